Source: an optimization exercise on an open RTL-to-GDS flow (aim: small area). Production flows keep margins and buffers that such runs may drop.
Function was checked by simulation only, so behaviour that the tests miss may differ from the original.
The runs stand in the order in which they began. Some may have run side by side, so a run need not build on the results above it, and the first need not be the original design.
Some runs may be left out. An edit can pass the tests and still lose a function that they never use.

==> design/flow/design.v <==
module pov
	(MemOE, MemWR, RamCS, FlashCS, QuadSpiFlashCS,
	ClkPort,
	BtnL, BtnU, BtnD, BtnR,
	BtnC,
	Sw7, Sw6, Sw5, Sw4, Sw3, Sw2, Sw1, Sw0,
	Ld2, Ld1, Ld0,
	JA1,
	JA2,
	JA3,
	JA4
	);
	input		ClkPort;
	input		BtnL, BtnU, BtnD, BtnR, BtnC;
	input		Sw7, Sw6, Sw5, Sw4, Sw3, Sw2, Sw1, Sw0;
	output 	MemOE, MemWR, RamCS, FlashCS, QuadSpiFlashCS;
	output 	Ld0, Ld1, Ld2;
	output wire JA1, JA2, JA4;
	input wire JA3;
	wire clk = ClkPort;
	wire rst = BtnC;
	assign {MemOE, MemWR, RamCS, FlashCS, QuadSpiFlashCS} = 5'b11111;
	assign JA4 = 1'b1;
	reg [4:0] cnt20;
	reg [5:0] cnt50;
	wire sec_tick = (cnt20 == 5'd19);
	wire pix_evt  = (cnt20 == 5'd18) && (cnt50 == 6'd49);
	always @(posedge clk, posedge rst)
		if (rst) begin
			cnt20 <= 5'd0;
			cnt50 <= 6'd0;
		end else begin
			cnt20 <= sec_tick ? 5'd0 : cnt20 + 5'd1;
			if (sec_tick)
				cnt50 <= (cnt50 == 6'd49) ? 6'd0 : cnt50 + 6'd1;
		end
	reg [3:0] so, mo, ho;
	reg [2:0] st, mt;
	reg [1:0] ht;
	reg       pending;    
	reg       blank;      
	wire s1 = (so == 4'd9);
	wire s2 = s1 && (st == 3'd5);
	wire m1 = s2 && (mo == 4'd9);
	wire m2 = m1 && (mt == 3'd5);
	wire hwrap = (ht == 2'd2) && (ho == 4'd4);
	wire [3:0] n_so = s1 ? 4'd0 : so + 4'd1;
	wire [2:0] n_st = s2 ? 3'd0 : (s1 ? st + 3'd1 : st);
	wire [3:0] n_mo = m1 ? 4'd0 : (s2 ? mo + 4'd1 : mo);
	wire [2:0] n_mt = m2 ? 3'd0 : (m1 ? mt + 3'd1 : mt);
	wire [3:0] n_ho = m2 ? ((hwrap || ho == 4'd9) ? 4'd0 : ho + 4'd1) : ho;
	wire [1:0] n_ht = m2 ? (hwrap ? 2'd0 : (ho == 4'd9 ? ht + 2'd1 : ht)) : ht;
	wire [2:0] c_s = {1'b0, n_st} + {2'b0, n_so != 4'd0};
	wire [2:0] c_m = {1'b0, n_mt} + {2'b0, n_mo != 4'd0};
	wire [2:0] c_h = {1'b0, n_ht} + {2'b0, n_ho != 4'd0};
	wire latch = pending && (cnt20 >= 5'd3) &&
		(cnt20 >= {2'b0, c_s} + 5'd2) &&
		(cnt20 >= {2'b0, c_m} + 5'd2) &&
		(cnt20 >= {2'b0, c_h} + 5'd2);
	always @(posedge clk, posedge rst)
		if (rst) begin
			so <= 4'd0; st <= 3'd4;
			mo <= 4'd4; mt <= 3'd3;
			ho <= 4'd4; ht <= 2'd0;
			pending <= 1'b0;
			blank <= 1'b1;
		end else begin
			if (sec_tick)
				pending <= 1'b1;
			if (latch) begin
				pending <= 1'b0;
				blank <= 1'b0;
				so <= n_so; st <= n_st;
				mo <= n_mo; mt <= n_mt;
				ho <= n_ho; ht <= n_ht;
			end
		end
	localparam WAIT = 2'd0, RIGHT_PAD = 2'd1, DIGIT = 2'd2, DIGIT_PAD = 2'd3;
	reg [1:0] state;
	reg [4:0] pc;
	reg [2:0] dc;
	reg       write_data;
	reg [6:0] col;       
	assign {Ld2, Ld1, Ld0} = {1'b0, state};
	reg [3:0] digit;
	always @* begin
		case (dc)
			3'd0: digit = so;
			3'd1: digit = {1'b0, st};
			3'd2: digit = mo;
			3'd3: digit = {1'b0, mt};
			3'd4: digit = ho;
			default: digit = {2'b0, ht};
		endcase
		if (blank)
			digit = 4'd0;
	end
	reg [6:0] glyph;
	always @* begin
		glyph = 7'd0;
		case (digit)
			4'd1: case (pc)
				5'd0: glyph = 7'b1000000;
				5'd1: glyph = 7'b1111111;
				5'd2: glyph = 7'b1000010;
				default: glyph = 7'd0;
			endcase
			4'd2: case (pc)
				5'd0: glyph = 7'b1000110;
				5'd1: glyph = 7'b1001001;
				5'd2: glyph = 7'b1010001;
				5'd3: glyph = 7'b1100001;
				5'd4: glyph = 7'b1000010;
				default: glyph = 7'd0;
			endcase
			4'd3: case (pc)
				5'd0: glyph = 7'b0110110;
				5'd1: glyph = 7'b1001001;
				5'd2: glyph = 7'b1001001;
				5'd3: glyph = 7'b1001001;
				5'd4: glyph = 7'b0100010;
				default: glyph = 7'd0;
			endcase
			4'd4: case (pc)
				5'd0: glyph = 7'b0010000;
				5'd1: glyph = 7'b1111111;
				5'd2: glyph = 7'b0010010;
				5'd3: glyph = 7'b0010100;
				5'd4: glyph = 7'b0011000;
				default: glyph = 7'd0;
			endcase
			4'd5: case (pc)
				5'd0: glyph = 7'b0110001;
				5'd1: glyph = 7'b1001001;
				5'd2: glyph = 7'b1001001;
				5'd3: glyph = 7'b1001001;
				5'd4: glyph = 7'b0101111;
				default: glyph = 7'd0;
			endcase
			4'd6: case (pc)
				5'd0: glyph = 7'b0110010;
				5'd1: glyph = 7'b1001001;
				5'd2: glyph = 7'b1001001;
				5'd3: glyph = 7'b1001001;
				5'd4: glyph = 7'b0111110;
				default: glyph = 7'd0;
			endcase
			4'd7: case (pc)
				5'd0: glyph = 7'b0000111;
				5'd1: glyph = 7'b0001001;
				5'd2: glyph = 7'b1110001;
				5'd3: glyph = 7'b0000001;
				5'd4: glyph = 7'b0111110;
				default: glyph = 7'd0;
			endcase
			4'd8: case (pc)
				5'd0: glyph = 7'b0110110;
				5'd1: glyph = 7'b1001001;
				5'd2: glyph = 7'b1001001;
				5'd3: glyph = 7'b1001001;
				5'd4: glyph = 7'b0110110;
				default: glyph = 7'd0;
			endcase
			4'd9: case (pc)
				5'd0: glyph = 7'b0111110;
				5'd1: glyph = 7'b1001001;
				5'd2: glyph = 7'b1001001;
				5'd3: glyph = 7'b1001001;
				5'd4: glyph = 7'b0100110;
				default: glyph = 7'd0;
			endcase
			default: case (pc)
				5'd0: glyph = 7'b0111110;
				5'd1: glyph = 7'b1000101;
				5'd2: glyph = 7'b1001001;
				5'd3: glyph = 7'b1010001;
				5'd4: glyph = 7'b0111110;
				default: glyph = 7'd0;
			endcase
		endcase
	end
	always @(posedge clk, posedge rst)
		if (rst) begin
			state <= WAIT;
			write_data <= 1'b1;
			col <= 7'd0;
		end else begin
			case (state)
				WAIT: begin
					write_data <= 1'b0;
					if (!JA3) begin
						state <= RIGHT_PAD;
						write_data <= 1'b1;
					end
				end
				RIGHT_PAD:
					if (pix_evt && pc == 5'd31)
						state <= DIGIT;
				DIGIT: begin
					if (pix_evt && pc == 5'd5) begin
						if (dc == 3'd1 || dc == 3'd3)
							state <= DIGIT_PAD;
						else if (dc == 3'd5)
							state <= WAIT;
					end
					col <= glyph;
				end
				DIGIT_PAD:
					if (pix_evt && pc == 5'd1)
						state <= DIGIT;
			endcase
		end
	always @(posedge clk)
		case (state)
			WAIT:
				if (!JA3) begin
					pc <= 5'd0;
					dc <= 3'd0;
				end
			RIGHT_PAD:
				if (pix_evt)
					pc <= pc + 5'd1;
			DIGIT:
				if (pix_evt) begin
					if (pc == 5'd5) begin
						pc <= 5'd0;
						dc <= dc + 3'd1;
					end else
						pc <= pc + 5'd1;
				end
			DIGIT_PAD:
				if (pix_evt)
					pc <= (pc == 5'd1) ? 5'd0 : pc + 5'd1;
		endcase
	localparam F_IDLE = 3'd0, F_START = 3'd1, F_TRIG = 3'd2, F_LOAD = 3'd3,
	           F_XFER = 3'd4, F_TAIL = 3'd5, F_UNLOAD = 3'd6, F_DONE = 3'd7;
	reg [2:0] phase;
	reg [1:0] div3;
	reg       bus_clk;
	reg [3:0] w;         
	reg [4:0] k;         
	reg       lit;       
	always @(posedge clk, posedge rst)
		if (rst)
			div3 <= 2'd0;
		else
			div3 <= (div3 == 2'd2) ? 2'd0 : div3 + 2'd1;
	always @(posedge clk, posedge rst)
		if (rst) begin
			phase <= F_IDLE;
			bus_clk <= 1'b0;
		end else
			case (phase)
				F_IDLE:   if (write_data) phase <= F_START;
				F_START:  phase <= F_TRIG;
				F_TRIG:   phase <= F_LOAD;
				F_LOAD:   phase <= F_XFER;
				F_XFER:
					if (div3 == 2'd2) begin
						bus_clk <= !bus_clk;
						if (bus_clk && k == 5'd0)
							phase <= F_TAIL;
					end
				F_TAIL:   phase <= F_UNLOAD;
				F_UNLOAD: phase <= F_DONE;
				F_DONE:   phase <= (w == 4'd9) ? F_IDLE : F_TRIG;
			endcase
	wire [7:0] led_lit = {col[0], col[1], col[2], col[3], col[4], col[5], col[6], 1'b0};
	always @(posedge clk)
		case (phase)
			F_START: w <= 4'd0;
			F_DONE: begin
				w <= w + 4'd1;
				lit <= led_lit[w[2:0]];
			end
			F_LOAD: k <= 5'd31;
			F_XFER:
				if (div3 == 2'd2 && bus_clk)
					k <= k - 5'd1;
			default: ;
		endcase
	reg bit_val;
	always @*
		if (w == 4'd0)
			bit_val = 1'b0;
		else if (w == 4'd9)
			bit_val = 1'b1;
		else
			bit_val = (k[4:3] == 2'b11) || ((k == 5'd23 || k == 5'd6) && lit);
	assign JA1 = (phase == F_XFER) && bit_val;
	assign JA2 = bus_clk;
endmodule
==> design/flow/run.sh <==
#!/bin/bash
# synth_recipe.tcl (not shown) runs the flow's synth.tcl, then flattens the netlist and writes it again
# the make line also repeats each setting of config.mk as NAME=value (left out here)
make -C /OpenROAD-flow-scripts/flow DESIGN_CONFIG=/design/flow/config.mk WORK_HOME=/design/flow/orfs CLKGATE_MAP_FILE= SYNTH_SCRIPT=/design/flow/synth_recipe.tcl finish
==> design/flow/config.mk <==
export PLATFORM = sky130hd
export DESIGN_NAME = pov
export DESIGN_NICKNAME = pov
export VERILOG_FILES = /design/flow/design.v
export SDC_FILE = /design/flow/constraint.sdc
export NUM_CORES = 4
export LEC_CHECK = 0
export CAP_MARGIN = 20
export CORE_MARGIN = 2
export CORE_UTILIZATION = 40
export SLEW_MARGIN = 20
==> design/flow/constraint.sdc <==
create_clock -name core_clock -period 10.0 [get_ports {ClkPort}]
set_input_delay 2.0000 -clock core_clock [delete_from_list [all_inputs] [get_ports {ClkPort}]]
set_output_delay 2.0000 -clock core_clock [all_outputs]
set_load 0.01 [all_outputs]
==> flow_summary.toml, run 1 <==
[outcome]
status = "no timing/DRC/antenna violations"

[die]
num_rows = 40
start_util = 0.415
ios = 26
core_mm2 = 0.0121
fp.dieH_um = 116
die_area_mm2 = 0.0135
fp.dieW_um = 116

[timing]
hold_viol = 0
tns_ns = 0
fin_ws_ns = 5.23
relSlewSlack = 0.422
fin_worst_skew_ns = 0.00703
setup_viol = 0
rsz0062_at_grt = "no"
drv_slew = 0
post-route-min-period_ns = 4.77
fin_crit_sh = 0.477
clock.fmax_ghz = 0.209
worst_pin_slew_ns = 0.867

[clocking]
cts-root-buf = "clkbuf_16"
hold_buffers = 0
insertion_delay_ns = 0.33
cts_setup_buffers = 0
clk_path_buf_depth = 2
post_cts_resized = 0
numCtsBuffers = 9
cts_tree = "built"
clk_pin_slew_ns = 0.06
cts_sinks = 67
h-tree-depth = 3

[final_layout]
nNetsFinal = 604
fillers = 1190
antenna_cells = 0
final_core_util = 0.449
seq_area_mm2 = 0.00178
design_area_mm2 = 0.00544
final_common_cell = "nor2_1"
syn2layout_area_growth_pct = 8.22
most-common-layout-cells = "nor2_1 (51), ha_1 (50), dfrtp_1 (42), nand2_1 (40), inv_1 (37)"
multi_input_area_mm2 = 0.00294
drive_above_1_share = 0.0956

[global_routing]
gr-total-overflow = 0
track_usage = 0.164
antenna_found_initial = 0
grt_pass1_vias = 3739
grt_pass1_wl_mm = 17.8
grt_max_degree = 50

[job]
maxCapViolCount = 0

[place]
dp_slack_ns = 5.26
gp_congestion = 0.936
place_area_mm2 = 0.00514
io_buffers = 6
dpl.hpwl_mm = 7.56

[critical_path]
path_buf_inv = 2
r2r_cells = 18
cp_top_family = "simple AND/OR/NAND/NOR gates"
timing.rr.end = "ho[3]"
cpMaxStageDelayCell = "dfrtp_1"
path_depth = 18
cp_data_required_time_ns = 10.22
worstPathArrival_ns = 4.99
max_stage_delay_ns = 0.51
startpoint = "mo[0]"
r2r-start = "mo[0]"
cp-end-kind = "flip-flop"
reg2reg_slack_ns = 5.23
path_max_fanout = 14
cpMostUsedCell = "ha_1"
worstSetupEndpoint = "ho[3]"
crit_chain = "ha_1 -> and3b_1 -> and4_1 -> and3_1 -> o21ai_0 -> a221oi_1 -> nand2_1 -> ha_1 -> inv_1 -> ha_1 -> ha_1 -> a21o_1 -> a21o_1 -> a21oi_1 -> o31ai_2 -> buf_4 -> nand2_1 -> mux2_2"
startpoint_type = "flip-flop"
path_class = "reg -> reg"

[route]
drc_errors = 0
drt_wl_total_mm = 10.3
firstDrtPassIters = 5
via_per_inst = 5.46
ant_nets = 0
wire_per_inst_um = 14.5
drtIter0Drc = 243
vias = 3887

[min_path]
hp-start = "div3[0]"
worstHoldPathType = "reg -> reg"

[synthesis]
async_reset_ff_frac = 0.731
ys_warn_count = 1
synth_area_mm2 = 0.00502
avgSynthCellArea_um2 = 9.25
synth_edf_count = 18
yosys_register_bits = 67
yosysSeqAreaShare = 0.353
synth_flop_cell = "dfrtp_1"
synth_cell_types = 73
synthCells = 543
## registers in the layout (all words and copies together) (netlist names), 2 cells and up
register and count:
state 2, k 5, dc 3, mo 4, cnt50 6, ht 2
mt 3, st 3, col 7, phase 3, so 4, div3 2
w 4, pc 5, ho 4, cnt20 5
## Yosys cell counts (all sizes together) (5+ instances only)
cell    count  share of area
dfrtp      42           0.21
mux2       13          0.029
edfxtp     18           0.11
nand2b      7         0.0087
dfstp       7          0.037
nor2       51          0.038
and2        8          0.010
o21ai      38          0.042
ha         50           0.12
xnor2      15          0.026
nand4       7         0.0087
clkbuf      9         0.0067
a22o        6          0.010
nand2      40          0.030
inv        39          0.029
buf        18          0.029
a21o       11          0.016
a31oi       9          0.011
mux2i       9          0.018
o211ai      5         0.0075
a211oi      6          0.011
nand3      22          0.022
nor2b       9          0.011
nor3       10          0.012
a21oi      20          0.020
o21a        5         0.0075
and3        9          0.011
## cell type report
| type | instances | area share |
|---|---|---|
| Sequential cell | 67 | 0.327 |
| Clock buffer | 10 | 0.0421 |
| Tap cell | 168 | 0.0387 |
| Multi-Input combinational cell | 415 | 0.541 |
| Timing Repair Buffer | 7 | 0.0124 |
| Inverter | 39 | 0.0272 |
| Clock inverter | 6 | 0.0122 |
## through the flow
step | hold slack [ns] | instances
2_1_floorplan | 0.411 | 548
3_3_place_gp | 0.425 | 696
5_1_grt | 0.452 | 712
6_report | 0.434 | 712
4_1_cts | 0.437 | 712
3_5_place_dp | 0.429 | 696
## how the worst min path moves through the flow
stage	to	slack, ns	depth (start not counted)
floorplan	div3[0]	0.41	1
global placement	div3[0]	0.42	1
detailed placement	div3[0]	0.43	1
CTS	div3[0]	0.44	1
global route	div3[0]	0.45	1
finish	div3[0]	0.43	1
## logic make-up after synthesis
family | Yosys count | synth area share
compound gates | 138 | 0.194
fa+ha+maj | 51 | 0.127
flops | 67 | 0.353
other cells | 2 | 0.00149
mux | 23 | 0.0516
xor+xnor | 18 | 0.0314
simple gates | 178 | 0.176
buf+inv | 66 | 0.0650
## metal layers
metal  vias up  share of wire  GRT usage
met1      1864           0.47      0.214
met5         -              0          0
met2        70           0.48      0.274
met4         0          0.011     0.0429
met3        11          0.031     0.0403
li1       1942              -          -
Power of run 1 is not shown: the default activity estimate is doubtful for this run.
==> inputs of run 2 (changes only) <==
--- a/design/flow/config.mk
+++ b/design/flow/config.mk
@@ -9,3 +9,6 @@
 export CORE_MARGIN = 2
-export CORE_UTILIZATION = 40
+export CORE_UTILIZATION = 60
+export CTS_BUF_LIST = sky130_fd_sc_hd__clkbuf_4
+export CTS_CLUSTER_DIAMETER = 100
+export CTS_CLUSTER_SIZE = 20
 export SLEW_MARGIN = 20
==> flow_summary.toml, run 2 <==
[outcome]
status = "no timing/DRC/antenna violations"

[synthesis]
synth_top_cell_by_area = "dfrtp_1"
synthCells = 543
muxShareOfSynthArea = 0.0516
synth_cell_types = 73
synth_area_leaders = "dfrtp_1 (21%), ha_1 (12%), edfxtp_1 (11%)"
avgSynthCellArea_um2 = 9.25
yosys_register_bits = 67
yosysSeqAreaShare = 0.353
async_reset_ff_frac = 0.731
synth-compound-area-share = 0.194
synth_top_family_by_area = "compound AO/OA/AOI/OAI gates"
ys_warn_count = 1
synth_xor_area_frac = 0.0314
synth.most_common_cell = "nor2_1"
synth_top_area_share = 0.209
synth_edf_count = 18
synth_area_mm2 = 0.00502
synth_flop_cell = "dfrtp_1"
synth_adder_area_share = 0.127
synth_common_cells = "nor2_1 (51), ha_1 (50), dfrtp_1 (42)"
synthSimpleGateAreaFrac = 0.176

[clocking]
h-tree-depth = 3
numCtsBuffers = 9
hold_buffers = 0
clk_path_buf_depth = 2
cts_tree = "built"
insertion_delay_ns = 0.42
clk_pin_slew_ns = 0.12
cts_setup_buffers = 0
post_cts_resized = 0
cts_sinks = 67
cts-root-buf = "clkbuf_4"

[timing]
clock.fmax_ghz = 0.188
relSlewSlack = 0.324
rsz0062_at_grt = "no"
post-route-min-period_ns = 5.32
fin_crit_sh = 0.532
tns_ns = 0
setup_viol = 0
hold_viol = 0
fin_worst_skew_ns = 0.0166
drv_slew = 0
fin_ws_ns = 4.68
worst_pin_slew_ns = 1.01

[place]
dpl.hpwl_mm = 7.50
io_buffers = 6
dp_slack_ns = 4.76
gp_congestion = 0.934

[final_layout]
most-common-layout-cells = "nor2_1 (51), ha_1 (50), dfrtp_1 (42), nand2_1 (40), inv_1 (37)"
syn2layout_area_growth_pct = 4.86
nNetsFinal = 603
drive_above_1_share = 0.0958
largest_reg_flops = 7
antenna_cells = 0
largest-register = "col"
largestRegisters = "col: 7 flops, cnt50: 6 flops"
fillers = 698
multi_input_area_mm2 = 0.00294
final_common_cell = "nor2_1"
seq_area_mm2 = 0.00178

[die]
ios = 26
start_util = 0.614
fp.dieH_um = 95.5
core_mm2 = 0.00818
num_rows = 33
fp.dieW_um = 95.5
die_area_mm2 = 0.00912

[global_routing]
gr-total-overflow = 0
grt_max_degree = 50
track_usage = 0.243
antenna_found_initial = 0
grt_pass1_vias = 3598
grt_pass1_wl_mm = 17.1

[critical_path]
path_max_fanout = 14
cp-end-kind = "flip-flop"
startpoint_type = "flip-flop"
worstPathArrival_ns = 5.64
r2r_cells = 17
path_class = "reg -> reg"
cp_data_required_time_ns = 10.32

[min_path]
hold_depth = 1
worstHoldPathType = "reg -> reg"

[route]
firstDrtPassIters = 5
ant_nets = 0
via_per_inst = 5.95
wire_per_inst_um = 15.8
vias = 3855
drtIter0Drc = 196
drt_wl_total_mm = 10.2
drc_errors = 0

[job]
maxCapViolCount = 0
## run 2: cell counts after synthesis
No cell type changed its count.
## run 2: kinds of logic (layout without fill, tap and decap cells)
group / Yosys count / after routing
AOI/OAI and AO/OA: 138 / 138
DFF: 67 / 67
other: 2 / 7
buffers and inverters: 66 / 61
xor gates and xnor gates: 18 / 18
adders and majority gates: 51 / 51
muxes: 23 / 23
and+or+nand+nor: 178 / 178
## run 2: area by class of cell
type                            count  share of cell area
Sequential cell                    67               0.337
Multi-Input combinational cell    415               0.558
Timing Repair Buffer                6              0.0114
Inverter                           39              0.0280
Clock inverter                      6              0.0261
Tap cell                          105              0.0249
Clock buffer                       10              0.0143
## run 2: stage by stage
step | std cells | utilization | area, µm² | hold slack, ns
2_1_floorplan | 548 | - | 5040 | 0.411
3_3_place_gp | 632 | 0.618 | 5050 | 0.423
3_5_place_dp | 632 | 0.618 | 5050 | 0.431
4_1_cts | 648 | 0.644 | 5270 | 0.448
5_1_grt | 648 | 0.644 | 5270 | 0.469
6_report | 648 | 0.644 | 5270 | 0.449
## run 2: final timing paths
kind | from | to | slack, ns
max in group asynchronous | BtnC | col[1] | 7.45
worst max-delay path | mo[0] | ho[3] | 4.68
worst max register to register | mo[0] | ho[3] | 4.68
worst min-delay path | div3[1] | div3[0] | 0.45
worst min register to register | div3[1] | div3[0] | 0.45
min in group asynchronous | BtnC | cnt50[2] | 2.03
## run 2: worst max-delay path, stage by stage (launching register included)
cell and delay (ns):
dfrtp_1 0.51, ha_1 0.19, and3b_1 0.28, and4_1 0.42, and3_1 0.40, o21ai_0 0.16
a221oi_1 0.28, nand2_1 0.10, ha_1 0.19, inv_1 0.05, ha_1 0.22, ha_1 0.27
a21o_1 0.10, a21o_1 0.10, a21oi_1 0.06, o31ai_2 0.82, nand2_1 0.61, mux2_2 0.45
## run 2: routing by layer
| metal | GRT usage | up-vias | routed length [µm] |
|---|---|---|---|
| met1 | 0.319 | 1820 | 4750 |
| met5 | 0 | - | 0 |
| met3 | 0.0348 | 25 | 383 |
| met4 | 0.120 | 0 | 284 |
| li1 | - | 1936 | - |
| met2 | 0.393 | 74 | 4830 |
Power of run 2 is not shown: the default activity estimate is doubtful for this run.
==> inputs of run 3 (changes only) <==
--- a/design/flow/config.mk
+++ b/design/flow/config.mk
@@ -9,6 +9,6 @@
 export CORE_MARGIN = 2
-export CORE_UTILIZATION = 60
-export CTS_BUF_LIST = sky130_fd_sc_hd__clkbuf_4
+export CORE_UTILIZATION = 40
+export CTS_BUF_LIST = sky130_fd_sc_hd__clkbuf_8
 export CTS_CLUSTER_DIAMETER = 100
-export CTS_CLUSTER_SIZE = 20
+export CTS_CLUSTER_SIZE = 40
 export SLEW_MARGIN = 20
==> flow_summary.toml, run 3 <==
[timing]
fin_crit_sh = 0.477
fin_ws_ns = 5.23
relSlewSlack = 0.419
rsz0062_at_grt = "no"
hold_viol = 0
fin_worst_skew_ns = 0.0126
drv_slew = 0
tns_ns = 0
clock.fmax_ghz = 0.210
worst_pin_slew_ns = 0.871
setup_viol = 0
post-route-min-period_ns = 4.77

[final_layout]
antenna_cells = 0
largest-register = "col"
most-common-layout-cells = "nor2_1 (51), ha_1 (50), dfrtp_1 (42), nand2_1 (40), inv_1 (38)"
final_core_util = 0.440
largest_reg_flops = 7
seq_area_mm2 = 0.00178
final_common_cell = "nor2_1"
fillers = 1200
multi_input_area_mm2 = 0.00294
largestRegisters = "col: 7 flops, cnt50: 6 flops"
drive_above_1_share = 0.0956
syn2layout_area_growth_pct = 6.20
nNetsFinal = 604

[clocking]
numCtsBuffers = 9
clk_path_buf_depth = 2
post_cts_resized = 0
insertion_delay_ns = 0.36
cts_sinks = 67
cts_setup_buffers = 0
h-tree-depth = 3
cts_tree = "built"
hold_buffers = 0
clk_pin_slew_ns = 0.08
cts-root-buf = "clkbuf_8"

[global_routing]
grt_pass1_vias = 3761
grt_pass1_wl_mm = 17.8
antenna_found_initial = 0
grt_max_degree = 50
gr-total-overflow = 0
track_usage = 0.165

[die]
core_mm2 = 0.0121
start_util = 0.415
num_rows = 40
fp.dieH_um = 116
fp.dieW_um = 116
ios = 26
die_area_mm2 = 0.0135

[critical_path]
max_stage_delay_ns = 0.51
path_max_fanout = 14
startpoint_type = "flip-flop"
cpMostUsedCell = "ha_1"
cp-end-kind = "flip-flop"
crit_chain = "ha_1 -> and3b_1 -> and4_1 -> and3_1 -> o21ai_0 -> a221oi_1 -> nand2_1 -> ha_1 -> inv_1 -> ha_1 -> ha_1 -> a21o_1 -> a21o_1 -> a21oi_1 -> o31ai_2 -> buf_4 -> nand2_1 -> mux2_2"
cpMaxStageDelayCell = "dfrtp_1"
cp_data_required_time_ns = 10.25
path_depth = 18
path_buf_inv = 2
cp_top_family = "simple AND/OR/NAND/NOR gates"
worstPathArrival_ns = 5.01
path_class = "reg -> reg"
r2r_cells = 18

[synthesis]
synthCells = 543
synth_top_cell_by_area = "dfrtp_1"
yosysSeqAreaShare = 0.353
synth_cell_types = 73
ys_warn_count = 1
synth_area_leaders = "dfrtp_1 (21%), ha_1 (12%), edfxtp_1 (11%)"
async_reset_ff_frac = 0.731
synth.most_common_cell = "nor2_1"
yosys_register_bits = 67
synth_area_mm2 = 0.00502
synth_edf_count = 18
synth_flop_cell = "dfrtp_1"
synth_common_cells = "nor2_1 (51), ha_1 (50), dfrtp_1 (42)"
avgSynthCellArea_um2 = 9.25
synth_top_area_share = 0.209

[place]
io_buffers = 6
gp_congestion = 0.936
dp_slack_ns = 5.26
dpl.hpwl_mm = 7.56

[route]
vias = 3869
ant_nets = 0
wire_per_inst_um = 14.5
drtIter0Drc = 238
drt_wl_total_mm = 10.3
via_per_inst = 5.43
firstDrtPassIters = 4
drc_errors = 0

[job]
maxCapViolCount = 0

[min_path]
worstHoldPathType = "reg -> reg"
hold_depth = 1

[outcome]
status = "no timing/DRC/antenna violations"
-- run 3: final timing paths --
kind	from	endpoint	slack (ns)
setup / recovery	mo[0]	ho[3]	5.23
setup reg to reg	mo[0]	ho[3]	5.23
min in group asynchronous	BtnC	cnt50[0]	2.10
hold / removal	div3[0]	div3[0]	0.44
max in group asynchronous	BtnC	col[5]	7.36
hold reg to reg	div3[0]	div3[0]	0.44
-- run 3: worst register-to-register path: stages (launching register included) --
cell      delay, ns
dfrtp_1        0.51
ha_1           0.19
and3b_1        0.27
and4_1         0.40
and3_1         0.40
o21ai_0        0.15
a221oi_1       0.26
nand2_1        0.11
ha_1           0.19
inv_1          0.08
ha_1           0.23
ha_1           0.27
a21o_1         0.15
a21o_1         0.17
a21oi_1        0.15
o31ai_2        0.07
buf_4          0.20
nand2_1        0.46
mux2_2         0.41
-- run 3: logic make-up after synthesis --
family | count (synthesis) | synth area share
xor+xnor | 18 | 0.0314
mux | 23 | 0.0516
fa+ha+maj | 51 | 0.127
flops | 67 | 0.353
simple gates | 178 | 0.176
other cells | 2 | 0.00149
buf+inv | 66 | 0.0650
compound gates | 138 | 0.194
-- run 3: layer usage --
metal | global-route usage | share of wire | wire length (µm)
met3 | 0.0356 | 0.028 | 286
met5 | 0 | 0 | 0
met2 | 0.273 | 0.48 | 4950
met4 | 0.0540 | 0.012 | 127
met1 | 0.216 | 0.48 | 4930
-- run 3: final cells by class --
| class | count | share of cell area |
|---|---|---|
| clock buffer | 9 | 0.0232 |
| inverter | 39 | 0.0277 |
| clock inverter | 7 | 0.0131 |
| timing repair buffer | 7 | 0.0127 |
| sequential | 67 | 0.333 |
| multi-input combinational | 415 | 0.551 |
| tap | 168 | 0.0394 |
-- run 3: per-stage QoR --
stage | hold slack, ns | instances | area, µm²
final | 0.437 | 712 | 5340
after global routing | 0.456 | 712 | 5340
after CTS | 0.440 | 712 | 5330
after detailed placement | 0.429 | 696 | 5140
after global placement | 0.425 | 696 | 5140
after floorplan | 0.411 | 548 | 5040
Power of run 3 is not shown: the default activity estimate is doubtful for this run.
==> inputs of run 4 (changes only) <==
--- a/design/flow/design.v
+++ b/design/flow/design.v
@@ -23,12 +23,12 @@
 	assign JA4 = 1'b1;
-	reg [4:0] cnt20;
+	reg [4:0] r;
 	reg [5:0] cnt50;
-	wire sec_tick = (cnt20 == 5'd19);
-	wire pix_evt  = (cnt20 == 5'd18) && (cnt50 == 6'd49);
-	always @(posedge clk, posedge rst)
-		if (rst) begin
-			cnt20 <= 5'd0;
+	wire sec_tick = (r == 5'd17);                       
+	wire pix_evt  = (r == 5'd16) && (cnt50 == 6'd49);   
+	always @(posedge clk, posedge rst)
+		if (rst) begin
+			r <= 5'd18;
 			cnt50 <= 6'd0;
 		end else begin
-			cnt20 <= sec_tick ? 5'd0 : cnt20 + 5'd1;
+			r <= (r == 5'd19) ? 5'd0 : r + 5'd1;
 			if (sec_tick)
@@ -52,9 +52,7 @@
 	wire [1:0] n_ht = m2 ? (hwrap ? 2'd0 : (ho == 4'd9 ? ht + 2'd1 : ht)) : ht;
-	wire [2:0] c_s = {1'b0, n_st} + {2'b0, n_so != 4'd0};
-	wire [2:0] c_m = {1'b0, n_mt} + {2'b0, n_mo != 4'd0};
-	wire [2:0] c_h = {1'b0, n_ht} + {2'b0, n_ho != 4'd0};
-	wire latch = pending && (cnt20 >= 5'd3) &&
-		(cnt20 >= {2'b0, c_s} + 5'd2) &&
-		(cnt20 >= {2'b0, c_m} + 5'd2) &&
-		(cnt20 >= {2'b0, c_h} + 5'd2);
+	wire [2:0] q = r[2:0];    
+	wire done_s = s2 || (q > st);
+	wire done_m = m2 || (q > mt) || (!s2 && mo == 4'd0 && q == mt);
+	wire done_h = (m2 && hwrap) || (q > {1'b0, ht}) || (!m2 && ho == 4'd0 && q == {1'b0, ht});
+	wire latch = pending && !r[4] && (q != 3'd0) && done_s && done_m && done_h;
 	always @(posedge clk, posedge rst)
@@ -82,3 +80,2 @@
 	reg       write_data;
-	reg [6:0] col;       
 	assign {Ld2, Ld1, Ld0} = {1'b0, state};
@@ -101,78 +98,78 @@
 		case (digit)
-			4'd1: case (pc)
-				5'd0: glyph = 7'b1000000;
-				5'd1: glyph = 7'b1111111;
-				5'd2: glyph = 7'b1000010;
-				default: glyph = 7'd0;
-			endcase
-			4'd2: case (pc)
-				5'd0: glyph = 7'b1000110;
-				5'd1: glyph = 7'b1001001;
-				5'd2: glyph = 7'b1010001;
-				5'd3: glyph = 7'b1100001;
-				5'd4: glyph = 7'b1000010;
-				default: glyph = 7'd0;
-			endcase
-			4'd3: case (pc)
-				5'd0: glyph = 7'b0110110;
-				5'd1: glyph = 7'b1001001;
-				5'd2: glyph = 7'b1001001;
-				5'd3: glyph = 7'b1001001;
-				5'd4: glyph = 7'b0100010;
-				default: glyph = 7'd0;
-			endcase
-			4'd4: case (pc)
-				5'd0: glyph = 7'b0010000;
-				5'd1: glyph = 7'b1111111;
-				5'd2: glyph = 7'b0010010;
-				5'd3: glyph = 7'b0010100;
-				5'd4: glyph = 7'b0011000;
-				default: glyph = 7'd0;
-			endcase
-			4'd5: case (pc)
-				5'd0: glyph = 7'b0110001;
-				5'd1: glyph = 7'b1001001;
-				5'd2: glyph = 7'b1001001;
-				5'd3: glyph = 7'b1001001;
-				5'd4: glyph = 7'b0101111;
-				default: glyph = 7'd0;
-			endcase
-			4'd6: case (pc)
-				5'd0: glyph = 7'b0110010;
-				5'd1: glyph = 7'b1001001;
-				5'd2: glyph = 7'b1001001;
-				5'd3: glyph = 7'b1001001;
-				5'd4: glyph = 7'b0111110;
-				default: glyph = 7'd0;
-			endcase
-			4'd7: case (pc)
-				5'd0: glyph = 7'b0000111;
-				5'd1: glyph = 7'b0001001;
-				5'd2: glyph = 7'b1110001;
-				5'd3: glyph = 7'b0000001;
-				5'd4: glyph = 7'b0111110;
-				default: glyph = 7'd0;
-			endcase
-			4'd8: case (pc)
-				5'd0: glyph = 7'b0110110;
-				5'd1: glyph = 7'b1001001;
-				5'd2: glyph = 7'b1001001;
-				5'd3: glyph = 7'b1001001;
-				5'd4: glyph = 7'b0110110;
-				default: glyph = 7'd0;
-			endcase
-			4'd9: case (pc)
-				5'd0: glyph = 7'b0111110;
-				5'd1: glyph = 7'b1001001;
-				5'd2: glyph = 7'b1001001;
-				5'd3: glyph = 7'b1001001;
-				5'd4: glyph = 7'b0100110;
-				default: glyph = 7'd0;
-			endcase
-			default: case (pc)
-				5'd0: glyph = 7'b0111110;
-				5'd1: glyph = 7'b1000101;
-				5'd2: glyph = 7'b1001001;
-				5'd3: glyph = 7'b1010001;
-				5'd4: glyph = 7'b0111110;
+			4'd1: case (pc[2:0])
+				3'd0: glyph = 7'b1000000;
+				3'd1: glyph = 7'b1111111;
+				3'd2: glyph = 7'b1000010;
+				default: glyph = 7'd0;
+			endcase
+			4'd2: case (pc[2:0])
+				3'd0: glyph = 7'b1000110;
+				3'd1: glyph = 7'b1001001;
+				3'd2: glyph = 7'b1010001;
+				3'd3: glyph = 7'b1100001;
+				3'd4: glyph = 7'b1000010;
+				default: glyph = 7'd0;
+			endcase
+			4'd3: case (pc[2:0])
+				3'd0: glyph = 7'b0110110;
+				3'd1: glyph = 7'b1001001;
+				3'd2: glyph = 7'b1001001;
+				3'd3: glyph = 7'b1001001;
+				3'd4: glyph = 7'b0100010;
+				default: glyph = 7'd0;
+			endcase
+			4'd4: case (pc[2:0])
+				3'd0: glyph = 7'b0010000;
+				3'd1: glyph = 7'b1111111;
+				3'd2: glyph = 7'b0010010;
+				3'd3: glyph = 7'b0010100;
+				3'd4: glyph = 7'b0011000;
+				default: glyph = 7'd0;
+			endcase
+			4'd5: case (pc[2:0])
+				3'd0: glyph = 7'b0110001;
+				3'd1: glyph = 7'b1001001;
+				3'd2: glyph = 7'b1001001;
+				3'd3: glyph = 7'b1001001;
+				3'd4: glyph = 7'b0101111;
+				default: glyph = 7'd0;
+			endcase
+			4'd6: case (pc[2:0])
+				3'd0: glyph = 7'b0110010;
+				3'd1: glyph = 7'b1001001;
+				3'd2: glyph = 7'b1001001;
+				3'd3: glyph = 7'b1001001;
+				3'd4: glyph = 7'b0111110;
+				default: glyph = 7'd0;
+			endcase
+			4'd7: case (pc[2:0])
+				3'd0: glyph = 7'b0000111;
+				3'd1: glyph = 7'b0001001;
+				3'd2: glyph = 7'b1110001;
+				3'd3: glyph = 7'b0000001;
+				3'd4: glyph = 7'b0111110;
+				default: glyph = 7'd0;
+			endcase
+			4'd8: case (pc[2:0])
+				3'd0: glyph = 7'b0110110;
+				3'd1: glyph = 7'b1001001;
+				3'd2: glyph = 7'b1001001;
+				3'd3: glyph = 7'b1001001;
+				3'd4: glyph = 7'b0110110;
+				default: glyph = 7'd0;
+			endcase
+			4'd9: case (pc[2:0])
+				3'd0: glyph = 7'b0111110;
+				3'd1: glyph = 7'b1001001;
+				3'd2: glyph = 7'b1001001;
+				3'd3: glyph = 7'b1001001;
+				3'd4: glyph = 7'b0100110;
+				default: glyph = 7'd0;
+			endcase
+			default: case (pc[2:0])
+				3'd0: glyph = 7'b0111110;
+				3'd1: glyph = 7'b1000101;
+				3'd2: glyph = 7'b1001001;
+				3'd3: glyph = 7'b1010001;
+				3'd4: glyph = 7'b0111110;
 				default: glyph = 7'd0;
@@ -185,3 +182,2 @@
 			write_data <= 1'b1;
-			col <= 7'd0;
 		end else begin
@@ -205,3 +201,2 @@
 					end
-					col <= glyph;
 				end
@@ -267,3 +262,4 @@
 			endcase
-	wire [7:0] led_lit = {col[0], col[1], col[2], col[3], col[4], col[5], col[6], 1'b0};
+	wire [7:0] led_lit = (state == DIGIT) ?
+		{glyph[0], glyph[1], glyph[2], glyph[3], glyph[4], glyph[5], glyph[6], 1'b0} : 8'd0;
 	always @(posedge clk)
@@ -271,6 +267,4 @@
 			F_START: w <= 4'd0;
-			F_DONE: begin
-				w <= w + 4'd1;
-				lit <= led_lit[w[2:0]];
-			end
+			F_UNLOAD: lit <= led_lit[w[2:0]];
+			F_DONE: w <= w + 4'd1;
 			F_LOAD: k <= 5'd31;
==> flow_summary.toml, run 4 <==
[timing]
post-route-min-period_ns = 4.24
drv_slew = 0
hold_viol = 0
tns_ns = 0
fin_worst_skew_ns = 0.0111
relSlewSlack = 0.434
worst_pin_slew_ns = 0.837
fin_crit_sh = 0.424
setup_viol = 0
clock.fmax_ghz = 0.236
rsz0062_at_grt = "no"

[synthesis]
synth_area_leaders = "dfrtp_1 (18%), edfxtp_1 (12%), ha_1 (12%)"
synth_edf_count = 18
synth_top_cell_by_area = "dfrtp_1"
yosysSeqAreaShare = 0.355
synth_top_family_by_area = "compound AO/OA/AOI/OAI gates"
synthCells = 499
synth_xor_area_frac = 0.0291
synth_area_mm2 = 0.00452
synth_cell_types = 76
synth_common_cells = "nand2_1 (49), nor2_1 (48), ha_1 (42)"
async_reset_ff_frac = 0.700
yosys_register_bits = 60
ys_warn_count = 1
synthSimpleGateAreaFrac = 0.199
synth-compound-area-share = 0.201
synth_adder_area_share = 0.116
synth_top_area_share = 0.183
synth_flop_cell = "dfrtp_1"
muxShareOfSynthArea = 0.0416
synth.most_common_cell = "nand2_1"
avgSynthCellArea_um2 = 9.05

[min_path]
worstHoldPathType = "reg -> reg"

[outcome]
status = "no timing/DRC/antenna violations"

[global_routing]
grt_pass1_wl_mm = 16.0
grt_pass1_vias = 3307
gr-total-overflow = 0
antenna_found_initial = 0
grt_max_degree = 43
track_usage = 0.168

[clocking]
clk_pin_slew_ns = 0.08
h-tree-depth = 3
numCtsBuffers = 9
insertion_delay_ns = 0.35
hold_buffers = 0
clk_path_buf_depth = 2
cts_sinks = 60
cts-root-buf = "clkbuf_8"
post_cts_resized = 0
cts_setup_buffers = 0
cts_tree = "built"

[die]
fp.dieW_um = 110
fp.dieH_um = 110
core_mm2 = 0.0109
die_area_mm2 = 0.0122
start_util = 0.413
ios = 26
num_rows = 38

[route]
via_per_inst = 5.62
drt_wl_total_mm = 9.42
drc_errors = 0
ant_nets = 0
wire_per_inst_um = 14.6
firstDrtPassIters = 5
vias = 3639
drtIter0Drc = 288

[critical_path]
path_class = "reg -> out"
path_max_fanout = 4
cpMaxStageDelayCell = "clkdlybuf4s50_1"
max_stage_delay_ns = 0.48
worstPathArrival_ns = 2.24
path_buf_inv = 2
cp_data_required_time_ns = 8.00
startpoint_type = "flip-flop"
crit_chain = "inv_1 -> ha_1 -> a22o_1 -> a32o_1 -> o21ai_0 -> a21oi_1 -> clkdlybuf4s50_1"
cp-end-kind = "output pin"
cp_top_family = "compound AO/OA/AOI/OAI gates"

[final_layout]
nNetsFinal = 559
most-common-layout-cells = "nand2_1 (49), nor2_1 (48), ha_1 (42), inv_1 (35)"
drive_above_1_share = 0.124
largest_reg_flops = 6
syn2layout_area_growth_pct = 7.54
final_common_cell = "nand2_1"
largest-register = "cnt50"
antenna_cells = 0

[place]
gp_congestion = 0.877
io_buffers = 6
dpl.hpwl_mm = 6.97

[job]
maxCapViolCount = 0
run 4: cell count changes in the layout (fill, tap and decap cells not counted), sizes merged, moves of 5 or more:
| cell | delta |
|---|---|
| a21o | -7 |
| nand2 | +9 |
| mux2i | -6 |
| dfrtp | -9 |
| a31o | +5 |
| o211ai | -5 |
| a21oi | -5 |
| ha | -8 |
run 4: worst register-to-register path, cell delays in order, from the launching register on:
cell	delay, ns
edfxtp_1	0.57
inv_1	0.08
ha_1	0.31
a222oi_1	0.51
a311o_1	0.69
mux2_2	0.41
a32o_1	0.27
or4_1	0.48
nand4_1	0.12
a211oi_2	0.08
run 4: final timing paths:
path | from | to | slack (ns) | depth (start not counted)
max | k[0] | JA1 | 5.76 | 7
min | div3[1] | div3[1] | 0.45 | 1
max reg2reg | dc[2] | lit | 6.23 | 9
min reg2reg | div3[1] | div3[1] | 0.45 | 1
max in group asynchronous | BtnC | mt[1] | 7.52 | 3
min in group asynchronous | BtnC | state[0] | 2.08 | 3
run 4: cells by family (layout without fill, tap and decap cells):
family,count (synthesis),count (layout)
muxes,16,16
buffers and inverters,58,61
adders and majority gates,42,42
AOI/OAI and AO/OA,126,126
other,2,7
and+or+nand+nor,180,180
xor gates and xnor gates,15,15
DFF,60,60
run 4: area by class of cell:
type                       count  area, µm²
inverter                      36        135
clock buffer                  10        138
clock inverter                 6       45.0
sequential                    60       1600
fill                        1042       6080
timing repair buffer           9       82.6
multi-input combinational    386       2680
tap                          140        175
run 4: per-stage QoR:
stage	utilization	setup slack [ns]	cells	hold WS (ns)	instance area [µm²]
final	0.444	5.76	647	0.452	4860
after global routing	0.444	5.54	647	0.491	4860
after global placement	0.427	6.14	631	0.427	4670
after detailed placement	0.427	6.13	631	0.436	4670
after CTS	0.444	5.73	647	0.452	4860
after floorplan	-	6.68	504	0.411	4530
run 4: per-layer routing:
layer,vias up,part of all wire,track usage
li1,1797,-,-
met2,90,0.46,0.267
met3,16,0.036,0.0329
met1,1736,0.49,0.230
met4,0,0.015,0.0554
met5,-,0,0
Power of run 4 is not shown: the default activity estimate is doubtful for this run.
==> inputs of run 5 (changes only) <==
--- a/design/flow/design.v
+++ b/design/flow/design.v
@@ -24,14 +24,10 @@
 	reg [4:0] r;
-	reg [5:0] cnt50;
 	wire sec_tick = (r == 5'd17);                       
-	wire pix_evt  = (r == 5'd16) && (cnt50 == 6'd49);   
-	always @(posedge clk, posedge rst)
-		if (rst) begin
+	always @(posedge clk, posedge rst)
+		if (rst)
 			r <= 5'd18;
-			cnt50 <= 6'd0;
-		end else begin
+		else
 			r <= (r == 5'd19) ? 5'd0 : r + 5'd1;
-			if (sec_tick)
-				cnt50 <= (cnt50 == 6'd49) ? 6'd0 : cnt50 + 6'd1;
-		end
+	reg [2:0] sec5;
+	wire pix_evt;                                      
 	reg [3:0] so, mo, ho;
@@ -52,2 +48,3 @@
 	wire [1:0] n_ht = m2 ? (hwrap ? 2'd0 : (ho == 4'd9 ? ht + 2'd1 : ht)) : ht;
+	assign pix_evt = (r == 5'd16) && (sec5 == 3'd4) && (so == 4'd9);
 	wire [2:0] q = r[2:0];    
@@ -64,2 +61,3 @@
 			blank <= 1'b1;
+			sec5 <= 3'd0;
 		end else begin
@@ -73,2 +71,4 @@
 				ho <= n_ho; ht <= n_ht;
+				if (s1)
+					sec5 <= (sec5 == 3'd4) ? 3'd0 : sec5 + 3'd1;
 			end
==> design/flow/flow/run.sh (new file) <==
#!/bin/bash
set -euo pipefail
export ADDER_MAP_FILE=
export CTS_ARGS="-sink_clustering_enable -repair_clock_nets -dont_use_dummy_load -buf_list sky130_fd_sc_hd__clkbuf_8 -sink_clustering_size 30 -sink_clustering_max_diameter 100"
export BUFFER_PORTS_ARGS="-buffer_cell sky130_fd_sc_hd__buf_1"
bash standard.sh > standard.log 2>&1
==> design/flow/standard.sh (new file) <==
#!/bin/bash
# synth_recipe.tcl (not shown) runs the flow's synth.tcl, then flattens the netlist and writes it again
# the make line also repeats each setting of config.mk as NAME=value (left out here)
make -C /OpenROAD-flow-scripts/flow DESIGN_CONFIG=/design/flow/config.mk WORK_HOME=/design/flow/orfs CLKGATE_MAP_FILE= SYNTH_SCRIPT=/design/flow/synth_recipe.tcl "${@:-finish}"
--- a/design/flow/config.mk
+++ b/design/flow/config.mk
@@ -10,5 +10,2 @@
 export CORE_UTILIZATION = 40
-export CTS_BUF_LIST = sky130_fd_sc_hd__clkbuf_8
-export CTS_CLUSTER_DIAMETER = 100
-export CTS_CLUSTER_SIZE = 40
 export SLEW_MARGIN = 20
removed: design/flow/run.sh
==> flow_summary.toml, run 5 <==
[outcome]
status = "no timing/DRC/antenna violations"

[critical_path]
path_class = "reg -> out"
max_stage_delay_ns = 0.46
cpMaxStageDelayCell = "edfxtp_1"
worstPathArrival_ns = 1.74
reg2reg_slack_ns = 6.69
cp-end-kind = "output pin"
cp_top_family = "compound AO/OA/AOI/OAI gates"
path_buf_inv = 1
r2r-start = "dc[1]"
path_max_fanout = 6
crit_chain = "nor3_1 -> a21oi_1 -> o21ai_0 -> o21ai_0 -> a21oi_1 -> buf_1"
r2r_cells = 9
timing.rr.end = "lit"
startpoint_type = "flip-flop"
cp_data_required_time_ns = 8.00

[global_routing]
antenna_found_initial = 0
grt_pass1_vias = 3140
grt_pass1_wl_mm = 15.4
gr-total-overflow = 0
grt_max_degree = 40
track_usage = 0.171

[clocking]
cts-root-buf = "clkbuf_8"
numCtsBuffers = 9
clk_path_buf_depth = 2
post_cts_resized = 0
h-tree-depth = 3
hold_buffers = 0
insertion_delay_ns = 0.34
cts_sinks = 57
clk_pin_slew_ns = 0.06
cts_tree = "built"
cts_setup_buffers = 0

[synthesis]
synth_common_cells = "nor2_1 (47), nand2_1 (43), dfrtp_1 (30)"
synth.most_common_cell = "nor2_1"
synth_area_leaders = "dfrtp_1 (19%), edfxtp_1 (13%), dfstp_2 (5.8%)"
synth_adder_area_share = 0.00494
yosys_register_bits = 57
ys_warn_count = 1
synthSimpleGateAreaFrac = 0.245
synth_top_cell_by_area = "dfrtp_1"
synth_top_area_share = 0.185
synthCells = 463
synth_area_mm2 = 0.00405
synth_xor_area_frac = 0.0540
synth-compound-area-share = 0.219
synth_cell_types = 82
async_reset_ff_frac = 0.684
muxShareOfSynthArea = 0.0343
synth_flop_cell = "dfrtp_1"
yosysSeqAreaShare = 0.377
synth_top_family_by_area = "simple AND/OR/NAND/NOR gates"
synth_edf_count = 18
avgSynthCellArea_um2 = 8.75

[die]
start_util = 0.413
num_rows = 36
fp.dieW_um = 105
ios = 26
core_mm2 = 0.00982
fp.dieH_um = 105
die_area_mm2 = 0.0109

[final_layout]
antenna_cells = 0
largestRegisters = "k: 5 flops, pc: 5 flops, r: 5 flops"
most-common-layout-cells = "nor2_1 (47), nand2_1 (43), dfrtp_1 (30), a21oi_1 (22), o21ai_0 (22)"
multi_input_area_mm2 = 0.00228
seq_area_mm2 = 0.00153
syn2layout_area_growth_pct = 3.61
fillers = 1002
final_cells = 581
nNetsFinal = 465
final_common_cell = "nor2_1"
drive_above_1_share = 0.0960

[job]
maxCapViolCount = 0

[route]
ant_nets = 0
drt_wl_total_mm = 8.90
wire_per_inst_um = 15.3
firstDrtPassIters = 5
vias = 3344
drc_errors = 0
via_per_inst = 5.76
drtIter0Drc = 298

[timing]
hold_ws_ns = 0.438
worst_pin_slew_ns = 0.853
fin_worst_skew_ns = 0.0215
drv_slew = 0
fin_crit_sh = 0.374
clock.fmax_ghz = 0.267
post-route-min-period_ns = 3.74
tns_ns = 0
setup_viol = 0
rsz0062_at_grt = "no"
hold_viol = 0
fin_ws_ns = 6.26
relSlewSlack = 0.429

[min_path]
worstHoldPathType = "reg -> reg"
hold_depth = 1
hp-start = "div3[0]"
whs_endpoint = "div3[0]"

[place]
io_buffers = 6
dpl.hpwl_mm = 6.37
dp.cells = 572
dp_slack_ns = 6.61
gp_congestion = 0.977
run 5: routing by layer:
metal  track usage  up-vias  part of all wire
li1              -     1635                 -
met1         0.245     1607              0.49
met2         0.255       89              0.45
met3        0.0399       13             0.047
met4        0.0524        0             0.014
met5             0        -                 0
run 5: cell type report:
class	instances	share of cell area
multi-input cells	357	0.544
flip-flops and latches	57	0.364
well taps	133	0.0396
clock buffers	9	0.0295
inverters	18	0.0161
repair buffers	7	0.00715
run 5: worst max-delay path by stage:
stage / start / to / slack [ns] / cells past startpoint
2_1_floorplan: k[0] / JA1 / 6.81 / 5
3_3_place_gp: k[0] / JA1 / 6.60 / 6
3_5_place_dp: k[0] / JA1 / 6.61 / 6
4_1_cts: k[0] / JA1 / 6.23 / 6
5_1_grt: k[0] / JA1 / 6.05 / 6
6_report: k[0] / JA1 / 6.26 / 6
run 5: cell families (layout without fill, tap and decap cells):
kind of cell / Yosys count / count (layout)
flops: 57 / 57
buf+inv: 54 / 34
fa+ha+maj: 2 / 2
compound gates: 119 / 119
simple gates: 192 / 192
mux: 12 / 12
other cells: 2 / 7
xor+xnor: 25 / 25
run 5: stage by stage:
stage,cell area (µm²),util
finish,4200,0.427
global route,4200,0.427
CTS,4200,0.427
detailed placement,4070,0.415
global placement,4070,0.415
floorplan,4070,-
Power of run 5 is not shown: the default activity estimate is doubtful for this run.
==> inputs of run 6 (changes only) <==
==> design/flow/flow/run.sh (replaced) <==
#!/bin/bash
set -euo pipefail
export ADDER_MAP_FILE=
export CTS_ARGS="-sink_clustering_enable -repair_clock_nets -dont_use_dummy_load -buf_list sky130_fd_sc_hd__clkbuf_4 -sink_clustering_size 20 -sink_clustering_max_diameter 100"
export BUFFER_PORTS_ARGS="-buffer_cell sky130_fd_sc_hd__buf_1"
bash standard.sh > standard.log 2>&1
==> flow_summary.toml, run 6 <==
[outcome]
status = "no timing/DRC/antenna violations"

[synthesis]
synthCells = 463
yosysSeqAreaShare = 0.377
synth_flop_cell = "dfrtp_1"
avgSynthCellArea_um2 = 8.75
synth_edf_count = 18
synth_top_cell_by_area = "dfrtp_1"
ys_warn_count = 1
yosys_register_bits = 57
synth_common_cells = "nor2_1 (47), nand2_1 (43), dfrtp_1 (30)"
synth_area_leaders = "dfrtp_1 (19%), edfxtp_1 (13%), dfstp_2 (5.8%)"
synth_top_area_share = 0.185
synth.most_common_cell = "nor2_1"
synth_cell_types = 82
async_reset_ff_frac = 0.684
synth_area_mm2 = 0.00405

[route]
via_per_inst = 5.72
drc_errors = 0
vias = 3325
drt_wl_total_mm = 8.83
drtIter0Drc = 328
wire_per_inst_um = 15.2
firstDrtPassIters = 5
ant_nets = 0

[min_path]
hold_depth = 1
whs_endpoint = "div3[0]"
hp-start = "div3[0]"
worstHoldPathType = "reg -> reg"

[clocking]
post_cts_resized = 0
clk_path_buf_depth = 2
insertion_delay_ns = 0.40
h-tree-depth = 3
cts_setup_buffers = 0
cts-root-buf = "clkbuf_4"
numCtsBuffers = 9
hold_buffers = 0
cts_sinks = 57
clk_pin_slew_ns = 0.09
cts_tree = "built"

[critical_path]
cp_data_required_time_ns = 8.00
reg2reg_slack_ns = 6.69
worstPathArrival_ns = 1.81
cp_top_family = "compound AO/OA/AOI/OAI gates"
crit_chain = "nor3_1 -> a21oi_1 -> o21ai_0 -> o21ai_0 -> a21oi_1 -> buf_1"
path_buf_inv = 1
r2r-start = "dc[1]"
path_max_fanout = 6
cp-end-kind = "output pin"
startpoint_type = "flip-flop"
max_stage_delay_ns = 0.47
cpMaxStageDelayCell = "edfxtp_1"
timing.rr.end = "lit"
r2r_cells = 9
path_class = "reg -> out"

[global_routing]
grt_max_degree = 40
antenna_found_initial = 0
track_usage = 0.170
gr-total-overflow = 0
grt_pass1_vias = 3123
grt_pass1_wl_mm = 15.3

[final_layout]
multi_input_area_mm2 = 0.00228
most-common-layout-cells = "nor2_1 (47), nand2_1 (43), dfrtp_1 (30), a21oi_1 (22), o21ai_0 (22)"
drive_above_1_share = 0.0960
seq_area_mm2 = 0.00153
largestRegisters = "k: 5 flops, pc: 5 flops, r: 5 flops"
final_common_cell = "nor2_1"
syn2layout_area_growth_pct = 2.22
design_area_mm2 = 0.00414
fillers = 1004
antenna_cells = 0
nNetsFinal = 465

[timing]
tns_ns = 0
fin_worst_skew_ns = 0.0363
hold_viol = 0
relSlewSlack = 0.424
rsz0062_at_grt = "no"
post-route-min-period_ns = 3.81
drv_slew = 0
worst_pin_slew_ns = 0.861
clock.fmax_ghz = 0.263
fin_ws_ns = 6.19
fin_crit_sh = 0.381
setup_viol = 0

[die]
fp.dieW_um = 105
start_util = 0.413
fp.dieH_um = 105
core_mm2 = 0.00982
die_area_mm2 = 0.0109
ios = 26
num_rows = 36

[job]
maxCapViolCount = 0

[place]
io_buffers = 6
gp_congestion = 0.977
dp_slack_ns = 6.61
dpl.hpwl_mm = 6.37
place_area_mm2 = 0.00407
-- run 6: cell counts after synthesis --
No cell type changed its count.
-- run 6: area by class of cell --
| class | instances | area share |
|---|---|---|
| flip-flops and latches | 57 | 0.369 |
| inverters | 18 | 0.0163 |
| multi-input cells | 357 | 0.551 |
| clock buffers | 9 | 0.0163 |
| repair buffers | 7 | 0.00725 |
| well taps | 133 | 0.0402 |
-- run 6: logic make-up (layout without fill, tap and decap cells) --
family | count (synthesis) | in the layout | synth area share
muxes | 12 | 12 | 0.0343
DFF | 57 | 57 | 0.377
and+or+nand+nor | 192 | 192 | 0.245
adders and majority gates | 2 | 2 | 0.00494
other | 2 | 7 | 0.00185
xor gates and xnor gates | 25 | 25 | 0.0540
buffers and inverters | 54 | 34 | 0.0642
AOI/OAI and AO/OA | 119 | 119 | 0.219
-- run 6: metal layers --
layer,wire length [µm],GRT usage,vias up
met2,4000,0.253,99
met4,95,0.0505,0
met3,458,0.0418,9
met1,4280,0.244,1578
met5,0,0,-
li1,-,-,1639
-- run 6: through the flow --
| step | util | hold slack [ns] | std cells |
|---|---|---|---|
| floorplan | - | 0.411 | 468 |
| global placement | 0.415 | 0.425 | 572 |
| detailed placement | 0.415 | 0.434 | 572 |
| CTS | 0.422 | 0.448 | 581 |
| global route | 0.422 | 0.476 | 581 |
| finish | 0.422 | 0.441 | 581 |
-- run 6: how the worst max path moves through the flow --
stage	startpoint	end	cells after the start	slack (ns)
2_1_floorplan	k[0]	JA1	5	6.81
3_3_place_gp	k[0]	JA1	6	6.60
3_5_place_dp	k[0]	JA1	6	6.61
4_1_cts	k[0]	JA1	6	6.15
5_1_grt	k[0]	JA1	6	5.95
6_report	k[0]	JA1	6	6.19
Power of run 6 is not shown: the default activity estimate is doubtful for this run.
==> inputs of run 7 (changes only) <==
--- a/design/flow/flow/run.sh
+++ b/design/flow/flow/run.sh
@@ -1,3 +1,25 @@
 #!/bin/bash
+# The standard layout (standard.sh) with these changes:
+#  - synthesis: synth_recipe.tcl unchanged, except that ABC maps the logic with
+#    an area-oriented script (flow/abc_area.script) and adders are left to ABC
+#    instead of being mapped to half/full-adder cells;
+#  - CTS: small clock buffers (clkbuf_4) and no dummy loads;
+#  - ports are buffered with buf_1.
+# make's output goes to standard.log; each ORFS step writes its own log
+# under orfs/logs.
 set -euo pipefail
+work=$(pwd)
+script="$work/flow/abc_area.script"
+{
+  cat <<EOT
+proc abc {args} {
+  set i [lsearch -exact \$args -script]
+  if {\$i >= 0} { lset args [expr {\$i + 1}] {$script} }
+  yosys abc {*}\$args
+}
+EOT
+  cat "$work/synth_recipe.tcl"
+} > "$work/area_synth.tcl"
+sed "s|SYNTH_SCRIPT=[^ ]*|SYNTH_SCRIPT=$work/area_synth.tcl|" "$work/standard.sh" > "$work/area_standard.sh"
+grep -q "SYNTH_SCRIPT=$work/area_synth.tcl" "$work/area_standard.sh"
 export ADDER_MAP_FILE=
@@ -5,2 +27,2 @@
 export BUFFER_PORTS_ARGS="-buffer_cell sky130_fd_sc_hd__buf_1"
-bash standard.sh > standard.log 2>&1
+bash "$work/area_standard.sh" > "$work/standard.log" 2>&1
==> design/flow/flow/abc_area.script (new file) <==
strash
balance
rewrite
refactor
balance
rewrite
rewrite -z
balance
refactor -z
rewrite -z
balance
dch -f
amap
topo
==> flow_summary.toml, run 7 <==
[synthesis]
synth_cell_types = 40
ys_warn_count = 1
synthCells = 429
synth_top_cell_by_area = "dfrtp_1"
synth_common_cells = "nor2_1 (95), clkinv_1 (68), nand2_1 (42)"
yosys_register_bits = 57
yosysSeqAreaShare = 0.454
synth_edf_count = 18
avgSynthCellArea_um2 = 7.84
synth_area_mm2 = 0.00336
synth.most_common_cell = "nor2_1"
synth_top_area_share = 0.223
synth_flop_cell = "dfrtp_1"
synth_area_leaders = "dfrtp_1 (22%), edfxtp_1 (16%), nor2_1 (11%)"
async_reset_ff_frac = 0.684

[critical_path]
path_class = "reg -> reg"
cp-end-kind = "flip-flop"
path_buf_inv = 3
crit_chain = "clkinv_1 -> nor4_1 -> nand3_1 -> nor4_1 -> nand2_1 -> o21ai_0 -> a311oi_1 -> nor3_1 -> clkinv_1 -> nor2_1 -> clkinv_1 -> nor2b_1 -> nand2_1 -> o21a_1 -> nor2_1 -> o22ai_1"
worstPathArrival_ns = 4.17
cpMaxStageDelayCell = "nor4_1"
cp_top_family = "simple AND/OR/NAND/NOR gates"
cp_data_required_time_ns = 10.30
startpoint_type = "flip-flop"
max_stage_delay_ns = 0.62
path_max_fanout = 4
cpMostUsedCell = "clkinv_1"

[global_routing]
grt_pass1_wl_mm = 13.3
grt_max_degree = 40
gr-total-overflow = 0
antenna_found_initial = 0
grt_pass1_vias = 2869
track_usage = 0.188

[timing]
tns_ns = 0
hold_viol = 0
rsz0062_at_grt = "no"
drv_slew = 0
post-route-min-period_ns = 3.88
clock.fmax_ghz = 0.258
relSlewSlack = 0.506
worst_pin_slew_ns = 0.730
fin_ws_ns = 6.12
fin_crit_sh = 0.388
setup_viol = 0
fin_worst_skew_ns = 0.0260

[die]
ios = 26
num_rows = 33
fp.dieH_um = 95.7
core_mm2 = 0.00818
start_util = 0.412
die_area_mm2 = 0.00916
fp.dieW_um = 95.7

[clocking]
cts-root-buf = "clkbuf_4"
clk_path_buf_depth = 2
numCtsBuffers = 9
cts_tree = "built"
insertion_delay_ns = 0.41
post_cts_resized = 0
h-tree-depth = 3
cts_sinks = 57
cts_setup_buffers = 0
clk_pin_slew_ns = 0.10
hold_buffers = 0

[final_layout]
drive_above_1_share = 0.0450
final_common_cell = "nor2_1"
syn2layout_area_growth_pct = 6.02
seq_area_mm2 = 0.00153
multi_input_area_mm2 = 0.00155
nNetsFinal = 461
most-common-layout-cells = "nor2_1 (95), clkinv_1 (68), nand2_1 (42), dfrtp_1 (30), a21oi_1 (20)"
largestRegisters = "k: 5 flops, pc: 5 flops, r: 5 flops"
final_cells = 549
antenna_cells = 0
fillers = 833

[min_path]
worstHoldPathType = "reg -> reg"

[route]
vias = 3068
drtIter0Drc = 173
drc_errors = 0
drt_wl_total_mm = 7.70
via_per_inst = 5.59
wire_per_inst_um = 14.0
ant_nets = 0
firstDrtPassIters = 4

[job]
maxCapViolCount = 0

[outcome]
status = "no timing/DRC/antenna violations"

[place]
gp_congestion = 0.931
dp.cells = 540
io_buffers = 6
dp_slack_ns = 6.17
dpl.hpwl_mm = 5.77
run 7: cell count changes in the layout (fill, tap and decap cells not counted), sizes merged, moves of 6 or more:
cell and delta:
nand2b -7, inv -18, o22ai +6, nor3b -7, mux2i -7, xor2 -9
nor2 +48, o21ai -6, nor2b -7, and2 -8, clkinv +68, xnor2 -15
run 7: area by class of cell:
| type | instances | share of cell area |
|---|---|---|
| clock buffers | 9 | 0.0189 |
| multi-input cells | 302 | 0.434 |
| well taps | 105 | 0.0368 |
| flip-flops and latches | 57 | 0.428 |
| repair buffers | 8 | 0.0105 |
| inverters | 68 | 0.0716 |
run 7: cell families after synthesis:
group                     Yosys count  synth area share
other                               2           0.00223
and+or+nand+nor                   186             0.234
AOI/OAI and AO/OA                 108             0.216
xor gates and xnor gates            1           0.00260
DFF                                57             0.454
buffers and inverters              75            0.0915
run 7: metrics by stage:
step | cell area [µm²] | util | hold WS [ns]
2_1_floorplan | 3380 | - | 0.404
3_3_place_gp | 3500 | 0.428 | 0.414
3_5_place_dp | 3500 | 0.428 | 0.419
4_1_cts | 3570 | 0.436 | 0.431
5_1_grt | 3570 | 0.436 | 0.465
6_report | 3570 | 0.436 | 0.425
run 7: worst register-to-register path, stage by stage (launching register included):
cell,delay (ns)
dfstp_2,0.54
clkinv_1,0.15
nor4_1,0.62
nand3_1,0.22
nor4_1,0.50
nand2_1,0.09
o21ai_0,0.10
a311oi_1,0.07
nor3_1,0.28
clkinv_1,0.18
nor2_1,0.23
clkinv_1,0.18
nor2b_1,0.23
nand2_1,0.10
o21a_1,0.12
nor2_1,0.09
o22ai_1,0.08
run 7: routing by layer:
layer,GRT usage,vias to the layer above,part of all wire
met5,0,-,0
met4,0.100,0,0.035
met3,0.0439,29,0.045
met2,0.280,88,0.45
met1,0.254,1410,0.47
li1,-,1541,-
run 7: worst paths after layout:
kind | slack (ns) | startpoint | cells after the start | to
setup reg to reg | 6.12 | st[2] | 16 | sec5[2]
setup / recovery | 6.12 | st[2] | 16 | sec5[2]
hold reg to reg | 0.42 | div3[0] | 1 | div3[0]
hold / removal | 0.42 | div3[0] | 1 | div3[0]
max in group asynchronous | 7.95 | BtnC | 3 | mt[0]
min in group asynchronous | 1.66 | BtnC | 3 | div3[1]
Power of run 7 is not shown: the default activity estimate is doubtful for this run.
==> inputs of run 8 (changes only) <==
--- a/design/flow/design.v
+++ b/design/flow/design.v
@@ -36,3 +36,3 @@
 	reg       pending;    
-	reg       blank;      
+	wire      blank = sec5[2] & sec5[0];   
 	wire s1 = (so == 4'd9);
@@ -48,3 +48,3 @@
 	wire [1:0] n_ht = m2 ? (hwrap ? 2'd0 : (ho == 4'd9 ? ht + 2'd1 : ht)) : ht;
-	assign pix_evt = (r == 5'd16) && (sec5 == 3'd4) && (so == 4'd9);
+	assign pix_evt = (r == 5'd16) && sec5[2] && (so == 4'd9);   
 	wire [2:0] q = r[2:0];    
@@ -60,4 +60,3 @@
 			pending <= 1'b0;
-			blank <= 1'b1;
-			sec5 <= 3'd0;
+			sec5 <= 3'd5;
 		end else begin
@@ -67,3 +66,2 @@
 				pending <= 1'b0;
-				blank <= 1'b0;
 				so <= n_so; st <= n_st;
@@ -71,4 +69,4 @@
 				ho <= n_ho; ht <= n_ht;
-				if (s1)
-					sec5 <= (sec5 == 3'd4) ? 3'd0 : sec5 + 3'd1;
+				if (s1 || blank)
+					sec5 <= sec5[2] ? 3'd0 : sec5 + 3'd1;
 			end
@@ -77,3 +75,3 @@
 	reg [1:0] state;
-	reg [4:0] pc;
+	reg [2:0] pc;
 	reg [2:0] dc;
@@ -192,6 +190,6 @@
 				RIGHT_PAD:
-					if (pix_evt && pc == 5'd31)
+					if (pix_evt && {dc[1:0], pc} == 5'd31)
 						state <= DIGIT;
 				DIGIT: begin
-					if (pix_evt && pc == 5'd5) begin
+					if (pix_evt && pc == 3'd5) begin
 						if (dc == 3'd1 || dc == 3'd3)
@@ -203,3 +201,3 @@
 				DIGIT_PAD:
-					if (pix_evt && pc == 5'd1)
+					if (pix_evt && pc == 3'd1)
 						state <= DIGIT;
@@ -211,3 +209,3 @@
 				if (!JA3) begin
-					pc <= 5'd0;
+					pc <= 3'd0;
 					dc <= 3'd0;
@@ -216,10 +214,10 @@
 				if (pix_evt)
-					pc <= pc + 5'd1;
+					{dc[1:0], pc} <= {dc[1:0], pc} + 5'd1;
 			DIGIT:
 				if (pix_evt) begin
-					if (pc == 5'd5) begin
-						pc <= 5'd0;
+					if (pc == 3'd5) begin
+						pc <= 3'd0;
 						dc <= dc + 3'd1;
 					end else
-						pc <= pc + 5'd1;
+						pc <= pc + 3'd1;
 				end
@@ -227,3 +225,3 @@
 				if (pix_evt)
-					pc <= (pc == 5'd1) ? 5'd0 : pc + 5'd1;
+					pc <= (pc == 3'd1) ? 3'd0 : pc + 3'd1;
 		endcase
--- a/design/flow/flow/run.sh
+++ b/design/flow/flow/run.sh
@@ -5,3 +5,3 @@
 #    instead of being mapped to half/full-adder cells;
-#  - CTS: small clock buffers (clkbuf_4) and no dummy loads;
+#  - CTS: clkbuf_8 clock buffers and no dummy loads;
 #  - ports are buffered with buf_1.
@@ -25,3 +25,3 @@
 export ADDER_MAP_FILE=
-export CTS_ARGS="-sink_clustering_enable -repair_clock_nets -dont_use_dummy_load -buf_list sky130_fd_sc_hd__clkbuf_4 -sink_clustering_size 20 -sink_clustering_max_diameter 100"
+export CTS_ARGS="-sink_clustering_enable -repair_clock_nets -dont_use_dummy_load -buf_list sky130_fd_sc_hd__clkbuf_8 -sink_clustering_size 20 -sink_clustering_max_diameter 100"
 export BUFFER_PORTS_ARGS="-buffer_cell sky130_fd_sc_hd__buf_1"
==> design/flow/flow/abc_area.script (replaced) <==
strash
balance
rewrite
refactor
balance
rewrite
rewrite -z
balance
refactor -z
rewrite -z
balance
dch -f
amap
strash
balance
rewrite
refactor
balance
rewrite
rewrite -z
balance
refactor -z
rewrite -z
balance
dch -f
amap
strash
balance
rewrite
refactor
balance
rewrite
rewrite -z
balance
refactor -z
rewrite -z
balance
dch -f
amap
topo
--- a/design/flow/config.mk
+++ b/design/flow/config.mk
@@ -9,3 +9,4 @@
 export CORE_MARGIN = 2
-export CORE_UTILIZATION = 40
+export CORE_UTILIZATION = 70
+export PLACE_DENSITY = 0.8
 export SLEW_MARGIN = 20
==> flow_summary.toml, run 8 <==
[outcome]
status = "no timing/DRC/antenna violations"

[clocking]
hold_buffers = 0
post_cts_resized = 0
h-tree-depth = 2
cts_setup_buffers = 0
insertion_delay_ns = 0.30
clk_pin_slew_ns = 0.10
cts_sinks = 54
cts_tree = "built"
numCtsBuffers = 5
cts-root-buf = "clkbuf_8"
clk_path_buf_depth = 2

[synthesis]
yosysSeqAreaShare = 0.439
synthCells = 426
avgSynthCellArea_um2 = 7.72
async_reset_ff_frac = 0.704
synth.most_common_cell = "nor2_1"
synth_area_leaders = "dfrtp_1 (21%), edfxtp_1 (15%), nor2_1 (11%)"
synth_edf_count = 16
synth_common_cells = "nor2_1 (92), clkinv_1 (73), nand2_1 (43)"
synth_top_area_share = 0.213
yosys_register_bits = 54
synth_flop_cell = "dfrtp_1"
ys_warn_count = 1
synth_cell_types = 43
synth_top_cell_by_area = "dfrtp_1"
synth_area_mm2 = 0.00329

[final_layout]
most-common-layout-cells = "nor2_1 (92), clkinv_1 (73), nand2_1 (43), dfrtp_1 (28), o21ai_0 (22)"
syn2layout_area_growth_pct = 4.19
largestRegisters = "k: 5 flops, r: 5 flops"
antenna_cells = 0
fillers = 334
nNetsFinal = 454
seq_area_mm2 = 0.00144
final_common_cell = "nor2_1"
drive_above_1_share = 0.0389
multi_input_area_mm2 = 0.00154

[timing]
relSlewSlack = 0.502
fin_worst_skew_ns = 0.0249
drv_slew = 0
clock.fmax_ghz = 0.254
hold_ws_ns = 0.449
hold_viol = 0
worst_pin_slew_ns = 0.744
fin_crit_sh = 0.394
setup_viol = 0
tns_ns = 0
post-route-min-period_ns = 3.94
rsz0062_at_grt = "no"

[critical_path]
cpMostUsedCell = "nor2_1"
worstPathArrival_ns = 3.98
max_stage_delay_ns = 0.68
cpMaxStageDelayCell = "o32ai_1"
reg2reg_slack_ns = 6.06
cp_data_required_time_ns = 10.04
path_class = "reg -> reg"
startpoint_type = "flip-flop"
crit_chain = "nor2_1 -> nor2_1 -> a221o_1 -> o21ai_0 -> clkinv_1 -> o32ai_1 -> clkinv_1 -> nor2_1 -> clkinv_1 -> o221a_1 -> o21ai_0 -> and3_1 -> nor2_1"
path_max_fanout = 9
cp-end-kind = "flip-flop"

[route]
firstDrtPassIters = 5
drc_errors = 0
ant_nets = 0
drtIter0Drc = 391
wire_per_inst_um = 15.4
via_per_inst = 6.51
vias = 3184
drt_wl_total_mm = 7.52

[die]
ios = 26
start_util = 0.740
core_mm2 = 0.00444
die_area_mm2 = 0.00526
fp.dieW_um = 72.5
fp.dieH_um = 72.5
num_rows = 24

[global_routing]
grt_pass1_vias = 2932
antenna_found_initial = 0
gr-total-overflow = 0
grt_pass1_wl_mm = 13.1
grt_max_degree = 39
track_usage = 0.315

[place]
gp_congestion = 0.962
io_buffers = 6
dpl.hpwl_mm = 5.62

[job]
maxCapViolCount = 0

[min_path]
worstHoldPathType = "reg -> reg"
## run 8: final cells by class
class,count,share of cell area
Clock buffer,5,0.0201
Sequential cell,54,0.421
Timing Repair Buffer,8,0.0110
Tap cell,52,0.0190
Multi-Input combinational cell,297,0.449
Inverter,73,0.0800
## run 8: worst max-delay path: cells and delay by family, from the launching register on
family                 cells  cell delay, ns
AO/OA/AOI/OAI              5            1.76
flip-flops                 1            0.52
buffers and inverters      3            0.62
AND/OR/NAND/NOR            5            0.77
## run 8: path summary, 6_finish.rpt
| kind | from | end | depth (start not counted) |
|---|---|---|---|
| min reg2reg | div3[0] | div3[0] | 1 |
| max in group asynchronous | BtnC | write_data | 3 |
| max reg2reg | dc[0] | lit | 13 |
| min in group asynchronous | BtnC | mt[2] | 3 |
| min | div3[0] | div3[0] | 1 |
| max | dc[0] | lit | 13 |
## run 8: layer usage
metal | up-vias | share of wire | track usage
li1 | 1516 | - | -
met1 | 1481 | 0.43 | 0.443
met2 | 165 | 0.47 | 0.504
met3 | 22 | 0.079 | 0.0444
met4 | 0 | 0.021 | 0.109
met5 | - | 0 | 0
## run 8: kinds of logic (layout without fill, tap and decap cells)
logic type	after synthesis	in the layout	synth area share
buffers and inverters	80	86	0.0993
other	2	7	0.00228
flip-flops	54	54	0.439
AO/OA/AOI/OAI	110	110	0.232
AND/OR/NAND/NOR	180	180	0.228
## run 8: stage by stage
step           std cells  worst slack (ns)  cell area (µm²)   util
4_1_cts              489              6.15             3430  0.771
2_1_floorplan        431              6.57             3310      -
3_3_place_gp         484              6.19             3360  0.755
5_1_grt              489              5.68             3430  0.771
6_report             489              6.06             3430  0.771
3_5_place_dp         484              6.22             3360  0.755
Power of run 8 is not shown: the default activity estimate is doubtful for this run.
==> inputs of run 9 (changes only) <==
--- a/design/flow/flow/run.sh
+++ b/design/flow/flow/run.sh
@@ -3,3 +3,4 @@
 #  - synthesis: synth_recipe.tcl unchanged, except that ABC maps the logic with
-#    an area-oriented script (flow/abc_area.script) and adders are left to ABC
+#    an area-oriented script (flow/abc_area.script, with &deepsyn) and adders
+#    are left to ABC
 #    instead of being mapped to half/full-adder cells;
==> design/flow/flow/abc_area.script (replaced) <==
strash
balance
rewrite
refactor
balance
rewrite
rewrite -z
balance
refactor -z
rewrite -z
balance
&get -n
&deepsyn -T 90 -S 7
&put
dch -f
amap
strash
balance
rewrite
refactor
balance
rewrite
rewrite -z
balance
refactor -z
rewrite -z
balance
dch -f
amap
topo
==> flow_summary.toml, run 9 <==
[outcome]
status = "no timing/DRC/antenna violations"

[route]
drtIter0Drc = 286
drt_wl_total_mm = 6.56
ant_nets = 0
firstDrtPassIters = 5
vias = 2696
wire_per_inst_um = 14.3
drc_errors = 0
via_per_inst = 5.90

[synthesis]
synth_area_mm2 = 0.00308
synth_edf_count = 16
synth.most_common_cell = "nor2_1"
synth_cell_types = 34
async_reset_ff_frac = 0.704
ys_warn_count = 1
synth_top_area_share = 0.228
synth_top_cell_by_area = "dfrtp_1"
avgSynthCellArea_um2 = 7.81
synth_flop_cell = "dfrtp_1"
synth_area_leaders = "dfrtp_1 (23%), edfxtp_1 (16%), nor2_1 (12%)"
yosys_register_bits = 54
synth_common_cells = "nor2_1 (101), clkinv_1 (70), nand2_1 (32)"
synthCells = 394
yosysSeqAreaShare = 0.469

[die]
fp.dieH_um = 70.3
core_mm2 = 0.00429
num_rows = 24
start_util = 0.716
die_area_mm2 = 0.00494
fp.dieW_um = 70.3
ios = 26

[clocking]
clk_path_buf_depth = 2
clk_pin_slew_ns = 0.09
hold_buffers = 0
h-tree-depth = 2
insertion_delay_ns = 0.31
cts-root-buf = "clkbuf_8"
cts_tree = "built"
cts_setup_buffers = 0
cts_sinks = 54
numCtsBuffers = 5
post_cts_resized = 0

[final_layout]
design_area_mm2 = 0.00321
antenna_cells = 0
final_common_cell = "nor2_1"
largestRegisters = "k: 5 flops, r: 5 flops"
nNetsFinal = 422
fillers = 323
most-common-layout-cells = "nor2_1 (101), clkinv_1 (70), nand2_1 (32), dfrtp_1 (28), o21ai_0 (24)"
syn2layout_area_growth_pct = 4.47
drive_above_1_share = 0.0420

[timing]
fin_crit_sh = 0.407
worst_pin_slew_ns = 0.922
fin_ws_ns = 5.93
clock.fmax_ghz = 0.246
setup_viol = 0
post-route-min-period_ns = 4.07
rsz0062_at_grt = "no"
relSlewSlack = 0.370
hold_viol = 0
drv_slew = 0
hold_ws_ns = 0.440
fin_worst_skew_ns = 0.0126
tns_ns = 0

[critical_path]
cp-end-kind = "flip-flop"
cp_data_required_time_ns = 10.06
crit_chain = "nor2_1 -> clkinv_1 -> o21ai_0 -> o21ai_0 -> a2111oi_0 -> a21oi_1 -> nand2_1 -> o221ai_1 -> clkinv_1 -> o21ai_0 -> nor2_1 -> clkinv_1 -> a21oi_1 -> a211oi_1 -> o21ai_0 -> o21ai_0 -> a31oi_1 -> a31oi_1 -> nor2b_1 -> nor2_1"
r2r_cells = 20
cp_top_family = "compound AO/OA/AOI/OAI gates"
startpoint = "dc[0]"
path_max_fanout = 6
path_buf_inv = 3
r2r-start = "dc[0]"
cpMaxStageDelayCell = "a2111oi_0"
path_class = "reg -> reg"
timing.rr.end = "lit"
worstPathArrival_ns = 4.13
path_depth = 20
startpoint_type = "flip-flop"
worstSetupEndpoint = "lit"
cpMostUsedCell = "o21ai_0"
reg2reg_slack_ns = 5.93
max_stage_delay_ns = 0.74

[job]
maxCapViolCount = 0

[global_routing]
gr-total-overflow = 0
grt_max_degree = 39
antenna_found_initial = 0
grt_pass1_wl_mm = 11.2
grt_pass1_vias = 2512
track_usage = 0.283

[place]
gp_congestion = 0.906
dpl.hpwl_mm = 5.03
io_buffers = 6
dp_slack_ns = 6.02
place_area_mm2 = 0.00315

[min_path]
worstHoldPathType = "reg -> reg"
run 9: cell types whose count changed after synthesis, moves of 3 or more:
cell	delta
nand3_1	-10
a211oi_1	+4
nand2_1	-11
nor2_1	+9
clkinv_1	-3
a21oi_1	+4
o221ai_1	-3
nor3_1	-5
o22ai_1	-3
a31oi_1	-6
run 9: kinds of logic after synthesis:
kind of cell    count (synthesis)  share of synthesized area
simple gates                  163                      0.216
compound gates                 98                      0.210
buf+inv                        77                      0.102
flops                          54                      0.469
other cells                     2                    0.00244
run 9: cell type report:
cell class                 instances  area, µm²  share of cell area
sequential                        54       1440               0.449
multi-input combinational        268       1340               0.416
inverter                          70        263              0.0817
clock buffer                       5       68.8              0.0214
tap                               52       65.1              0.0202
timing repair buffer               8       37.5              0.0117
run 9: how the worst min path moves through the flow:
stage / start / end / depth (start not counted) / slack [ns]
floorplan: div3[0] / div3[0] / 1 / 0.40
global placement: div3[0] / div3[0] / 1 / 0.42
detailed placement: div3[0] / div3[0] / 1 / 0.42
CTS: div3[0] / div3[0] / 1 / 0.44
global route: div3[0] / div3[0] / 1 / 0.46
finish: div3[0] / div3[0] / 1 / 0.44
run 9: metrics by stage:
step                 util  instances
CTS                 0.749        457
floorplan               -        399
detailed placement  0.733        452
global placement    0.733        452
global route        0.749        457
finish              0.749        457
run 9: routing by layer:
| layer | vias up | part of all wire | global-route usage |
|---|---|---|---|
| met2 | 77 | 0.47 | 0.442 |
| li1 | 1382 | - | - |
| met1 | 1229 | 0.47 | 0.397 |
| met5 | - | 0 | 0 |
| met3 | 8 | 0.047 | 0.0592 |
| met4 | 0 | 0.012 | 0.0940 |
Power of run 9 is not shown: the default activity estimate is doubtful for this run.
==> inputs of run 10 (changes only) <==
--- a/design/flow/design.v
+++ b/design/flow/design.v
@@ -205,4 +205,7 @@
 		end
-	always @(posedge clk)
-		case (state)
+	always @(posedge clk, posedge rst)
+		if (rst) begin
+			pc <= 3'd0;
+			dc <= 3'd0;
+		end else case (state)
 			WAIT:
@@ -262,4 +265,8 @@
 		{glyph[0], glyph[1], glyph[2], glyph[3], glyph[4], glyph[5], glyph[6], 1'b0} : 8'd0;
-	always @(posedge clk)
-		case (phase)
+	always @(posedge clk, posedge rst)
+		if (rst) begin
+			w <= 4'd0;
+			k <= 5'd0;
+			lit <= 1'b0;
+		end else case (phase)
 			F_START: w <= 4'd0;
==> flow_summary.toml, run 10 <==
[clocking]
hold_buffers = 0
post_cts_resized = 0
insertion_delay_ns = 0.31
cts_sinks = 54
clk_pin_slew_ns = 0.09
h-tree-depth = 2
cts_tree = "built"
numCtsBuffers = 5
cts_setup_buffers = 0
clk_path_buf_depth = 2
cts-root-buf = "clkbuf_8"

[route]
drc_errors = 0
ant_nets = 0
drt_wl_total_mm = 6.71
firstDrtPassIters = 5
via_per_inst = 6.12
drtIter0Drc = 340
wire_per_inst_um = 14.5
vias = 2827

[synthesis]
muxShareOfSynthArea = 0
synth_top_family_by_area = "compound AO/OA/AOI/OAI gates"
synth_top_cell_by_area = "dfrtp_1"
synth_top_area_share = 0.357
async_reset_ff_frac = 1.00
yosysSeqAreaShare = 0.442
synthCells = 401
synth_area_mm2 = 0.00309
synth_adder_area_share = 0
synth_common_cells = "nor2_1 (90), clkinv_1 (68), dfrtp_1 (44)"
synthSimpleGateAreaFrac = 0.221
synth-compound-area-share = 0.235
avgSynthCellArea_um2 = 7.70
yosys_register_bits = 54
synth_edf_count = 0
ys_warn_count = 1
synth_area_leaders = "dfrtp_1 (36%), nor2_1 (11%), dfstp_2 (8.5%)"
synth_xor_area_frac = 0
synth.most_common_cell = "nor2_1"
synth_cell_types = 41
synth_flop_cell = "dfrtp_1"

[place]
dp_slack_ns = 6.37
io_buffers = 6
gp_congestion = 0.945
dpl.hpwl_mm = 5.00

[final_layout]
drive_above_1_share = 0.0390
final_common_cell = "nor2_1"
largestRegisters = "k: 5 flops, r: 5 flops"
most-common-layout-cells = "nor2_1 (90), clkinv_1 (67), dfrtp_1 (44), nand2_1 (40), o21ai_0 (25)"
antenna_cells = 0
nNetsFinal = 427
fillers = 328
syn2layout_area_growth_pct = 4.01

[outcome]
status = "no timing/DRC/antenna violations"

[critical_path]
cp_data_required_time_ns = 10.22
timing.rr.end = "lit"
cp-end-kind = "flip-flop"
worstPathArrival_ns = 4.04
path_class = "reg -> reg"
reg2reg_slack_ns = 6.18
max_stage_delay_ns = 0.42
cpMostUsedCell = "nor2_1"
path_buf_inv = 2
crit_chain = "clkinv_1 -> nand3_1 -> o22ai_1 -> nor3_1 -> clkinv_1 -> nor2_1 -> nor2_1 -> nor2_1 -> o21ai_0 -> o21a_1 -> o221a_1 -> o21ai_0 -> o221ai_1 -> a311oi_1 -> o21bai_1"
cp_top_family = "compound AO/OA/AOI/OAI gates"
cpMaxStageDelayCell = "dfrtp_1"
r2r-start = "dc[2]"
path_max_fanout = 6
r2r_cells = 15
startpoint_type = "flip-flop"

[timing]
setup_viol = 0
clock.fmax_ghz = 0.262
relSlewSlack = 0.406
fin_crit_sh = 0.382
drv_slew = 0
hold_viol = 0
fin_worst_skew_ns = 0.0136
fin_ws_ns = 6.18
worst_pin_slew_ns = 0.890
post-route-min-period_ns = 3.82
tns_ns = 0
rsz0062_at_grt = "no"

[global_routing]
grt_pass1_wl_mm = 12.1
grt_pass1_vias = 2634
grt_max_degree = 55
gr-total-overflow = 0
antenna_found_initial = 0
track_usage = 0.307

[die]
die_area_mm2 = 0.00496
fp.dieH_um = 70.4
start_util = 0.719
fp.dieW_um = 70.4
num_rows = 24
ios = 26
core_mm2 = 0.00429

[min_path]
worstHoldPathType = "reg -> reg"
hold_depth = 1
whs_endpoint = "div3[0]"
hp-start = "div3[0]"

[job]
maxCapViolCount = 0
==> run 10: changes by cell type after synthesis, moves of 4 or more <==
cell and delta:
a211oi_1 -8, a21oi_1 -4, dfrtp_1 +16, edfxtp_1 -16
nand2_1 +8, nor2_1 -11, o21a_1 +7, o221ai_1 +6
==> run 10: metrics by stage <==
| step | util | std cells | cell area [µm²] | hold slack [ns] |
|---|---|---|---|---|
| final | 0.748 | 462 | 3210 | 0.447 |
| after global routing | 0.748 | 462 | 3210 | 0.464 |
| after CTS | 0.747 | 462 | 3210 | 0.440 |
| after detailed placement | 0.731 | 457 | 3140 | 0.427 |
| after global placement | 0.731 | 457 | 3140 | 0.418 |
| after floorplan | - | 406 | 3110 | 0.404 |
==> run 10: logic make-up (layout without fill, tap and decap cells) <==
group,count (synthesis),count (layout)
and+or+nand+nor,164,164
buffers and inverters,75,79
DFF,54,54
AOI/OAI and AO/OA,106,106
other,2,7
==> run 10: cell type report <==
| type | instances | area [µm²] | share of cell area |
|---|---|---|---|
| Multi-Input combinational cell | 277 | 1430 | 0.447 |
| Sequential cell | 54 | 1360 | 0.425 |
| Inverter | 68 | 256 | 0.0799 |
| Timing Repair Buffer | 6 | 22.5 | 0.00701 |
| Clock buffer | 5 | 68.8 | 0.0214 |
| Tap cell | 52 | 65.1 | 0.0203 |
==> run 10: worst max path at each step <==
stage                     depth (start not counted)   to   from
after floorplan                                   4  JA1   w[0]
after global placement                           16  lit  dc[2]
after detailed placement                         16  lit  dc[2]
after CTS                                         5  JA1   w[0]
after global routing                             15  lit  dc[2]
final                                            15  lit  dc[2]
==> run 10: per-layer routing <==
layer / share of wire / wire [µm] / global-route usage / up-vias
li1: - / - / - / 1406
met1: 0.48 / 3230 / 0.472 / 1280
met2: 0.42 / 2850 / 0.438 / 131
met3: 0.078 / 525 / 0.0563 / 10
met4: 0.015 / 99 / 0.100 / 0
met5: 0 / 0 / 0 / -
Power of run 10 is not shown: the default activity estimate is doubtful for this run.
==> inputs of run 11 (changes only) <==
==> design/flow/flow/run.sh (replaced) <==
#!/bin/bash
# The standard layout (standard.sh) with these changes:
#  - synthesis: synth_recipe.tcl unchanged, except that ABC maps the logic with
#    an area-oriented script (flow/abc_area.script, built around &deepsyn) and
#    adders are left to ABC instead of being mapped to half/full-adder cells.
#    The synthesis is run with three &deepsyn seeds in parallel, each in its
#    own ORFS work folder, and the netlist with the smallest cell area is
#    laid out;
#  - CTS: clkbuf_8 clock buffers and no dummy loads;
#  - ports are buffered with buf_1.
# Logs: synth_s<seed>.log and standard.log hold make's output; each ORFS
# step writes its own log under orfs/logs (orfs_s<seed>/logs for the seeds
# not chosen).
set -euo pipefail
work=$(pwd)
export ADDER_MAP_FILE=
export CTS_ARGS="-sink_clustering_enable -repair_clock_nets -dont_use_dummy_load -buf_list sky130_fd_sc_hd__clkbuf_8 -sink_clustering_size 20 -sink_clustering_max_diameter 100"
export BUFFER_PORTS_ARGS="-buffer_cell sky130_fd_sc_hd__buf_1"

seeds="7 11 20"
for seed in $seeds; do
  sed "s/-S 7/-S $seed/" "$work/flow/abc_area.script" > "$work/abc_area_s$seed.script"
  {
    cat <<EOT
proc abc {args} {
  set i [lsearch -exact \$args -script]
  if {\$i >= 0} { lset args [expr {\$i + 1}] {$work/abc_area_s$seed.script} }
  yosys abc {*}\$args
}
EOT
    cat "$work/synth_recipe.tcl"
  } > "$work/area_synth_s$seed.tcl"
  sed -e "s|SYNTH_SCRIPT=[^ ]*|SYNTH_SCRIPT=$work/area_synth_s$seed.tcl|" \
      -e "s|WORK_HOME=[^ ]*|WORK_HOME=$work/orfs_s$seed|" \
      "$work/standard.sh" > "$work/standard_s$seed.sh"
  grep -q "WORK_HOME=$work/orfs_s$seed " "$work/standard_s$seed.sh"
  (bash "$work/standard_s$seed.sh" synth > "$work/synth_s$seed.log" 2>&1) &
done
wait

best=""
best_area=""
for seed in $seeds; do
  stat="$work/orfs_s$seed/reports/sky130hd/pov/base/synth_stat.txt"
  [[ -f "$stat" ]] || continue
  area=$(awk '/Chip area for module/ {print $NF}' "$stat" | tail -1)
  echo "seed $seed: synthesis area $area" >> "$work/synth_choice.log"
  if [[ -z "$best" ]] || awk -v a="$area" -v b="$best_area" 'BEGIN {exit !(a < b)}'; then
    best=$seed
    best_area=$area
  fi
done
[[ -n "$best" ]]
echo "chosen: seed $best" >> "$work/synth_choice.log"
rm -rf "$work/orfs"
mv "$work/orfs_s$best" "$work/orfs"
sed "s|SYNTH_SCRIPT=[^ ]*|SYNTH_SCRIPT=$work/area_synth_s$best.tcl|" "$work/standard.sh" > "$work/area_standard.sh"
bash "$work/area_standard.sh" > "$work/standard.log" 2>&1
==> flow_summary.toml, run 11 <==
[synthesis]
synthCells = 388
synth_common_cells = "nor2_1 (93), clkinv_1 (67), dfrtp_1 (44)"
synth_area_leaders = "dfrtp_1 (36%), nor2_1 (12%), dfstp_2 (8.7%)"
synth_top_cell_by_area = "dfrtp_1"
ys_warn_count = 1
synth_area_mm2 = 0.00303
avgSynthCellArea_um2 = 7.80
synth_top_area_share = 0.364
synth_cell_types = 40
synth_flop_cell = "dfrtp_1"
synth.most_common_cell = "nor2_1"
yosys_register_bits = 54
yosysSeqAreaShare = 0.451
synth_edf_count = 0
async_reset_ff_frac = 1.00

[route]
vias = 2708
via_per_inst = 6.06
wire_per_inst_um = 14.2
ant_nets = 0
drt_wl_total_mm = 6.34
drtIter0Drc = 232
drc_errors = 0
firstDrtPassIters = 5

[job]
maxCapViolCount = 0

[global_routing]
antenna_found_initial = 0
met3_usage = 0.0523
grt_busiest_layer = "met1"
grt_pass1_wl_mm = 11.2
track_usage = 0.286
grt_pass1_vias = 2443
gr-total-overflow = 0
use_met2 = 0.423
grt_max_degree = 55
met1_usage = 0.439

[clocking]
cts_setup_buffers = 0
cts-root-buf = "clkbuf_8"
cts_tree = "built"
clk_path_buf_depth = 2
h-tree-depth = 2
insertion_delay_ns = 0.30
clk_pin_slew_ns = 0.09
numCtsBuffers = 5
post_cts_resized = 0
cts_sinks = 54
hold_buffers = 0

[critical_path]
cp_data_required_time_ns = 10.19
cpMaxStageDelayCell = "dfstp_2"
cp-end-kind = "flip-flop"
path_class = "reg -> reg"
crit_chain = "clkinv_1 -> nor4_1 -> nand2_1 -> nor3_1 -> nor2b_1 -> nor2_1 -> o311ai_0 -> a31oi_1 -> o311ai_0 -> nor2_1 -> clkinv_1 -> nor2_1 -> clkinv_1 -> nor2_1 -> nand2_1 -> nor2_1 -> clkinv_1 -> nor2_1 -> a21oi_1 -> o32a_1"
path_max_fanout = 5
worstPathArrival_ns = 4.88
max_stage_delay_ns = 0.59
cpMostUsedCell = "nor2_1"
startpoint_type = "flip-flop"

[place]
place_area_mm2 = 0.00308
dp_slack_ns = 5.40
io_buffers = 6
gp_congestion = 0.939
dpl.hpwl_mm = 4.87

[final_layout]
most-common-layout-cells = "nor2_1 (93), clkinv_1 (66), dfrtp_1 (44), nand2_1 (30), a21oi_1 (18)"
syn2layout_area_growth_pct = 4.01
drive_above_1_share = 0.0403
seq_area_mm2 = 0.00136
final_common_cell = "nor2_1"
design_area_mm2 = 0.00315
fillers = 309
multi_input_area_mm2 = 0.00138
largestRegisters = "k: 5 flops, r: 5 flops"
nNetsFinal = 414
antenna_cells = 0

[timing]
fin_crit_sh = 0.469
clock.fmax_ghz = 0.213
hold_viol = 0
post-route-min-period_ns = 4.69
drv_slew = 0
relSlewSlack = 0.329
rsz0062_at_grt = "no"
fin_worst_skew_ns = 0.00812
tns_ns = 0
setup_viol = 0
worst_pin_slew_ns = 1.01
fin_ws_ns = 5.31

[die]
fp.dieH_um = 69.8
die_area_mm2 = 0.00487
num_rows = 23
start_util = 0.741
fp.dieW_um = 69.8
core_mm2 = 0.00409
ios = 26

[min_path]
worstHoldPathType = "reg -> reg"

[outcome]
status = "no timing/DRC/antenna violations"
## run 11: path summary, 6_finish.rpt
path | startpoint | endpoint | slack (ns) | depth (start not counted)
worst max-delay path | st[2] | mo[3] | 5.31 | 20
worst min-delay path | div3[0] | div3[0] | 0.45 | 1
worst max register to register | st[2] | mo[3] | 5.31 | 20
worst min register to register | div3[0] | div3[0] | 0.45 | 1
max in group asynchronous | BtnC | ho[1] | 7.65 | 2
min in group asynchronous | BtnC | k[2] | 1.83 | 2
## run 11: stage by stage
stage / hold slack, ns / std cells / utilization
after floorplan: 0.404 / 393 / -
after global placement: 0.414 / 442 / 0.753
after detailed placement: 0.433 / 442 / 0.753
after CTS: 0.446 / 447 / 0.770
after global routing: 0.473 / 447 / 0.770
final: 0.451 / 447 / 0.770
## run 11: layout make-up
type	count	share of cell area
clock buffers	5	0.0219
inverters	67	0.0803
multi-input cells	265	0.438
flip-flops and latches	54	0.433
well taps	50	0.0199
repair buffers	6	0.00715
## run 11: critical path: cells and delay by family, from the launching register on
| family | cells | cell delay, ns |
|---|---|---|
| AO/OA/AOI/OAI | 5 | 1.10 |
| buffers and inverters | 4 | 0.58 |
| flip-flops | 1 | 0.59 |
| AND/OR/NAND/NOR | 11 | 2.30 |
## run 11: routing by layer
layer / part of all wire / up-vias
met5: 0 / -
met4: 0.013 / 0
met3: 0.064 / 10
met2: 0.44 / 95
met1: 0.48 / 1246
li1: - / 1357
## run 11: cells by family after synthesis
group	share of synthesized area
flip-flops	0.451
AND/OR/NAND/NOR	0.217
other	0.00248
AO/OA/AOI/OAI	0.229
buffers and inverters	0.100
Power of run 11 is not shown: the default activity estimate is doubtful for this run.
==> inputs of run 12 (changes only) <==
--- a/design/flow/flow/run.sh
+++ b/design/flow/flow/run.sh
@@ -5,5 +5,5 @@
 #    adders are left to ABC instead of being mapped to half/full-adder cells.
-#    The synthesis is run with three &deepsyn seeds in parallel, each in its
-#    own ORFS work folder, and the netlist with the smallest cell area is
-#    laid out;
+#    The synthesis is run with eight &deepsyn seeds, four at a time, each in
+#    its own ORFS work folder, and the netlist with the smallest cell area
+#    is laid out;
 #  - CTS: clkbuf_8 clock buffers and no dummy loads;
@@ -19,3 +19,4 @@
 
-seeds="7 11 20"
+seeds="7 11 20 13 3 1 5 2"
+n=0
 for seed in $seeds; do
@@ -37,2 +38,4 @@
   (bash "$work/standard_s$seed.sh" synth > "$work/synth_s$seed.log" 2>&1) &
+  n=$((n + 1))
+  if (( n % 4 == 0 )); then wait; fi
 done
--- a/design/flow/flow/abc_area.script
+++ b/design/flow/flow/abc_area.script
@@ -12,3 +12,3 @@
 &get -n
-&deepsyn -T 90 -S 7
+&deepsyn -T 120 -S 7
 &put
==> flow_summary.toml, run 12 <==
[die]
core_mm2 = 0.00406
fp.dieW_um = 69.6
num_rows = 23
start_util = 0.742
ios = 26
fp.dieH_um = 69.6
die_area_mm2 = 0.00484

[clocking]
cts_setup_buffers = 0
cts-root-buf = "clkbuf_8"
insertion_delay_ns = 0.30
clk_pin_slew_ns = 0.09
numCtsBuffers = 5
h-tree-depth = 2
post_cts_resized = 0
hold_buffers = 0
cts_sinks = 54
cts_tree = "built"
clk_path_buf_depth = 2

[synthesis]
synth_top_area_share = 0.366
synthCells = 382
synth_area_mm2 = 0.00301
synth_top_cell_by_area = "dfrtp_1"
synth_area_leaders = "dfrtp_1 (37%), nor2_1 (9.5%), dfstp_2 (8.7%)"
yosysSeqAreaShare = 0.453
synth_flop_cell = "dfrtp_1"
synth_cell_types = 36
ys_warn_count = 1
async_reset_ff_frac = 1.00
yosys_register_bits = 54
synth_edf_count = 0
avgSynthCellArea_um2 = 7.88
synth_common_cells = "nor2_1 (76), clkinv_1 (67), dfrtp_1 (44)"
synth.most_common_cell = "nor2_1"

[timing]
fin_crit_sh = 0.391
drv_slew = 0
tns_ns = 0
worst_pin_slew_ns = 0.921
clock.fmax_ghz = 0.256
post-route-min-period_ns = 3.91
rsz0062_at_grt = "no"
setup_viol = 0
hold_viol = 0
relSlewSlack = 0.386
fin_worst_skew_ns = 0.00900

[critical_path]
r2r-start = "st[2]"
worstPathArrival_ns = 4.09
path_buf_inv = 2
reg2reg_slack_ns = 6.09
r2r_cells = 15
max_stage_delay_ns = 0.74
timing.rr.end = "lit"
path_class = "reg -> reg"
cpMaxStageDelayCell = "nor3_1"
startpoint_type = "flip-flop"
cp_data_required_time_ns = 10.18
cp_top_family = "compound AO/OA/AOI/OAI gates"
crit_chain = "clkinv_1 -> a31oi_1 -> a21oi_1 -> nor3_1 -> nor2_1 -> o21ai_0 -> clkinv_1 -> o311ai_0 -> nand2_1 -> o2111ai_1 -> o21ai_0 -> or2_0 -> a31oi_1 -> nor3_1 -> o21bai_1"
cp-end-kind = "flip-flop"
path_max_fanout = 9

[global_routing]
track_usage = 0.279
antenna_found_initial = 0
met1_usage = 0.430
grt_pass1_wl_mm = 10.9
grt_max_degree = 55
grt_pass1_vias = 2363
gr-total-overflow = 0
met3_usage = 0.0581
grt_busiest_layer = "met1"
use_met2 = 0.402

[min_path]
worstHoldPathType = "reg -> reg"
whs_endpoint = "div3[0]"
hp-start = "div3[0]"
hold_depth = 1

[route]
vias = 2722
drc_errors = 0
via_per_inst = 6.17
drt_wl_total_mm = 6.16
ant_nets = 0
drtIter0Drc = 293
wire_per_inst_um = 14.0
firstDrtPassIters = 5

[place]
dpl.hpwl_mm = 4.71
gp_congestion = 0.958
io_buffers = 6

[outcome]
status = "no timing/DRC/antenna violations"

[final_layout]
drive_above_1_share = 0.0409
most-common-layout-cells = "nor2_1 (76), clkinv_1 (66), dfrtp_1 (44), nand2_1 (29), a21oi_1 (25)"
final_common_cell = "nor2_1"
nNetsFinal = 408
syn2layout_area_growth_pct = 4.03
largestRegisters = "k: 5 flops, r: 5 flops"
antenna_cells = 0

[job]
maxCapViolCount = 0
[run 12: worst max path at each step]
stage          startpoint  endpoint  slack (ns)  cells after the start
3_5_place_dp        dc[0]       lit        6.22                     16
2_1_floorplan       dc[0]       lit        6.74                     16
6_report            st[2]       lit        6.09                     15
3_3_place_gp        dc[0]       lit        6.25                     16
5_1_grt             st[2]       lit        5.82                     15
4_1_cts             dc[0]       lit        6.20                     16
[run 12: logic make-up (layout without fill, tap and decap cells)]
logic type                after synthesis  after routing  share of synthesized area
and+or+nand+nor                       142            142                      0.199
buffers and inverters                  74             78                      0.101
xor gates and xnor gates                1              1                    0.00291
DFF                                    54             54                      0.453
other                                   2              7                    0.00249
AOI/OAI and AO/OA                     109            109                      0.241
[run 12: layout make-up]
type	instances	area (µm²)
Clock buffer	5	68.8
Fill cell	299	925
Inverter	67	253
Multi-Input combinational cell	259	1360
Sequential cell	54	1360
Tap cell	50	62.6
Timing Repair Buffer	6	22.5
[run 12: metal layers]
layer / wire length, µm / share of wire
met1: 2900 / 0.47
met2: 2740 / 0.44
met3: 432 / 0.070
met4: 84 / 0.014
met5: 0 / 0
[run 12: per-stage QoR]
step	hold slack, ns	std cells	cell area, µm²	util	setup WS [ns]
2_1_floorplan	0.404	387	3030	-	6.74
3_3_place_gp	0.415	436	3060	0.755	6.25
3_5_place_dp	0.422	436	3060	0.755	6.22
4_1_cts	0.434	441	3130	0.772	6.20
5_1_grt	0.460	441	3130	0.772	5.82
6_report	0.435	441	3130	0.772	6.09
[run 12: worst register-to-register path: cells and delay by family, from the launching register on]
family	cells	cell delay, ns
AOI/OAI and AO/OA	8	1.50
buffers and inverters	2	0.36
DFF	1	0.59
and+or+nand+nor	5	1.35
Power of run 12 is not shown: the default activity estimate is doubtful for this run.
==> inputs of run 13 (changes only) <==
--- a/design/flow/flow/abc_area.script
+++ b/design/flow/flow/abc_area.script
@@ -12,3 +12,3 @@
 &get -n
-&deepsyn -T 120 -S 7
+&deepsyn -T 200 -S 7
 &put
==> flow_summary.toml, run 13 <==
[timing]
worst_pin_slew_ns = 0.918
setup_viol = 0
fin_crit_sh = 0.398
fin_ws_ns = 6.02
hold_viol = 0
clock.fmax_ghz = 0.251
rsz0062_at_grt = "no"
fin_worst_skew_ns = 0.0110
post-route-min-period_ns = 3.98
tns_ns = 0
relSlewSlack = 0.388
drv_slew = 0

[clocking]
post_cts_resized = 0
clk_path_buf_depth = 2
hold_buffers = 0
cts_setup_buffers = 0
cts_sinks = 54
h-tree-depth = 2
cts_tree = "built"
insertion_delay_ns = 0.31
numCtsBuffers = 5
clk_pin_slew_ns = 0.09
cts-root-buf = "clkbuf_8"

[outcome]
status = "no timing/DRC/antenna violations"

[place]
dpl.hpwl_mm = 4.95
place_area_mm2 = 0.00306
dp_slack_ns = 6.19
gp_congestion = 0.994
io_buffers = 6

[final_layout]
most-common-layout-cells = "nor2_1 (77), clkinv_1 (60), dfrtp_1 (44), nand2_1 (40), a21oi_1 (26)"
multi_input_area_mm2 = 0.00139
syn2layout_area_growth_pct = 4.03
final_common_cell = "nor2_1"
nNetsFinal = 414
seq_area_mm2 = 0.00136
largestRegisters = "k: 5 flops, r: 5 flops"
fillers = 304
antenna_cells = 0
final_core_util = 0.772
drive_above_1_share = 0.0403
design_area_mm2 = 0.00313

[critical_path]
crit_chain = "clkinv_1 -> nand2_1 -> nor2_1 -> o32ai_1 -> clkinv_1 -> nor2_1 -> nor2_1 -> nor2_1 -> clkinv_1 -> a222oi_1 -> a21o_1 -> nor2_1 -> a21oi_1 -> o21ai_0 -> o31a_1 -> nor3_1 -> nor2_1 -> nor4_1 -> a21o_1"
startpoint_type = "flip-flop"
cpMaxStageDelayCell = "o32ai_1"
r2r-start = "dc[1]"
path_buf_inv = 3
path_class = "reg -> reg"
cp-end-kind = "flip-flop"
path_max_fanout = 7
max_stage_delay_ns = 0.72
startpoint = "dc[1]"
cp_top_family = "compound AO/OA/AOI/OAI gates"
cp_data_required_time_ns = 10.25
cpMostUsedCell = "nor2_1"
worstPathArrival_ns = 4.23

[min_path]
worstHoldPathType = "reg -> reg"
hp-start = "div3[0]"

[global_routing]
grt_pass1_vias = 2542
gr-total-overflow = 0
track_usage = 0.296
antenna_found_initial = 0
grt_max_degree = 55
grt_pass1_wl_mm = 11.5

[die]
die_area_mm2 = 0.00484
core_mm2 = 0.00406
fp.dieH_um = 69.6
num_rows = 23
fp.dieW_um = 69.6
ios = 26
start_util = 0.742

[job]
maxCapViolCount = 0

[synthesis]
synthCells = 388
async_reset_ff_frac = 1.00
synth_top_cell_by_area = "dfrtp_1"
synth.most_common_cell = "nor2_1"
ys_warn_count = 1
synth_cell_types = 38
synth_edf_count = 0
synth_common_cells = "nor2_1 (77), clkinv_1 (61), dfrtp_1 (44)"
yosysSeqAreaShare = 0.453
synth_area_mm2 = 0.00301
synth_top_area_share = 0.366
synth_area_leaders = "dfrtp_1 (37%), nor2_1 (9.6%), dfstp_2 (8.7%)"
yosys_register_bits = 54
synth_flop_cell = "dfrtp_1"
avgSynthCellArea_um2 = 7.76

[route]
ant_nets = 0
drtIter0Drc = 338
drt_wl_total_mm = 6.72
via_per_inst = 6.17
wire_per_inst_um = 15.0
firstDrtPassIters = 5
drc_errors = 0
vias = 2760
-- run 13: per-layer routing --
layer	wire, µm	GRT usage	vias up	share of wire
li1	-	-	1367	-
met1	3160	0.439	1279	0.47
met2	3060	0.449	104	0.46
met3	422	0.0581	10	0.063
met4	78	0.0763	0	0.012
met5	0	0	-	0
-- run 13: layout make-up --
class	count	share of cell area
inverter	61	0.0735
timing repair buffer	6	0.00719
clock buffer	5	0.0220
sequential	54	0.435
multi-input combinational	271	0.442
tap	50	0.0200
-- run 13: path summary, 6_finish.rpt --
path | endpoint | slack [ns] | depth (start not counted)
setup / recovery | lit | 6.02 | 19
max in group asynchronous | phase[0] | 7.63 | 2
setup reg to reg | lit | 6.02 | 19
min in group asynchronous | k[2] | 1.83 | 2
hold / removal | div3[0] | 0.44 | 1
hold reg to reg | div3[0] | 0.44 | 1
-- run 13: cells by family after synthesis --
family / share of synthesized area
AND/OR/NAND/NOR: 0.206
AO/OA/AOI/OAI: 0.246
buffers and inverters: 0.0935
flip-flops: 0.453
other: 0.00249
-- run 13: stage by stage --
stage	hold WS, ns	instances
4_1_cts	0.449	447
6_report	0.445	447
3_3_place_gp	0.420	442
2_1_floorplan	0.404	393
5_1_grt	0.461	447
3_5_place_dp	0.436	442
Power of run 13 is not shown: the default activity estimate is doubtful for this run.

[port drivers added, routing unchanged]
The flow's constraints put no driver on any port. The routed layouts listed below were extracted and timed again, unchanged, in two steps.
Step 1 (the two cells are an assumption about what drives the block):
set clk [get_ports {ClkPort}]
set_driving_cell -lib_cell sky130_fd_sc_hd__clkbuf_16 $clk
set_driving_cell -lib_cell sky130_fd_sc_hd__buf_2 [delete_from_list [all_inputs] $clk]
Step 2 adds t to the input delays and takes it off the output delays; t is the mean of the earliest and latest rising clock arrival at the registers after step 1. Input paths then give back, and output paths get back, about the clock's delay inside the block.
Slacks: ideal ports / drivers / drivers and shift; pairs: ideal ports / drivers.
run	t (ns)	setup WS [ns]	hold WS [ns]	clock arrival spread, ns	slew at the worst register clock pin (ns)
run 1	0.367	5.227 / 5.227 / 5.227	0.434 / 0.434 / 0.434	0.007 / 0.007	0.06 / 0.06
run 2	0.448	4.677 / 4.677 / 4.677	0.449 / 0.449 / 0.449	0.017 / 0.017	0.12 / 0.12
run 3	0.387	5.233 / 5.233 / 5.233	0.437 / 0.437 / 0.437	0.013 / 0.012	0.08 / 0.08
run 4	0.374	5.761 / 5.727 / 6.102	0.452 / 0.452 / 0.452	0.011 / 0.011	0.08 / 0.08
run 5	0.360	6.258 / 6.224 / 6.585	0.438 / 0.438 / 0.438	0.022 / 0.021	0.07 / 0.07
run 6	0.411	6.193 / 6.161 / 6.573	0.441 / 0.441 / 0.441	0.036 / 0.037	0.11 / 0.11
run 7	0.421	6.125 / 6.125 / 6.125	0.425 / 0.425 / 0.425	0.027 / 0.026	0.11 / 0.11
run 8	0.321	6.058 / 6.058 / 6.058	0.449 / 0.449 / 0.449	0.025 / 0.025	0.10 / 0.10
run 9	0.328	5.931 / 5.931 / 5.931	0.440 / 0.440 / 0.440	0.012 / 0.012	0.09 / 0.09
run 10	0.330	6.181 / 6.161 / 6.181	0.447 / 0.447 / 0.447	0.014 / 0.014	0.09 / 0.09
run 11	0.325	5.308 / 5.308 / 5.308	0.451 / 0.451 / 0.451	0.009 / 0.009	0.09 / 0.09
run 12	0.324	6.089 / 6.089 / 6.089	0.435 / 0.435 / 0.435	0.009 / 0.009	0.09 / 0.09
run 13	0.335	6.016 / 6.016 / 6.016	0.445 / 0.445 / 0.445	0.011 / 0.011	0.09 / 0.09
After both steps every run listed still meets setup and hold.
